Background: an optimization exercise with open tools, aiming at small area. Do not read the settings as production practice.
RTL that was checked went through simulation tests only; none was proved equivalent to the original.
The runs stand in the order in which they began. Some may have run side by side, so a run need not build on the results above it, and the first need not be the original design.
Not every run is shown, and edits may drop behaviour that the tests do not exercise.
Only the layout flow was run in runs 3, 4 and 8; the RTL was not checked for function there.

File: constraint.sdc
create_clock -name core_clock -period 10.0 [get_ports {clk}]
set_input_delay 2.0000 -clock core_clock [delete_from_list [all_inputs] [get_ports {clk}]]
set_output_delay 2.0000 -clock core_clock [all_outputs]
set_load 0.01 [all_outputs]
File: config.mk
export PLATFORM = sky130hd
export DESIGN_NAME = top
export DESIGN_NICKNAME = top
export VERILOG_FILES = /design/flow/design.v
export SDC_FILE = /design/flow/constraint.sdc
export NUM_CORES = 4
export LEC_CHECK = 0
export CAP_MARGIN = 20
export CORE_MARGIN = 2
export CORE_UTILIZATION = 40
export SLEW_MARGIN = 20
File: design.v
module i2c
	(	
		i_clk,
		i_rst,
		i_RW,
		i_start,
		i_opcode,
		i_sda,
		o_sda,
		o_sda_oe,
		o_scl,
		o_data,
		o_tick_done,
		o_busy
	);
	input					i_clk;
	input					i_rst;
	input					i_RW;
	input					i_start;
	input		[7:0]		i_opcode;
	input					i_sda;
	output				o_sda;
	output				o_sda_oe;
	output				o_scl;
	output	[15:0]	o_data;
	output				o_tick_done;
	output				o_busy;
	parameter			s_ready				= 0;
	parameter 			s_start 				= 1;
	parameter			s_address			= 2;
	parameter			s_slave_ack1		= 3;
	parameter			s_opcode				= 4;
	parameter			s_slave_ack2		= 5;
	parameter			s_master_ack		= 6;
	parameter			s_master_nack		= 7;
	parameter			s_read_h_byte		= 8;
	parameter			s_read_l_byte		= 9;
	parameter			s_stop				= 10;
	parameter			s_idle				= 11;
	parameter			p_devider			= 500;
	parameter			p_ADDRESS			= 7'b010_0011;
	parameter			p_WRITE				= 1'b0;
	parameter			p_READ				= 1'b1;
	reg	[3:0]			r_state;
	reg 	[8:0]			r_clk_count;
	reg					r_sda;
	reg					r_scl;
	reg					r_sda_en;
	reg					r_scl_en;
	reg					r_tick_done;
	reg 					r_RW;
	reg	[2:0]			r_bit_index;
	reg 	[7:0]			r_address_buf;
	reg	[7:0]			r_opcode_buf;
	reg	[15:0]		r_data_buf;
	reg					r_ack_flag;
	reg					r_start;
	reg					r_busy;
	assign o_sda = r_sda;
	assign o_sda_oe = r_sda_en;			 
	assign o_scl = r_scl_en ? r_scl : 1'b1;
	assign o_data = r_data_buf;
	assign o_tick_done = r_tick_done;
	assign o_busy = r_busy;
	always @(posedge i_clk)
		begin
			if(i_rst == 0)
				begin
					r_tick_done <= 0;
					r_clk_count	<= 0;
					r_address_buf <= 0;
					r_opcode_buf <= 0;
					r_data_buf <= 0;
					r_start <= 0;
					r_busy <= 0;
					r_state <= s_idle;
					r_sda <= 1;
					r_scl <= 1;
					r_sda_en <= 1;
					r_scl_en <= 1;
					r_RW <= 0;
					r_bit_index <= 7;
					r_ack_flag <= 0;
				end
			else
				begin
					case(r_state)
						s_ready:
							begin
								r_clk_count <= 0;
								r_tick_done <= 0;
								r_RW <= i_RW;
								r_scl	<= 1;
								r_sda <= 1;
								r_sda_en <= 1;
								r_scl_en <= 1;
								r_state <= s_start;
								r_busy <= 1;
								if(i_RW)
									r_address_buf <= {p_ADDRESS, p_READ};
								else
									begin
										r_address_buf <= {p_ADDRESS, p_WRITE};
										r_opcode_buf <= i_opcode;
									end
							end
						s_start:
							begin
								r_clk_count <= r_clk_count + 1;
								if(r_clk_count == 0)
									r_sda <= 0;
								else if(r_clk_count == p_devider/4 - 1)
									r_scl <= 0;
								else if(r_clk_count == p_devider/2 - 1)
									begin
										r_clk_count <= 0;
										r_state <= s_address;
									end
							end
						s_address:
							begin
								r_clk_count <= r_clk_count + 1;
								if(r_clk_count == 0)
									r_sda <= r_address_buf[r_bit_index];
								else if(r_clk_count == p_devider/4 - 1)
									r_scl <= 1;
								else if(r_clk_count == p_devider*3/4 - 1)
									r_scl <= 0;
								else if(r_clk_count == p_devider*4/5 - 1)
									r_sda <= 0;
								else if(r_clk_count == p_devider - 1)
									begin
										r_clk_count <= 0;
										if(r_bit_index > 0)
											begin
												r_bit_index <= r_bit_index - 1;
												r_state <= s_address;
											end
										else
											begin
												r_bit_index <= 7;
												r_sda_en <= 0;
												r_state <= s_slave_ack1;
											end
									end
							end
						s_slave_ack1:
							begin
								r_clk_count <= r_clk_count + 1;
								if(r_clk_count == p_devider/4 - 1)
									r_scl <= 1;
								else if(r_clk_count == p_devider*3/4 - 1)
									r_scl <= 0;
								else if(r_clk_count == p_devider - 1)
									begin
										if(r_ack_flag)
											begin
												r_ack_flag <= 0;
												r_clk_count <= 0;
												if(r_address_buf[0] == 0)
													begin
														r_state <= s_opcode;
														r_sda_en <= 1;
													end
												else
													begin
														r_state <= s_read_h_byte;
														r_sda_en <= 0;
													end
											end
										else
											begin
												r_clk_count <= p_devider*3/4;
												r_state <= s_slave_ack1;
											end
									end
								else if(r_clk_count > p_devider/4 - 1)
									begin
										if(i_sda == 0)
											r_ack_flag <= 1;
										else
											r_ack_flag <= r_ack_flag;
									end							
							end
						s_opcode:
							begin
								r_clk_count <= r_clk_count + 1;
								if(r_clk_count == 0)
									r_sda <= r_opcode_buf[r_bit_index];
								else if(r_clk_count == p_devider/4 - 1)
									r_scl <= 1;
								else if(r_clk_count == p_devider*3/4 - 1)
									r_scl <= 0;
								else if(r_clk_count == p_devider*4/5 - 1)
									r_sda <= 0;
								else if(r_clk_count == p_devider - 1)
									begin
										r_clk_count <= 0;
										if(r_bit_index > 0)
											begin
												r_bit_index <= r_bit_index - 1;
												r_state <= s_opcode;
											end
										else
											begin
												r_bit_index <= 7;
												r_sda_en <= 0;
												r_state <= s_slave_ack2;
											end
									end
							end
						s_slave_ack2:
							begin
								r_clk_count <= r_clk_count + 1;
								if(r_clk_count == p_devider/4 - 1)
									r_scl <= 1;
								else if(r_clk_count == p_devider*3/4 - 1)
									r_scl <= 0;
								else if(r_clk_count == p_devider - 1)
									begin
										if(r_ack_flag)
											begin
												r_ack_flag <= 0;
												r_clk_count <= 0;
												r_sda_en <= 1;
												r_state <= s_stop;
											end
										else
											begin
												r_clk_count <= p_devider*3/4;
												r_state <= s_slave_ack2;
											end
									end
								else if(r_clk_count > p_devider/4 - 1)
									begin
										if(i_sda == 0)
											r_ack_flag <= 1;
										else
											r_ack_flag <= r_ack_flag;
									end							
							end
						s_read_h_byte:
							begin
								r_clk_count <= r_clk_count + 1;
								if(r_clk_count == p_devider/4 - 1)
									r_scl <= 1;
								else if(r_clk_count == p_devider/2 - 1)
									r_data_buf[r_bit_index + 8] <= i_sda;
								else if(r_clk_count == p_devider*3/4 - 1)
									r_scl <= 0;
								else if(r_clk_count == p_devider - 1)
									begin
										r_clk_count <= 0;
										if(r_bit_index > 0)
											begin
												r_bit_index <= r_bit_index - 1;
												r_state <= s_read_h_byte;
											end
										else
											begin
												r_bit_index <= 7;
												r_sda_en <= 1;
												r_state <= s_master_ack;
											end
									end
							end
						s_master_ack:
							begin	
								r_clk_count <= r_clk_count + 1;
								if(r_clk_count == 0)
									r_sda <= 0;
								else if(r_clk_count == p_devider/4 - 1)
									r_scl <= 1;
								else if(r_clk_count == p_devider*3/4 - 1)
									r_scl <= 0;
								else if(r_clk_count == p_devider - 1)
									begin
										r_clk_count <= 0;
										r_sda_en <= 0;
										r_state <= s_read_l_byte;
									end
							end
						s_read_l_byte:
							begin
								r_clk_count <= r_clk_count + 1;
								if(r_clk_count == p_devider/4 - 1)
									r_scl <= 1;
								else if(r_clk_count == p_devider/2 - 1)
									r_data_buf[r_bit_index] <= i_sda;
								else if(r_clk_count == p_devider*3/4 - 1)
									r_scl <= 0;
								else if(r_clk_count == p_devider - 1)
									begin
										r_clk_count <= 0;
										if(r_bit_index > 0)
											begin
												r_bit_index <= r_bit_index - 1;
												r_state <= s_read_l_byte;
											end
										else
											begin
												r_bit_index <= 7;
												r_sda_en <= 1;
												r_state <= s_master_nack;
											end
									end
							end
						s_master_nack:
							begin
								r_clk_count <= r_clk_count + 1;
								if(r_clk_count == 0)
									r_sda <= 1;
								else if(r_clk_count == p_devider/4 - 1)
									r_scl <= 1;
								else if(r_clk_count == p_devider*3/4 - 1)
									r_scl <= 0;
								else if(r_clk_count == p_devider - 1)
									begin
										r_clk_count <= 0;
										r_sda_en <= 1;
										r_state <= s_stop;
									end
							end
						s_stop:
							begin
								r_clk_count <= r_clk_count + 1;
								if(r_clk_count == 0)
									r_sda <= 0;
								if(r_clk_count == p_devider/4 - 1)
									r_scl <= 1;
								if(r_clk_count == p_devider/2 - 1)
									begin
										r_sda <= 1;
										r_tick_done <= 1;
										r_clk_count <= 0;
										r_state <= s_idle;
									end
							end
						s_idle:
							begin
								r_tick_done <= 0;
								r_busy <= 0;
								r_start <= i_start;
								r_clk_count <= r_clk_count + 1;
								if(r_clk_count < p_devider - 1)
									r_state <= s_idle;
								else
									begin
										if(r_start)
											r_state <= s_ready;
										else
											r_state <= s_idle;
									end	
							end
					endcase
				end
		end
endmodule
module bh1750_i2c(
	i_clk,
	i_rst,
	i_sda,
	o_sda,
	o_sda_oe,
	o_scl,
	o_data,
	o_tick_done
);
	input 			i_clk;
	input			i_rst;
	input 			i_sda;
	output			o_sda;
	output			o_sda_oe;
	output			o_scl;
	output	[15:0] 	o_data;
	output			o_tick_done;
	parameter			s_power_down		= 0;
	parameter			s_power_on			= 1;
	parameter			s_reg_reset			= 2;
	parameter			s_command			= 3;
	parameter			s_measure			= 4;
	parameter			s_read_data			= 5;
	parameter			s_idle				= 6;
	parameter			p_POWER_DOWN		= 8'b0000_0000;
	parameter			p_POWER_ON			= 8'b0000_0001;
	parameter			p_RESET				= 8'b0000_0111;
	parameter			p_ONE_TIME_H		= 8'b0010_0000;
	parameter			t_200ms		= 50_000;
	parameter			t_1s		= 250_000;
	reg	[2:0]			r_state;
	reg	[31:0]		    r_clk_count;
	reg	[7:0]			r_opcode;
	reg					r_RW;
	reg					r_start;
	reg					r_tick_done;
	wire				w_busy;
	wire				w_tick_done;
	wire	[15:0]		w_data;
	i2c U0(
		.i_clk(i_clk),
		.i_rst(i_rst),
		.i_RW(r_RW),
		.i_start(r_start),
		.i_opcode(r_opcode),
		.i_sda(i_sda),
		.o_sda(o_sda),
		.o_sda_oe(o_sda_oe),
		.o_scl(o_scl),
		.o_data(w_data),
		.o_tick_done(w_tick_done),
		.o_busy(w_busy)
	);
	assign o_data = w_data;
	assign o_tick_done = r_tick_done;
	always @(posedge i_clk)
		begin
			if(i_rst == 0)
				begin
					r_state <= s_power_down;
					r_opcode <= p_POWER_DOWN;
					r_clk_count <= 0;
					r_tick_done <= 0;
					r_RW <= 0;
					r_start <= 0;
				end
			else
				begin
					case(r_state)
						s_power_down:
							begin
								r_opcode <= p_POWER_DOWN;
								r_RW <= 0;
								if(w_busy == 0)
									r_start <= 1;
								else if(w_busy == 1)
									r_start <= 0;	
								if(w_tick_done == 1)
									r_state <= s_power_on;
								else
									r_state <= s_power_down;
							end
						s_power_on:
							begin
								r_opcode <= p_POWER_ON;
								r_RW <= 0;
								if(w_busy == 0)
									r_start <= 1;
								else if(w_busy == 1)
									r_start <= 0;	
								if(w_tick_done == 1)
									r_state <= s_reg_reset;
								else
									r_state <= s_power_on;
							end
						s_reg_reset:
							begin
								r_opcode <= p_RESET;
								r_RW <= 0;
								if(w_busy == 0)
									r_start <= 1;
								else if(w_busy == 1)
									r_start <= 0;	
								if(w_tick_done == 1)
									r_state <= s_command;
								else
									r_state <= s_reg_reset;
							end
						s_command:
							begin
								r_opcode <= p_ONE_TIME_H;
								r_RW <= 0;
								if(w_busy == 0)
									r_start <= 1;
								else if(w_busy == 1)
									r_start <= 0;	
								if(w_tick_done == 1)
									r_state <= s_measure;
								else
									r_state <= s_command;
							end
						s_measure:
							begin
								r_clk_count <= r_clk_count + 1;
								if(r_clk_count == t_200ms - 1)
									begin
										r_state <= s_read_data;
										r_clk_count <= 0;
									end
								else
									r_state <= s_measure;
							end
						s_read_data:
							begin
								r_RW <= 1;
								if(w_busy == 0)
									r_start <= 1;
								else if(w_busy == 1)
									r_start <= 0;	
								if(w_tick_done == 1)
									begin
										r_state <= s_idle;
										r_tick_done <= 1;
									end
								else
									r_state <= s_read_data;
							end
						s_idle:
							begin
								r_clk_count <= r_clk_count + 1;
								r_start <= 0;
								if(r_clk_count == t_1s - 1)
									begin
										r_tick_done <= 0;
										r_state <= s_power_down;
										r_clk_count <= 0;
									end
								else
									r_state <= s_idle;
							end
					endcase
				end
		end
endmodule
module i2c_control #(
    parameter CLK_FREQ = 25_000_000
) (
    input  logic clk,
    input  logic rst_n,
    input  logic [7:0] sda_i,
    output logic [7:0] sda_o,
    output logic [7:0] sda_oe,
    output logic [7:0] scl,
    output logic [127:0] data_o
);
    parameter TWO_SECONDS = 2 * CLK_FREQ;  
    logic [15:0] bh1750_data [8];
    logic [7:0]  bh1750_tick_done;
    genvar i;
    generate
        for (i = 0; i < 8; i = i + 1) begin : g_bh1750
            bh1750_i2c U (
                .i_clk       (clk),
                .i_rst       (rst_n),
                .i_sda       (sda_i[i]),
                .o_sda       (sda_o[i]),
                .o_sda_oe    (sda_oe[i]),
                .o_scl       (scl[i]),
                .o_data      (bh1750_data[i]),
                .o_tick_done (bh1750_tick_done[i])
            );
        end
    endgenerate
    logic [127:0] data_buffer_reg;
    always_ff @(posedge clk) begin
        if (!rst_n) begin
            data_buffer_reg <= 128'h0;
        end else begin
            if (bh1750_tick_done[0]) data_buffer_reg[15:0]   <= bh1750_data[0];
            if (bh1750_tick_done[1]) data_buffer_reg[31:16]  <= bh1750_data[1];
            if (bh1750_tick_done[2]) data_buffer_reg[47:32]  <= bh1750_data[2];
            if (bh1750_tick_done[3]) data_buffer_reg[63:48]  <= bh1750_data[3];
            if (bh1750_tick_done[4]) data_buffer_reg[79:64]  <= bh1750_data[4];
            if (bh1750_tick_done[5]) data_buffer_reg[95:80]  <= bh1750_data[5];
            if (bh1750_tick_done[6]) data_buffer_reg[111:96] <= bh1750_data[6];
            if (bh1750_tick_done[7]) data_buffer_reg[127:112]<= bh1750_data[7];
        end
    end
    assign data_o = data_buffer_reg;
endmodule
module top (
    input  logic clk,
    input  logic rst,
    output logic builtin_led,
    input  logic [7:0] sda_i,
    output logic [7:0] sda_o,
    output logic [7:0] sda_oe,
    output logic [7:0] scl,
    output logic [127:0] lux_data
);
    localparam SECOND       = 250_000;
    logic [31:0] counter;
    logic rst_n;
    assign rst_n = ~rst;
    always_ff @(posedge clk) begin
        if (rst) begin
            counter     <= 0;
            builtin_led <= 0;
        end else if(counter < SECOND) begin
            counter <= counter + 1;
        end else begin
            builtin_led <= ~builtin_led;
            counter     <= 0;
        end
    end
    i2c_control #(
        .CLK_FREQ             (25_000_000)
    ) u_i2c_control (
        .clk                  (clk),
        .rst_n                (rst_n),
        .sda_i                (sda_i),
        .sda_o                (sda_o),
        .sda_oe               (sda_oe),
        .scl                  (scl),
        .data_o               (lux_data)
    );
endmodule
File: run.sh
#!/bin/bash
# synth_recipe.tcl (not shown) runs the flow's synth.tcl, then flattens the netlist and writes it again
# the make line also repeats each setting of config.mk as NAME=value (left out here)
make -C /OpenROAD-flow-scripts/flow DESIGN_CONFIG=/design/flow/config.mk WORK_HOME=/design/flow/orfs CLKGATE_MAP_FILE= SYNTH_SCRIPT=/design/flow/synth_recipe.tcl finish
==> metrics.md, run 1 <==
| Metric | Value |
|---|---|
| Outcome | timing/DRC/antenna clean |
| Share of layout cells above drive strength 1 | 5.31% |
| Total grt overflow | 0 |
| Starting Density | about two fifths |
| Slew Limit Fails | 0 |
| Fin Setup TNS | 0 ps |
| CTS root buf | clkbuf_16 |
| Cell Area, Synth | 43,900 um2 |
| Syn Inst Count | 5,490 |
| Max FFs per register | ~260 |
| CP Max Fanout | 98 |
| Peak Freq | 233 MHz |
| Clk buf depth | 3 |
| DIE AREA | approximately 110,000 um2 |
| # hold bufs at CTS | 0 |
| Top-count cell post-synth | nor2_1 |
| Sequential element share of the synthesized area | 38.3% |
| Worst slew margin | roughly 27% |
| GR Layer Usage met1 | 26.3% |
| First-pass GRT wire length | 180,000 um |
| Die Y | 335 um |
| Synth top area cells | dfxtp_1 (38%), nor2_1 (7.3%), nand2_1 (4.3%), mux2i_1 (4.2%), a21oi_1 (3.6%) |
| All-Layer GR Usage | between 10% and 20% |
| Max Cap Viol | 0 |
| Final period util | 42.9% |
| RSZ-0062 raised after global routing | false |
| Count of final hold-check violations | 0 |
| GR peak layer | met2 |
| FF+latch count, synth | between 800 and 900 |
| Drt drc | 0 |
| Die width | 335 um |
| Antenna violations before repair | 0 |
| Core Area | 109,000 um2 |
| Layout Nets | 5,534 |
| Post-synth top cells | nor2_1 (859), dfxtp_1 (841), nand2_1 (504) |
| CTS H-tree lvls | 3 |
| Vias | 38,500 |
| CTS tree | yes |
| Layout area overhead | 12.5% |
| Post-Syn Area per Cell | between 7 and 8 um2 |
| Insertion delay to the later sink of the worst-skew pair | 660 ps |
| Worst setup SP type | input pin |
| Worst slew pin tran | 1090 ps |
| Setup Crit Path Kind | in -> reg |
| Via count of the first global-routing pass | 35,300 |
| Largest net degree at the start of global routing | 162 |
| Crit. End Element | flip-flop |
| DP HPWL | 73,100 um |
| Final worst path period need | 4290 ps |
| WL per Instance | 15.6 um |
| Reg-to-reg setup timing slack | around 6800 ps |
| 1st-iter DRT viols | 2,893 |
| Post-route ant nets | 0 |
| Syn. warnings | 5 |
| Hold crit path type | reg -> reg |
| IO buf count | between 150 and 200 |
| Pre-antenna DRT Iters | 6 |
| # setup viols final | 0 |
| Post-synth EDFFs | 0 |
| CP Data Arrival Time | 4860 ps |
| GRT met3 Usage | approximately 2.4% |
| GR Util met2 | a little under 30% |
| Cts bufs inserted | 97 |
| GPL Wtd Cong | 0.877 |
| Final WL | 108,000 um |
| Ys flop type | dfxtp_1 |
| Post-synth ARST share | 0% |
| Largest area contributor in the netlist | dfxtp_1 |
| Clk slew on worst S/H paths | 60 ps |
| Final clock skew | about 21 ps |
| Netlist cell types | 107 |
| Post-CTS Setup Bufs | 0 |
| Antenna cells | 0 |
| CP Data Required Time | 10,560 ps |
| Core Rows | 121 |
| Cts repair resizes | 0 |
| Top cell type's share of synthesized area | 38.3% |
| Clk sinks | about 840 |
| Vias/cell | 5.56 |
| Ports | 163 |
==> path summary, 6_finish.rpt <==
kind | end | from | depth (start not counted)
max | u_i2c_control.g_bh1750[4].U.r_clk_count[14]$_SDFFE_PP0P_ | rst | 5
min reg2reg | u_i2c_control.g_bh1750[0].U.U0.r_opcode_buf[5]$_SDFFE_PP0P_ | u_i2c_control.g_bh1750[0].U.r_opcode[5]$_SDFFE_PP0P_ | 2
max reg2reg | u_i2c_control.g_bh1750[4].U.U0.r_data_buf[2]$_SDFFE_PP0P_ | u_i2c_control.g_bh1750[4].U.U0.r_bit_index[0]$_SDFFE_PP1P_ | 9
min | u_i2c_control.g_bh1750[0].U.U0.r_opcode_buf[5]$_SDFFE_PP0P_ | u_i2c_control.g_bh1750[0].U.r_opcode[5]$_SDFFE_PP0P_ | 2
==> stage by stage <==
step	setup slack (ps)	hold slack (ps)	area (um2)	util, %	std cells
2_1_floorplan	6680	426	44000	-	5503
3_3_place_gp	5050	441	46000	42.3	6747
3_5_place_dp	5010	449	46000	42.3	6747
4_1_cts	5740	458	49400	45.4	6928
5_1_grt	5500	474	49400	45.4	6928
6_report	5710	451	49400	45.4	6928
==> critical path, stage by stage <==
cell	delay, ps
buf_8	220
inv_4	700
buf_4	680
nand2_1	770
nor2_1	290
==> cells in the final DEF (no fill, tap or decap), types with 92 or more instances in the layout <==
master	n
nor2_1	859
dfxtp_1	841
nand2_1	504
a21oi_1	316
nand3_1	245
o21ai_0	219
mux2i_1	185
xor2_1	176
clkdlybuf4s50_1	161
nor3_1	152
inv_1	129
nand4_1	113
xnor2_1	113
clkbuf_16	101
nor4_1	98
ha_1	92
==> logic make-up after synthesis <==
| family | after synthesis | synth area share (%) |
|---|---|---|
| simple gates | 2487 | 27.9 |
| compound gates | 1095 | 16.3 |
| flops | 841 | 38.3 |
| buf+inv | 490 | 4.66 |
| xor+xnor | 289 | 5.76 |
| mux | 194 | 4.45 |
| fa+ha+maj | 93 | 2.64 |
| other cells | 1 | 0.00854 |
==> cell type report <==
cell class / instances / area, um2
clock inverters: 42 / 477
repair buffers: 186 / 1820
fillers: 10700 / 59400
inverters: 134 / 505
multi-input cells: 4172 / 25100
clock buffers: 139 / 2890
flip-flops and latches: 841 / 16800
well taps: 1414 / 1770
==> layer usage <==
layer,up-vias,wire length (um)
met2,853,48200
met1,18100,53300
li1,19500,-
met5,-,0
met4,0,1990
met3,134,4720
Power of run 1 is not shown: the default activity estimate is doubtful for this run.
==> inputs of run 2 (changes only) <==
==> design.v (replaced) <==
module i2c (
    input  wire        clk,
    input  wire        rst,
    input  wire        sda_i,
    output wire        sda_o,
    output wire        sda_oe,
    output wire        scl,
    output reg  [15:0] lux
);
    localparam [6:0] S0 = 7'd0;
    localparam [6:0] S24 = 7'd87;
    localparam [6:0] S38 = 7'd116;
    localparam [6:0] S105 = 7'd81;
    localparam [6:0] S124 = 7'd80;
    localparam [8:0] WSEEDL = 9'd0;
    localparam [8:0] WSEEDM = 9'd336;
    localparam [8:0] WEND = 9'd67;
    localparam [3:0] P_IDLE   = 4'b0000;   
    localparam [3:0] P_IDLEM  = 4'b0001;   
    localparam [3:0] P_IDLEL0 = 4'b0010;   
    localparam [3:0] P_IDLEL1 = 4'b0011;   
    localparam [3:0] P_IDLEL  = 4'b0100;   
    localparam [3:0] P_READY  = 4'b0101;
    localparam [3:0] P_START  = 4'b0110;
    localparam [3:0] P_STOP   = 4'b0111;
    localparam [3:0] P_ADDR   = 4'b1000;
    localparam [3:0] P_OPC    = 4'b1001;
    localparam [3:0] P_MACK   = 4'b1010;
    localparam [3:0] P_MNACK  = 4'b1011;
    localparam [3:0] P_ACK1   = 4'b1100;
    localparam [3:0] P_ACK2   = 4'b1101;
    localparam [3:0] P_RDH    = 4'b1110;
    localparam [3:0] P_RDL    = 4'b1111;
    reg [6:0]  s;
    reg [1:0]  q;
    reg [3:0]  ph;
    reg [2:0]  txn;      
    reg [2:0]  bi;
    reg        ack;
    reg        sda_r;
    reg [15:0] sh;
    wire tick    = (s == S124);
    wire at0     = (s == S0);
    wire slot    = ph[3];
    wire en_low  = ph[3] & ph[2];
    wire in_ack  = (ph == P_ACK1) | (ph == P_ACK2);
    wire byte_ph = ph[3] & ~(ph[2] ^ ph[1]);
    wire idle_l  = ~ph[3] & ~(ph[2] & ph[1]);
    wire slot_end = tick & (q == 2'd3);
    wire is_rd   = txn[2];
    wire wend    = (sh[8:0] == WEND);
    reg  [7:0] byte_v;
    always @* begin
        if (ph == P_ADDR) byte_v = {7'b0100011, is_rd};
        else case (txn[1:0])
            2'd0: byte_v = 8'h00;
            2'd1: byte_v = 8'h01;
            2'd2: byte_v = 8'h07;
            default: byte_v = 8'h20;
        endcase
    end
    wire bit_v = byte_v[bi];
    assign sda_o  = sda_r;
    assign sda_oe = ~en_low;
    assign scl    = idle_l | (q == 2'd1) | (q == 2'd2);
    reg [3:0] ph_n;
    reg [2:0] txn_n;
    always @* begin
        ph_n = ph;
        txn_n = txn;
        case (ph)
            P_IDLE:   if (q == 2'd1 && tick) ph_n = P_READY;
            P_IDLEM:  if (wend && q == 2'd3 && s == S38) ph_n = P_READY;
            P_IDLEL0: ph_n = P_IDLEL1;
            P_IDLEL1: ph_n = P_IDLEL;
            P_IDLEL:  if (wend && q == 2'd0 && s == S105) ph_n = P_READY;
            P_READY:  ph_n = P_START;
            P_START:  if (q == 2'd3 && tick) ph_n = P_ADDR;
            P_ADDR:   if (slot_end && bi == 3'd0) ph_n = P_ACK1;
            P_ACK1:   if (slot_end && ack) ph_n = is_rd ? P_RDH : P_OPC;
            P_OPC:    if (slot_end && bi == 3'd0) ph_n = P_ACK2;
            P_ACK2:   if (slot_end && ack) ph_n = P_STOP;
            P_RDH:    if (slot_end && bi == 3'd0) ph_n = P_MACK;
            P_MACK:   if (slot_end) ph_n = P_RDL;
            P_RDL:    if (slot_end && bi == 3'd0) ph_n = P_MNACK;
            P_MNACK:  if (slot_end) ph_n = P_STOP;
            P_STOP:   if (q == 2'd1 && tick) begin
                          ph_n  = is_rd ? P_IDLEL0 : (txn[1:0] == 2'd3) ? P_IDLEM : P_IDLE;
                          txn_n = is_rd ? 3'd0 : txn + 3'd1;
                      end
            default:  ph_n = ph;
        endcase
    end
    always @(posedge clk) begin
        if (rst) begin
            ph  <= P_IDLE;
            txn <= 3'd0;
        end else begin
            ph  <= ph_n;
            txn <= txn_n;
        end
    end
    always @(posedge clk) begin
        if (rst || tick || ph == P_READY)
            s <= S0;
        else
            s <= {s[5:0], ~(s[6] ^ s[5])};
    end
    always @(posedge clk) begin
        if (rst || ph == P_READY)
            q <= 2'd2;
        else if (tick && !(in_ack && q == 2'd3 && !ack))
            q <= q + 2'd1;
    end
    always @(posedge clk) begin
        if (rst)
            bi <= 3'd7;
        else if (slot_end && byte_ph)
            bi <= bi - 3'd1;
    end
    always @(posedge clk) begin
        if (!in_ack || slot_end)
            ack <= 1'b0;
        else if (!sda_i && (q == 2'd1 || !tick) && q != 2'd0)
            ack <= 1'b1;
    end
    always @(posedge clk) begin
        if (rst)
            sda_r <= 1'b1;
        else if (at0 && q == 2'd0 && (ph == P_ADDR || ph == P_OPC))
            sda_r <= bit_v;
        else if (s == S24 && q == 2'd3 && (ph == P_ADDR || ph == P_OPC))
            sda_r <= 1'b0;
        else if (at0 && q == 2'd0 && ph == P_MNACK)
            sda_r <= 1'b1;
        else if (at0 && q == 2'd0 && ph == P_STOP)
            sda_r <= 1'b0;
        else if (at0 && q == 2'd2 && ph == P_START)
            sda_r <= 1'b0;
        else if (tick && q == 2'd1 && ph == P_STOP)
            sda_r <= 1'b1;
    end
    wire sh_step = tick && q == 2'd1 &&
                   (ph == P_RDH || ph == P_RDL || ph == P_IDLEM || ph == P_IDLEL);
    wire sh_in   = en_low ? sda_i : ~(sh[8] ^ sh[4]);
    always @(posedge clk) begin
        if (ph == P_STOP && tick && q == 2'd1 && txn == 3'd3)
            sh[8:0] <= WSEEDM;
        else if (ph == P_IDLEL1)
            sh[8:0] <= WSEEDL;
        else if (sh_step)
            sh[8:0] <= {sh[7:0], sh_in};
        if (sh_step)
            sh[15:9] <= sh[14:8];
    end
    always @(posedge clk) begin
        if (rst)
            lux <= 16'h0;
        else if (ph == P_IDLEL1)
            lux <= sh;
    end
endmodule
module i2c_control (
    input  logic clk,
    input  logic rst,
    input  logic [7:0] sda_i,
    output logic [7:0] sda_o,
    output logic [7:0] sda_oe,
    output logic [7:0] scl,
    output logic [127:0] data_o
);
    genvar i;
    generate
        for (i = 0; i < 8; i = i + 1) begin : g_ch
            i2c U (
                .clk    (clk),
                .rst    (rst),
                .sda_i  (sda_i[i]),
                .sda_o  (sda_o[i]),
                .sda_oe (sda_oe[i]),
                .scl    (scl[i]),
                .lux    (data_o[16*i +: 16])
            );
        end
    endgenerate
endmodule
module top (
    input  logic clk,
    input  logic rst,
    output logic builtin_led,
    input  logic [7:0] sda_i,
    output logic [7:0] sda_o,
    output logic [7:0] sda_oe,
    output logic [7:0] scl,
    output logic [127:0] lux_data
);
    localparam [17:0] LEND = 18'd56963;
    logic [17:0] lc;
    logic        lend;
    assign lend = (lc == LEND);
    always_ff @(posedge clk) begin
        if (rst || lend)
            lc <= 18'd0;
        else
            lc <= {lc[16:0], ~(lc[17] ^ lc[10])};
    end
    always_ff @(posedge clk) begin
        if (rst)
            builtin_led <= 1'b0;
        else if (lend)
            builtin_led <= ~builtin_led;
    end
    i2c_control u_i2c_control (
        .clk    (clk),
        .rst    (rst),
        .sda_i  (sda_i),
        .sda_o  (sda_o),
        .sda_oe (sda_oe),
        .scl    (scl),
        .data_o (lux_data)
    );
endmodule
==> run 2 against run 1 <==
  * Largest cell class unchanged
  * Maximum frequency fell by 4.2%
  * Highest routed layer is now met5
  * Count of clock-buffer cells in the layout is 72 lower
  * Critical path depth decreased by 2
  * Cell count fell by 55%
  * Die area fell by 53%
  * Flip-flop and latch count decreased by 398
  * Still clean
  * Final area shrank 51%
  * First-iteration DRC count is 61% lower
  * Synthesized area shrank 54%
==> metrics.md, run 2 <==
| Metric | Value |
|---|---|
| Outcome | timing/DRC/antenna clean |
| Antenna violations before repair | 1 (+1) |
| First-pass GRT wire length | 78,800 um (-56%) |
| CTS root buf | clkbuf_16 |
| Cell Area, Synth | 20,300 um2 (-54%) |
| Core Rows | 82 (-32%) |
| Antenna cells | 0 (unchanged) |
| Sequential element share of the synthesized area | 46.4% (+8.0 points) |
| Netlist cell types | 81 (-24%) |
| Post-CTS Setup Bufs | 0 (unchanged) |
| Core Area | 50,200 um2 (-54%) |
| Drt drc | 0 (unchanged) |
| Layout Nets | 2,480 (-55%) |
| Fin Setup TNS | 0 ps (unchanged) |
| Hold crit path type | reg -> reg |
| Post-route ant nets | 0 (unchanged) |
| Max Cap Viol | 0 (unchanged) |
| Commonest non-fill, non-tap cell in the layout | dfxtp_1 |
| Top cell type's share of synthesized area | 38.1% (-0.22 points) |
| Clk sinks | 443 (-47%) |
| 1st-iter DRT viols | 1,141 (-61%) |
| Post-synth ARST share | 0% (unchanged) |
| Largest area contributor in the netlist | dfxtp_1 |
| Slew Limit Fails | 0 (unchanged) |
| Post-synth top cells | dfxtp_1 (387), nand2_1 (376), a21oi_1 (210) |
| Clk slew on worst S/H paths | 60 ps (about the same) |
| Synth top area cells | dfxtp_1 (38%), edfxtp_1 (8.3%), nand2_1 (6.9%), a21oi_1 (5.2%), mux2i_1 (4.6%) |
| Layout area overhead | 18.1% |
| Count of final hold-check violations | 0 (unchanged) |
| RSZ-0062 raised after global routing | false |
| Peak Freq | 223 MHz (-4.2%) |
| Pre-antenna DRT Iters | 5 (-1) |
| Share of layout cells above drive strength 1 | 4.84% (-0.48 points) |
| Syn. warnings | 2 (-3) |
| Insertion delay to the later sink of the worst-skew pair | 590 ps (-70 ps) |
| Post-synth EDFFs | 56 (+56) |
| WL per Instance | 15.1 um (-3.2%) |
| Worst slew margin | 33.3% (+6.1 points) |
| Crit. End Element | primary output |
| Ports | 163 (unchanged) |
| Largest net degree at the start of global routing | 79 (-51%) |
| Fill cells | 4,717 (-56%) |
| Commonest non-fill, non-tap cells in the layout | dfxtp_1 (387), nand2_1 (376), a21oi_1 (210) |
| Setup Crit Path Kind | reg -> out |
| Total grt overflow | 0 (unchanged) |
| Final period util | 44.8% (+1.9 points) |
| CTS tree | yes |
| Via count of the first global-routing pass | 15,700 (-55%) |
| Ys flop type | dfxtp_1 |
| Worst slew pin tran | 998 ps (-92.3 ps) |
| Final WL | 47,100 um (-57%) |
| Top-count cell post-synth | dfxtp_1 |
| # hold bufs at CTS | 0 (unchanged) |
| Starting Density | 40.5% (+0.17 points) |
| Cts repair resizes | 0 (unchanged) |
| GPL Wtd Cong | 0.851 (-3.0%) |
| # setup viols final | 0 (unchanged) |
| IO buf count | 162 (unchanged) |
| DIE AREA | 52,600 um2 (-53%) |
| All-Layer GR Usage | 17.6% (-0.91 points) |
| Final clock skew | 17.1 ps (-3.46 ps) |
| Final worst path period need | 4480 ps (+188 ps) |
| DP HPWL | 32,100 um (-56%) |
| CP Max Fanout | 17 (-83%) |
| Vias/cell | 5.34 (-4.1%) |
| Vias | 16,600 (-57%) |
| CTS H-tree lvls | 2 (-1) |
| CP Data Required Time | 8000 ps (-2560 ps) |
| Clk buf depth | 3 (unchanged) |
| Die width | 229 um (-32%) |
| Post-Syn Area per Cell | 8.79 um2 (+9.9%) |
| Syn Inst Count | 2,313 (-58%) |
| Worst setup SP type | flip-flop |
| CP Data Arrival Time | 2480 ps (-2380 ps) |
| Cts bufs inserted | 49 (-49%) |
| Die Y | 229 um (-32%) |
| FF+latch count, synth | 443 (-47%) |
-- run 2: cell type report --
cell class	instances	area (um2)	area share, %
Clock inverter	25	312	1.30
Multi-Input combinational cell	1645	9990	41.6
Clock buffer	67	1410	5.86
Inverter	87	327	1.36
Sequential cell	443	9430	39.3
Tap cell	672	841	3.50
Timing Repair Buffer	172	1700	7.07
-- run 2: stage by stage --
step | hold slack, ps | std cells | area, um2 | util (%) | setup WS (ps)
global placement | 431 | 3019 | 22300 | 44.4 | 5770
CTS | 445 | 3111 | 24000 | 47.8 | 5400
detailed placement | 431 | 3019 | 22300 | 44.4 | 5680
global route | 457 | 3111 | 24000 | 47.9 | 5330
floorplan | 426 | 2313 | 20300 | - | 6830
finish | 436 | 3111 | 24000 | 47.9 | 5520
-- run 2: logic make-up (layout without fill, tap and decap cells) --
group / count (synthesis) / count (layout) / synth area share (%)
simple gates: 946 / 946 / 22.9
mux: 98 / 98 / 4.85
xor+xnor: 50 / 50 / 2.15
buf+inv: 225 / 351 / 4.60
compound gates: 479 / 479 / 14.7
flops: 443 / 443 / 46.4
fa+ha+maj: 72 / 72 / 4.43
-- run 2: worst paths after layout --
kind                                                            startpoint                                    endpoint  slack (ps)  depth (start not counted)
worst max-delay path            u_i2c_control.g_ch[0].U.ph[1]$_SDFFE_PP0P_                                      scl[0]        5520                          3
worst min-delay path               u_i2c_control.g_ch[3].U.sh[9]$_DFFE_PN_    u_i2c_control.g_ch[3].U.sh[10]$_DFFE_PN_         440                          0
worst max register to register  u_i2c_control.g_ch[3].U.sh[3]$_SDFFE_PP0N_  u_i2c_control.g_ch[3].U.ph[0]$_SDFFE_PP0P_        7230                          6
worst min register to register     u_i2c_control.g_ch[3].U.sh[9]$_DFFE_PN_    u_i2c_control.g_ch[3].U.sh[10]$_DFFE_PN_         440                          0
-- run 2: critical path: stages (launching register included) --
cell             delay [ps]
dfxtp_1                 490
ha_1                    290
o21ai_0                 470
clkdlybuf4s50_1         650
-- run 2: routing by layer --
layer  track usage (%)  wire length (um)  vias up
met3              3.17              2040       88
met5                 0                13        -
met2              28.6             21400      335
li1                  -                 -     8288
met4              5.07              1050        2
met1              23.8             22500     7889
Power of run 2 is not shown: the default activity estimate is doubtful for this run.
==> inputs of run 3 (changes only) <==
--- a/design.v
+++ b/design.v
@@ -9,16 +9,16 @@
 );
-    localparam [6:0] S0 = 7'd0;
-    localparam [6:0] S24 = 7'd87;
-    localparam [6:0] S38 = 7'd116;
+    localparam [6:0] S0   = 7'd0;
+    localparam [6:0] S24  = 7'd87;
+    localparam [6:0] S38  = 7'd116;
     localparam [6:0] S105 = 7'd81;
     localparam [6:0] S124 = 7'd80;
-    localparam [8:0] WSEEDL = 9'd0;
-    localparam [8:0] WSEEDM = 9'd336;
-    localparam [8:0] WEND = 9'd67;
+    localparam [8:0] WSEED = 9'd141;    
+    localparam [8:0] W0    = 9'd133;    
+    localparam [8:0] WM    = 9'd229;    
+    localparam [1:0] Q0 = 2'b00, Q1 = 2'b01, Q2 = 2'b11, Q3 = 2'b10;
     localparam [3:0] P_IDLE   = 4'b0000;   
     localparam [3:0] P_IDLEM  = 4'b0001;   
-    localparam [3:0] P_IDLEL0 = 4'b0010;   
-    localparam [3:0] P_IDLEL1 = 4'b0011;   
-    localparam [3:0] P_IDLEL  = 4'b0100;   
-    localparam [3:0] P_READY  = 4'b0101;
+    localparam [3:0] P_IDLEL1 = 4'b0010;   
+    localparam [3:0] P_IDLEL  = 4'b0011;   
+    localparam [3:0] P_READY  = 4'b0100;
     localparam [3:0] P_START  = 4'b0110;
@@ -36,3 +36,3 @@
     reg [3:0]  ph;
-    reg [2:0]  txn;      
+    reg        rd;       
     reg [2:0]  bi;
@@ -41,41 +41,36 @@
     reg [15:0] sh;
-    wire tick    = (s == S124);
-    wire at0     = (s == S0);
-    wire slot    = ph[3];
-    wire en_low  = ph[3] & ph[2];
-    wire in_ack  = (ph == P_ACK1) | (ph == P_ACK2);
-    wire byte_ph = ph[3] & ~(ph[2] ^ ph[1]);
-    wire idle_l  = ~ph[3] & ~(ph[2] & ph[1]);
-    wire slot_end = tick & (q == 2'd3);
-    wire is_rd   = txn[2];
-    wire wend    = (sh[8:0] == WEND);
-    reg  [7:0] byte_v;
+    wire tick     = (s == S124);
+    wire at0      = (s == S0);
+    wire en_low   = ph[3] & ph[2];
+    wire in_ack   = (ph == P_ACK1) | (ph == P_ACK2);
+    wire byte_ph  = ph[3] & ~(ph[2] ^ ph[1]);
+    wire idle_l   = ~ph[3] & ~(ph[2] & ph[1]);
+    wire slot_end = tick & (q == Q3);
+    wire q1_end   = tick & (q == Q1);
+    reg  bit_v;
     always @* begin
-        if (ph == P_ADDR) byte_v = {7'b0100011, is_rd};
-        else case (txn[1:0])
-            2'd0: byte_v = 8'h00;
-            2'd1: byte_v = 8'h01;
-            2'd2: byte_v = 8'h07;
-            default: byte_v = 8'h20;
+        if (ph == P_ADDR)
+            bit_v = (bi == 3'd6) | (bi == 3'd2) | (bi == 3'd1) | ((bi == 3'd0) & rd);
+        else case (sh[1:0])
+            2'd3:    bit_v = (bi == 3'd0);                  
+            2'd2:    bit_v = (bi == 3'd0) | (bi == 3'd1) | (bi == 3'd2);  
+            2'd0:    bit_v = (bi == 3'd5);                  
+            default: bit_v = 1'b0;                          
         endcase
     end
-    wire bit_v = byte_v[bi];
     assign sda_o  = sda_r;
     assign sda_oe = ~en_low;
-    assign scl    = idle_l | (q == 2'd1) | (q == 2'd2);
+    assign scl    = idle_l | q[0];
     reg [3:0] ph_n;
-    reg [2:0] txn_n;
     always @* begin
         ph_n = ph;
-        txn_n = txn;
         case (ph)
-            P_IDLE:   if (q == 2'd1 && tick) ph_n = P_READY;
-            P_IDLEM:  if (wend && q == 2'd3 && s == S38) ph_n = P_READY;
-            P_IDLEL0: ph_n = P_IDLEL1;
+            P_IDLE:   if (q1_end) ph_n = P_READY;
+            P_IDLEM:  if (sh[8:0] == WM && q == Q3 && s == S38) ph_n = P_READY;
             P_IDLEL1: ph_n = P_IDLEL;
-            P_IDLEL:  if (wend && q == 2'd0 && s == S105) ph_n = P_READY;
+            P_IDLEL:  if (sh[8:0] == W0 && q == Q0 && s == S105) ph_n = P_READY;
             P_READY:  ph_n = P_START;
-            P_START:  if (q == 2'd3 && tick) ph_n = P_ADDR;
+            P_START:  if (slot_end) ph_n = P_ADDR;
             P_ADDR:   if (slot_end && bi == 3'd0) ph_n = P_ACK1;
-            P_ACK1:   if (slot_end && ack) ph_n = is_rd ? P_RDH : P_OPC;
+            P_ACK1:   if (slot_end && ack) ph_n = rd ? P_RDH : P_OPC;
             P_OPC:    if (slot_end && bi == 3'd0) ph_n = P_ACK2;
@@ -86,6 +81,4 @@
             P_MNACK:  if (slot_end) ph_n = P_STOP;
-            P_STOP:   if (q == 2'd1 && tick) begin
-                          ph_n  = is_rd ? P_IDLEL0 : (txn[1:0] == 2'd3) ? P_IDLEM : P_IDLE;
-                          txn_n = is_rd ? 3'd0 : txn + 3'd1;
-                      end
+            P_STOP:   if (q == Q2 && at0)
+                          ph_n = rd ? P_IDLEL1 : rd_next ? P_IDLEM : P_IDLE;
             default:  ph_n = ph;
@@ -93,9 +86,11 @@
     end
+    wire rd_next = (sh[1:0] == 2'd1);   
     always @(posedge clk) begin
         if (rst) begin
-            ph  <= P_IDLE;
-            txn <= 3'd0;
+            ph <= P_IDLE;
+            rd <= 1'b0;
         end else begin
-            ph  <= ph_n;
-            txn <= txn_n;
+            ph <= ph_n;
+            if (ph == P_STOP && q == Q2 && at0)
+                rd <= ~rd & rd_next;
         end
@@ -110,5 +105,5 @@
         if (rst || ph == P_READY)
-            q <= 2'd2;
-        else if (tick && !(in_ack && q == 2'd3 && !ack))
-            q <= q + 2'd1;
+            q <= Q2;
+        else if (tick && !(in_ack && q == Q3 && !ack))
+            q <= {q[0], ~q[1]};
     end
@@ -118,3 +113,3 @@
         else if (slot_end && byte_ph)
-            bi <= bi - 3'd1;
+            bi <= {bi[2] ^ ~(bi[1] | bi[0]), bi[1] ^ ~bi[0], ~bi[0]};
     end
@@ -123,3 +118,3 @@
             ack <= 1'b0;
-        else if (!sda_i && (q == 2'd1 || !tick) && q != 2'd0)
+        else if (!sda_i && (q == Q1 || (!tick && q != Q0)))
             ack <= 1'b1;
@@ -129,23 +124,24 @@
             sda_r <= 1'b1;
-        else if (at0 && q == 2'd0 && (ph == P_ADDR || ph == P_OPC))
+        else if (at0 && q == Q0 && (ph == P_ADDR || ph == P_OPC))
             sda_r <= bit_v;
-        else if (s == S24 && q == 2'd3 && (ph == P_ADDR || ph == P_OPC))
+        else if (s == S24 && q == Q3 && (ph == P_ADDR || ph == P_OPC))
             sda_r <= 1'b0;
-        else if (at0 && q == 2'd0 && ph == P_MNACK)
+        else if (at0 && q == Q0 && ph == P_MNACK)
             sda_r <= 1'b1;
-        else if (at0 && q == 2'd0 && ph == P_STOP)
+        else if (at0 && q == Q0 && ph == P_STOP)
             sda_r <= 1'b0;
-        else if (at0 && q == 2'd2 && ph == P_START)
+        else if (at0 && q == Q2 && ph == P_START)
             sda_r <= 1'b0;
-        else if (tick && q == 2'd1 && ph == P_STOP)
+        else if (q1_end && ph == P_STOP)
             sda_r <= 1'b1;
     end
-    wire sh_step = tick && q == 2'd1 &&
-                   (ph == P_RDH || ph == P_RDL || ph == P_IDLEM || ph == P_IDLEL);
+    wire sh_step = q1_end &&
+                   (ph == P_RDH || ph == P_RDL || ph == P_IDLEM || ph == P_IDLEL ||
+                    (ph == P_STOP && !rd));
     wire sh_in   = en_low ? sda_i : ~(sh[8] ^ sh[4]);
     always @(posedge clk) begin
-        if (ph == P_STOP && tick && q == 2'd1 && txn == 3'd3)
-            sh[8:0] <= WSEEDM;
+        if (rst)
+            sh[8:0] <= W0;
         else if (ph == P_IDLEL1)
-            sh[8:0] <= WSEEDL;
+            sh[8:0] <= WSEED;
         else if (sh_step)
==> flow/run.sh (new file) <==
#!/bin/bash
# Standard ORFS layout with port buffers made of the smallest buffer cell.
set -euo pipefail
bash standard.sh "BUFFER_PORTS_ARGS=-buffer_cell sky130_fd_sc_hd__buf_1" finish > make_finish.log 2>&1
==> standard.sh (new file) <==
#!/bin/bash
# synth_recipe.tcl (not shown) runs the flow's synth.tcl, then flattens the netlist and writes it again
# the make line also repeats each setting of config.mk as NAME=value (left out here)
make -C /OpenROAD-flow-scripts/flow DESIGN_CONFIG=/design/flow/config.mk WORK_HOME=/design/flow/orfs CLKGATE_MAP_FILE= SYNTH_SCRIPT=/design/flow/synth_recipe.tcl "${@:-finish}"
removed: run.sh
==> run 3 against run 2 <==
  * Synthesized cell count decreased by 2.1%
  * Flip-flop and latch count down 16
  * Maximum frequency rose by 15%
  * Via count shrank 2.5%
  * Worst setup slack better by 570 ps
  * Sequential share of layout area grew 2.4 points
  * Critical path type unchanged
  * Highest routed layer unchanged
==> metrics.md, run 3 <==
| Metric | Value |
|---|---|
| Worst hold slack | 445 ps (+8.88 ps) |
| Clk sinks | 427 (-3.6%) |
| Post-synth ARST share | 0% (unchanged) |
| # setup viols final | 0 (unchanged) |
| Hold Crit Endpoint | u_i2c_control.g_ch[6].U.sh[14]$_DFFE_PP_ |
| Die width | 224 um (-2.2%) |
| Ports | 163 (unchanged) |
| Commonest non-fill, non-tap cells in the layout | nand2_1 (443), dfxtp_1 (371), a21oi_1 (200) |
| Slew Limit Fails | 0 (unchanged) |
| Worst slew pin tran | 1040 ps (+45.6 ps) |
| Starting Density | 40.6% (+0.075 points) |
| CTS root buf | clkbuf_16 |
| Final worst path period need | 3910 ps (-575 ps) |
| Drt drc | 0 (unchanged) |
| CP Cell Sequence | nand2_1, buf_1 |
| Largest area contributor in the netlist | dfxtp_1 |
| Pre-antenna DRT Iters | 5 (unchanged) |
| Antenna violations before repair | 1 (unchanged) |
| Cts bufs inserted | 48 (-2.0%) |
| Top-count cell post-synth | nand2_1 |
| Share of layout cells above drive strength 1 | 5.35% (+0.51 points) |
| Vias/cell | 5.41 (+1.4%) |
| Post-route ant nets | 0 (unchanged) |
| Sequential element share of the synthesized area | 46.9% (+0.51 points) |
| Largest net degree at the start of global routing | 79 (unchanged) |
| Vias | 16,200 (-2.5%) |
| Post-synth EDFFs | 56 (unchanged) |
| Cell Area, Synth | 19,400 um2 (-4.5%) |
| Crit path max-delay cell type | dfxtp_1 |
| Worst stage delay on the critical path | 770 ps (+120 ps) |
| CTS H-tree lvls | 2 (unchanged) |
| Core Rows | 80 (-2.4%) |
| Setup Crit Path Kind | reg -> out |
| Worst slew margin | 30.4% (-2.9 points) |
| Clk slew on worst S/H paths | 60 ps (about the same) |
| WL per Instance | 15.3 um (+1.4%) |
| Reg2Reg Depth | 5 (-1) |
| CTS tree | yes |
| GPL Wtd Cong | 0.907 (+6.5%) |
| Cts repair resizes | 0 (unchanged) |
| CP Max Fanout | 20 (+3) |
| Outcome | timing/DRC/antenna clean |
| RSZ-0062 raised after global routing | false |
| Via count of the first global-routing pass | 15,400 (-2.3%) |
| Antenna cells | 0 (unchanged) |
| Post-Syn Area per Cell | 8.58 um2 (-2.4%) |
| Max Cap Viol | 0 (unchanged) |
| Total grt overflow | 0 (unchanged) |
| Reg-to-reg setup timing slack | 7160 ps (-70 ps) |
| Hold path depth | 0 (unchanged) |
| Hold crit path type | reg -> reg |
| Layout Nets | 2,386 (-3.8%) |
| # hold bufs at CTS | 0 (unchanged) |
| Syn Inst Count | 2,264 (-2.1%) |
| IO buf count | 162 (unchanged) |
| Post-synth top cells | nand2_1 (443), dfxtp_1 (371), a21oi_1 (201) |
| Worst reg2reg endpoint | u_i2c_control.g_ch[0].U.sh[14]$_DFFE_PP_ |
| Core Area | 47,800 um2 (-4.6%) |
| Die Y | 224 um (-2.2%) |
| Fin Setup TNS | 0 ps (unchanged) |
| Ys flop type | dfxtp_1 |
| Clk buf depth | 3 (unchanged) |
| Peak Freq | 256 MHz (+15%) |
| CP Data Arrival Time | 1910 ps (-570 ps) |
| DP HPWL | 31,100 um (-3.2%) |
| 1st-iter DRT viols | 1,398 (+23%) |
| Crit. End Element | primary output |
| CP Data Required Time | 8000 ps (about the same) |
| Layout area overhead | 12.4% |
| Placed cell count | 2,901 (-3.9%) |
| Final WL | 45,900 um (-2.5%) |
| DIE AREA | 50,300 um2 (-4.4%) |
| Crit Reg-Reg Startpoint | u_i2c_control.g_ch[0].U.s[1]$_SDFF_PP0_ |
| Syn. warnings | 2 (unchanged) |
| Top cell type's share of synthesized area | 38.2% (+0.13 points) |
| Layout Cells excl Fill | 2,991 (-3.9%) |
| Final period util | 39.1% (-5.7 points) |
| All-Layer GR Usage | 18.0% (+0.40 points) |
| First-pass GRT wire length | 76,800 um (-2.6%) |
| Count of final hold-check violations | 0 (unchanged) |
| Hold Path Origin | u_i2c_control.g_ch[6].U.sh[13]$_DFFE_PP_ |
| Post-CTS Setup Bufs | 0 (unchanged) |
| Netlist cell types | 91 (+12%) |
| Commonest non-fill, non-tap cell in the layout | nand2_1 |
| FF+latch count, synth | 427 (-3.6%) |
| Insertion delay to the later sink of the worst-skew pair | 580 ps (about the same) |
| Synth top area cells | dfxtp_1 (38%), edfxtp_1 (8.7%), nand2_1 (8.6%), a21oi_1 (5.2%), mux2i_1 (3.6%) |
| Final clock skew | 13.3 ps (-3.84 ps) |
| Worst setup SP type | flip-flop |
-- run 3: cell types whose count changed after synthesis, sizes merged, moves of 13 or more --
cell | before | now
a211oi | 26 | 10
a31oi | 15 | 32
and2 | 71 | 52
clkbuf | 100 | 116
dfxtp | 387 | 371
ha | 72 | 40
inv | 87 | 68
mux2i | 94 | 70
nand2 | 376 | 443
nand3 | 30 | 60
nor2 | 171 | 158
-- run 3: area by class of cell --
class	instances	area, um2
clock buffers	66	1350
clock inverters	24	324
fillers	4659	26000
inverters	69	259
multi-input cells	1612	9290
flip-flops and latches	427	9110
well taps	615	769
repair buffers	178	732
-- run 3: critical path: cells and delay by family (launching register included) --
family / cells / cell delay [ps]
simple gates: 1 / 340
flops: 1 / 770
buf+inv: 1 / 220
-- run 3: cell families after synthesis --
kind of cell,Yosys count,synth area share (%)
simple gates,998,25.0
compound gates,469,14.9
flops,427,46.9
buf+inv,225,5.39
mux,72,3.72
fa+ha+maj,40,2.58
xor+xnor,33,1.49
-- run 3: per-layer routing --
layer  vias up  routed length, um  track usage, %
li1       8105                  -               -
met1      7657              21500            24.7
met2       357              21300            28.7
met3        67               2010            3.12
met4         2               1100            6.07
met5         -                 13               0
-- run 3: metrics by stage --
| stage | worst slack (ps) | util [%] | cell area, um2 |
|---|---|---|---|
| 2_1_floorplan | 6850 | - | 19400 |
| 3_3_place_gp | 5970 | 42.1 | 20200 |
| 3_5_place_dp | 5880 | 42.1 | 20200 |
| 4_1_cts | 6060 | 45.6 | 21800 |
| 5_1_grt | 5960 | 45.6 | 21800 |
| 6_report | 6090 | 45.6 | 21800 |
-- run 3: worst max path at each step --
stage | startpoint | endpoint | slack, ps | cells past startpoint
final | u_i2c_control.g_ch[2].U.ph[2]$_SDFFE_PP0P_ | sda_oe[2] | 6090 | 2
after global routing | u_i2c_control.g_ch[2].U.ph[2]$_SDFFE_PP0P_ | sda_oe[2] | 5960 | 2
after CTS | u_i2c_control.g_ch[3].U.ph[2]$_SDFFE_PP0P_ | scl[3] | 6060 | 3
after detailed placement | rst | u_i2c_control.g_ch[1].U.s[5]$_SDFF_PP0_ | 5880 | 5
after global placement | rst | u_i2c_control.g_ch[1].U.s[5]$_SDFF_PP0_ | 5970 | 5
after floorplan | rst | u_i2c_control.g_ch[7].U.sh[2]$_SDFFE_PP1P_ | 6850 | 5
Power of run 3 is not shown: the default activity estimate is doubtful for this run.
==> inputs of run 4 (changes only) <==
==> flow/run.sh (replaced) <==
#!/bin/bash
# Standard ORFS layout with port buffers made of the smallest buffer cell
# and a clock tree with larger sink clusters and no dummy loads.
set -euo pipefail
bash standard.sh "BUFFER_PORTS_ARGS=-buffer_cell sky130_fd_sc_hd__buf_1" \
  "CTS_ARGS=-sink_clustering_enable -repair_clock_nets -dont_use_dummy_load -sink_clustering_size 30 -sink_clustering_max_diameter 100" \
  finish > make_finish.log 2>&1
==> run 4 against run 3 <==
  * Hold slack better by 7.9 ps
  * Wire length down 2.0%
  * Synthesized cell count unchanged
  * Count of clock-buffer cells in the layout down 47
  * Global-route usage down 0.56 points
  * Register-to-register slack about the same
  * Synthesized area unchanged
  * Via count down 1.9%
  * Critical path type unchanged
  * Largest cell class unchanged
==> metrics.md, run 4 <==
| Metric | Value |
|---|---|
| Syn. warnings | 2 (unchanged) |
| Via count of the first global-routing pass | 15,000 (-2.3%) |
| Vias | 15,900 (-1.9%) |
| Post-synth top cells | nand2_1 (443), dfxtp_1 (371), a21oi_1 (201) |
| CTS tree | yes |
| Pre-CTS setup slack | 5880 ps (unchanged) |
| Worst reg2reg endpoint | u_i2c_control.g_ch[0].U.sh[14]$_DFFE_PP_ |
| Crit Reg-Reg Startpoint | u_i2c_control.g_ch[0].U.s[1]$_SDFF_PP0_ |
| Slew Limit Fails | 0 (unchanged) |
| Layout area overhead | 6.26% |
| Fin Setup TNS | 0 ps (unchanged) |
| 1st-iter DRT viols | 1,399 (+0.072%) |
| Largest area contributor in the netlist | dfxtp_1 |
| Outcome | timing/DRC/antenna clean |
| Adder-cell share of the synthesized area | 2.58% (unchanged) |
| Top-count cell post-synth | nand2_1 |
| Drt drc | 0 (unchanged) |
| CP Data Required Time | 8000 ps (about the same) |
| FF+latch count, synth | 427 (unchanged) |
| Cts bufs inserted | 19 (-60%) |
| Share of layout cells above drive strength 1 | 3.12% (-2.2 points) |
| Hold Path Origin | u_i2c_control.g_ch[5].U.sh[12]$_DFFE_PP_ |
| Cell Area, Synth | 19,400 um2 (unchanged) |
| Worst slew margin | 30.7% (+0.32 points) |
| Die Y | 224 um (unchanged) |
| FF+latch area | 9110 um2 (unchanged) |
| Layout Nets | 2,357 (-1.2%) |
| DP HPWL | 31,100 um (unchanged) |
| Final clock skew | 32.3 ps (+19.1 ps) |
| Multi-input logic area | 9290 um2 (unchanged) |
| Post-synthesis simple-gate area fraction | 25.0% (unchanged) |
| Commonest non-fill, non-tap cells in the layout | nand2_1 (443), dfxtp_1 (371), a21oi_1 (200) |
| Reg-to-reg setup timing slack | 7150 ps (about the same) |
| Die width | 224 um (unchanged) |
| Critical Path Source | u_i2c_control.g_ch[3].U.ph[1]$_SDFFE_PP0P_ |
| Sequential element share of the synthesized area | 46.9% (unchanged) |
| Starting Density | 40.6% (unchanged) |
| DIE AREA | 50,300 um2 (unchanged) |
| Post-synth EDFFs | 56 (unchanged) |
| # setup viols final | 0 (unchanged) |
| Post-synth ARST share | 0% (unchanged) |
| CTS root buf | clkbuf_16 |
| IO buf count | 162 (unchanged) |
| CP Data Arrival Time | 1890 ps (-20 ps) |
| Worst Setup Slack, final | 6110 ps (+12.4 ps) |
| Clk sinks | 427 (unchanged) |
| Netlist cell types | 91 (unchanged) |
| CTS H-tree lvls | 1 (-1) |
| Worst setup SP type | flip-flop |
| Post-Syn Area per Cell | 8.58 um2 (unchanged) |
| Clk slew on worst S/H paths | 110 ps (+50 ps) |
| Mux cell area share after synthesis | 3.72% (unchanged) |
| Post-route ant nets | 0 (unchanged) |
| Final WL | 45,000 um (-2.0%) |
| Final period util | 38.9% (-0.12 points) |
| Ports | 163 (unchanged) |
| Final worst path period need | 3890 ps (-12.4 ps) |
| # hold bufs at CTS | 0 (unchanged) |
| Core Area | 47,800 um2 (unchanged) |
| Hold crit path type | reg -> reg |
| Count of final hold-check violations | 0 (unchanged) |
| Post-Synth XOR/XNOR Area | 1.49% (unchanged) |
| Synth top area cells | dfxtp_1 (38%), edfxtp_1 (8.7%), nand2_1 (8.6%), a21oi_1 (5.2%), mux2i_1 (3.6%) |
| Peak Freq | 257 MHz (+0.32%) |
| Antenna violations before repair | 1 (unchanged) |
| RSZ-0062 raised after global routing | false |
| WL per Instance | 15.4 um (+0.42%) |
| Max Cap Viol | 0 (unchanged) |
| Clk buf depth | 3 (unchanged) |
| GPL Wtd Cong | 0.907 (unchanged) |
| Commonest non-fill, non-tap cell in the layout | nand2_1 |
| Hold path depth | 0 (unchanged) |
| CP Max Fanout | 22 (+10%) |
| Hold Crit Endpoint | u_i2c_control.g_ch[5].U.sh[13]$_DFFE_PP_ |
| First-pass GRT wire length | 75,300 um (-1.9%) |
| Pre-antenna DRT Iters | 5 (unchanged) |
| Syn Inst Count | 2,264 (unchanged) |
| Reg2Reg Depth | 5 (unchanged) |
| Compound-gate portion of the synthesized area | 14.9% (unchanged) |
| Vias/cell | 5.44 (+0.44%) |
| Placed cell count | 2,901 (unchanged) |
| Insertion delay to the later sink of the worst-skew pair | 540 ps (-40 ps) |
| Worst slew pin tran | 1040 ps (-4.83 ps) |
| Antenna cells | 0 (unchanged) |
| Layout Cells excl Fill | 2,920 (-2.4%) |
| Crit. End Element | primary output |
| Core Rows | 80 (unchanged) |
| Post-CTS Setup Bufs | 0 (unchanged) |
| Cts repair resizes | 0 (unchanged) |
| All-Layer GR Usage | 17.4% (-0.56 points) |
| Top cell type's share of synthesized area | 38.2% (unchanged) |
| Setup Crit Path Kind | reg -> out |
| Ys flop type | dfxtp_1 |
| Largest net degree at the start of global routing | 79 (unchanged) |
| Largest family of logic cells by synthesized area | simple AND/OR/NAND/NOR gates |
| Post-layout util | 43.1% (-2.5 points) |
| Total grt overflow | 0 (unchanged) |
| Fill cells | 4,764 (+2.3%) |
## run 4: through the flow
| step | instance area [um2] | hold slack [ps] |
|---|---|---|
| 5_1_grt | 20600 | 464 |
| 2_1_floorplan | 19400 | 426 |
| 3_5_place_dp | 20200 | 432 |
| 3_3_place_gp | 20200 | 427 |
| 6_report | 20600 | 453 |
| 4_1_cts | 20600 | 459 |
## run 4: area by class of cell
| type | count | area share (%) |
|---|---|---|
| multi-input cells | 1612 | 45.0 |
| flip-flops and latches | 427 | 44.1 |
| well taps | 615 | 3.73 |
| repair buffers | 178 | 3.55 |
| clock buffers | 19 | 2.30 |
| inverters | 69 | 1.26 |
## run 4: per-layer routing
layer / share of wire [%] / global-route usage [%] / routed length, um / vias to the layer above
met5: 0.029 / 0 / 13 / -
met4: 2.1 / 4.87 / 950 / 2
met3: 3.4 / 1.71 / 1530 / 57
met2: 46 / 28.5 / 20900 / 303
met1: 48 / 24.5 / 21700 / 7514
li1: - / - / - / 7997
## run 4: worst max-delay path, stage by stage, from the launching register on
cell and delay [ps]:
dfxtp_1 830, ha_1 270, o21bai_1 90, buf_1 160
## run 4: kinds of logic after synthesis
logic type / after synthesis
buf+inv: 225
flops: 427
mux: 72
fa+ha+maj: 40
compound gates: 469
simple gates: 998
xor+xnor: 33
## run 4: worst max path at each step
stage                                                            end  slack (ps)  cells after the start
after detailed placement     u_i2c_control.g_ch[1].U.s[5]$_SDFF_PP0_        5880                      5
after global placement       u_i2c_control.g_ch[1].U.s[5]$_SDFF_PP0_        5970                      5
after CTS                                                     scl[3]        6090                      3
final                                                         scl[3]        6110                      3
after global routing                                          scl[3]        5980                      3
after floorplan           u_i2c_control.g_ch[7].U.sh[2]$_SDFFE_PP1P_        6850                      5
Power of run 4 is not shown: the default activity estimate is doubtful for this run.
==> inputs of run 5 (changes only) <==
==> design.v (replaced) <==
module i2c (
    input  wire        clk,
    input  wire        rst,
    input  wire        sda_i,
    output wire        sda_o,
    output wire        sda_oe,
    output wire        scl,
    output reg  [15:0] lux
);
    localparam [6:0] S24  = 7'd87;
    localparam [6:0] S39  = 7'd105;
    localparam [6:0] S106 = 7'd34;
    localparam [6:0] S124 = 7'd80;
    localparam [8:0] WSEED = 9'd89;     
    localparam [8:0] W0    = 9'd121;    
    localparam [8:0] WM    = 9'd309;    
    localparam [1:0] Q0 = 2'b00, Q1 = 2'b01, Q2 = 2'b11, Q3 = 2'b10;
    localparam [3:0] P_IDLE   = 4'b0000;   
    localparam [3:0] P_IDLEM  = 4'b0001;   
    localparam [3:0] P_IDLEL  = 4'b0011;   
    localparam [3:0] P_STOPR  = 4'b0010;   
    localparam [3:0] P_START  = 4'b0110;
    localparam [3:0] P_STOP   = 4'b0111;
    localparam [3:0] P_ADDR   = 4'b1000;
    localparam [3:0] P_OPC    = 4'b1001;
    localparam [3:0] P_MACK   = 4'b1010;
    localparam [3:0] P_MNACK  = 4'b1011;
    localparam [3:0] P_ACK1   = 4'b1100;
    localparam [3:0] P_ACK2   = 4'b1101;
    localparam [3:0] P_RDH    = 4'b1110;
    localparam [3:0] P_RDL    = 4'b1111;
    reg [6:0]  s;
    reg [1:0]  q;
    reg [3:0]  ph;
    reg [3:0]  bi;       
    reg        ack;
    reg        sda_r;
    reg [15:0] sh;
    wire hi0      = (s[6:1] == 6'd0);
    wire at0      = hi0 & ~s[0];
    wire at1      = hi0 & s[0];
    wire tick     = (s == S124);
    wire en_low   = ph[3] & ph[2];
    wire idle     = (ph == P_IDLE) | (ph == P_IDLEM) | (ph == P_IDLEL);
    wire in_ack   = (ph == P_ACK1) | (ph == P_ACK2);
    wire byte_ph  = (ph == P_ADDR) | (ph == P_OPC) | (ph == P_RDH) | (ph == P_RDL);
    wire tx_ph    = (ph == P_ADDR) | (ph == P_OPC);
    wire stop_ph  = (ph == P_STOP) | (ph == P_STOPR);
    wire slot_end = tick & (q == Q3);
    wire q1_end   = tick & (q == Q1);
    wire last_bit = bi[3] & ~bi[2];
    wire rd       = ~sh[6];              
    wire idle_end = ((ph == P_IDLE)  & (q == Q2) & at0) |
                    ((ph == P_IDLEM) & (q == Q3) & (s == S39) &
                     (sh[7] == WM[7]) & (sh[6] == WM[6]) & (sh[4] == WM[4]) &
                     (sh[2] == WM[2]) & (sh[1] == WM[1])) |
                    ((ph == P_IDLEL) & (q == Q0) & (s == S106) & (sh[8:0] == W0));
    reg  bit_v;
    always @* begin
        if (ph == P_ADDR)                
            bit_v = (bi[0] & ~bi[1]) | (bi[2] & ~bi[0]) | (last_bit & rd);
        else case (sh[4:3])
            2'd2:    bit_v = last_bit;                
            2'd0:    bit_v = bi[3] & ~bi[0];          
            2'd1:    bit_v = bi[1] & ~bi[2];          
            default: bit_v = 1'b0;                    
        endcase
    end
    assign sda_o  = sda_r;
    assign sda_oe = ~en_low;
    assign scl    = idle | q[0] | (stop_ph & q[1]);
    reg [3:0] ph_n;
    always @* begin
        ph_n = ph;
        case (ph)
            P_IDLE, P_IDLEM, P_IDLEL:
                      if (idle_end) ph_n = P_START;
            P_START:  if (slot_end) ph_n = P_ADDR;
            P_ADDR:   if (slot_end && last_bit) ph_n = P_ACK1;
            P_ACK1:   if (slot_end && ack) ph_n = rd ? P_RDH : P_OPC;
            P_OPC:    if (slot_end && last_bit) ph_n = P_ACK2;
            P_ACK2:   if (slot_end && ack) ph_n = P_STOP;
            P_RDH:    if (slot_end && last_bit) ph_n = P_MACK;
            P_MACK:   if (slot_end) ph_n = P_RDL;
            P_RDL:    if (slot_end && last_bit) ph_n = P_MNACK;
            P_MNACK:  if (slot_end) ph_n = P_STOPR;
            P_STOP:   if (slot_end) ph_n = sh[6] ? P_IDLE : P_IDLEM;
            P_STOPR:  if (slot_end) ph_n = P_IDLEL;
            default:  ph_n = ph;
        endcase
    end
    always @(posedge clk) begin
        if (rst)
            ph <= P_STOP;    
        else
            ph <= ph_n;
    end
    always @(posedge clk) begin
        if (rst || tick || idle_end)
            s <= 7'd0;
        else
            s <= {s[5:0], ~(s[6] ^ s[5])};
    end
    always @(posedge clk) begin
        if (rst || idle_end)
            q <= Q2;
        else if (tick && !(in_ack && q == Q3 && !ack))
            q <= {q[0], ~q[1]};
    end
    always @(posedge clk) begin
        if (rst)
            bi <= 4'b0000;
        else if (slot_end && byte_ph)
            bi <= {bi[2:0], ~bi[3]};
    end
    always @(posedge clk) begin
        if (!in_ack || slot_end)
            ack <= 1'b0;
        else if (!sda_i && (q == Q1 || (!tick && q != Q0)))
            ack <= 1'b1;
    end
    always @(posedge clk) begin
        if (rst)
            sda_r <= 1'b1;
        else if (at0 && q == Q0)
            sda_r <= tx_ph ? bit_v : (idle || ph == P_MNACK);
        else if (at0 && q == Q2 && ph == P_START)
            sda_r <= 1'b0;
        else if (s == S24 && q == Q3 && tx_ph)
            sda_r <= 1'b0;
        else if (q1_end && stop_ph)
            sda_r <= 1'b1;
    end
    wire sh_step = q1_end &&
                   (ph == P_RDH || ph == P_RDL || ph == P_IDLEM || ph == P_IDLEL ||
                    ph == P_STOP);
    wire sh_in   = en_low ? sda_i : ~(sh[8] ^ sh[4]);
    always @(posedge clk) begin
        if (rst)
            sh[8:0] <= W0;
        else if (ph == P_STOPR && slot_end)
            sh[8:0] <= WSEED;
        else if (sh_step)
            sh[8:0] <= {sh[7:0], sh_in};
        if (sh_step)
            sh[15:9] <= sh[14:8];
    end
    always @(posedge clk) begin
        if (rst)
            lux <= 16'h0;
        else if (ph == P_STOPR && q == Q2 && at1)
            lux <= sh;
    end
endmodule
module i2c_control (
    input  logic clk,
    input  logic rst,
    input  logic [7:0] sda_i,
    output logic [7:0] sda_o,
    output logic [7:0] sda_oe,
    output logic [7:0] scl,
    output logic [127:0] data_o
);
    genvar i;
    generate
        for (i = 0; i < 8; i = i + 1) begin : g_ch
            i2c U (
                .clk    (clk),
                .rst    (rst),
                .sda_i  (sda_i[i]),
                .sda_o  (sda_o[i]),
                .sda_oe (sda_oe[i]),
                .scl    (scl[i]),
                .lux    (data_o[16*i +: 16])
            );
        end
    endgenerate
endmodule
module top (
    input  logic clk,
    input  logic rst,
    output logic builtin_led,
    input  logic [7:0] sda_i,
    output logic [7:0] sda_o,
    output logic [7:0] sda_oe,
    output logic [7:0] scl,
    output logic [127:0] lux_data
);
    localparam [17:0] LEND = 18'd56963;
    logic [17:0] lc;
    logic        lend;
    assign lend = (lc == LEND);
    always_ff @(posedge clk) begin
        if (rst || lend)
            lc <= 18'd0;
        else
            lc <= {lc[16:0], ~(lc[17] ^ lc[10])};
    end
    always_ff @(posedge clk) begin
        if (rst)
            builtin_led <= 1'b0;
        else if (lend)
            builtin_led <= ~builtin_led;
    end
    i2c_control u_i2c_control (
        .clk    (clk),
        .rst    (rst),
        .sda_i  (sda_i),
        .sda_o  (sda_o),
        .sda_oe (sda_oe),
        .scl    (scl),
        .data_o (lux_data)
    );
endmodule
--- a/config.mk
+++ b/config.mk
@@ -9,3 +9,3 @@
 export CORE_MARGIN = 2
-export CORE_UTILIZATION = 40
+export CORE_UTILIZATION = 65
 export SLEW_MARGIN = 20
==> run 5 against run 4 <==
  * Via count down 3.6%
  * Critical path depth up 3
  * Non-clock buffer count down 10
  * Synthesized area down 0.95%
  * Worst setup slack worse by 250 ps
  * Register-to-register slack better by 190 ps
  * Cell count down 12%
  * Final area down 2.5%
  * Wire length down 6.7%
  * First-iteration DRC count up 6.4%
  * Sequential share of layout area up 1.2 points
  * Global-route usage up 9.1 points
==> metrics.md, run 5 <==
| Metric | Value |
|---|---|
| Final WL | 42,000 um (-6.7%) |
| Crit path max-delay cell type | dfxtp_1 |
| DIE AREA | 31,000 um2 (-38%) |
| Crit. End Element | primary output |
| All-Layer GR Usage | 26.5% (+9.1 points) |
| Worst setup SP type | flip-flop |
| Bufs and invs on worst path | 2 (+1) |
| Setup Crit Path Kind | reg -> out |
| Cts repair resizes | 0 (unchanged) |
| Commonest non-fill, non-tap cells in the layout | dfxtp_1 (371), nand2_1 (298), nor2_1 (251) |
| Worst slew pin tran | 903 ps (-136 ps) |
| First-pass GRT wire length | 69,800 um (-7.2%) |
| Antenna cells | 0 (unchanged) |
| 1st-iter DRT viols | 1,488 (+6.4%) |
| Hold path depth | 2 (+2) |
| Max Cap Viol | 0 (unchanged) |
| Setup crit end | scl[5] |
| Multi-input logic area | 9190 um2 (-1.0%) |
| Starting Density | 66.5% (+26 points) |
| Die Y | 176 um (-22%) |
| Fill cells | 2,414 (-49%) |
| Worst stage delay on the critical path | 670 ps (-160 ps) |
| Crit Reg-Reg Startpoint | u_i2c_control.g_ch[2].U.ph[1]$_SDFFE_PP1P_ |
| Post-route ant nets | 0 (unchanged) |
| Delay-heaviest family, CP | flip-flops |
| Cts bufs inserted | 18 (-1) |
| Reg-to-reg setup timing slack | 7340 ps (+190 ps) |
| Post-synth ARST share | 0% (unchanged) |
| Layout area overhead | 4.55% |
| Vias | 15,300 (-3.6%) |
| Hold crit path type | reg -> reg |
| Crit path top cell by count | nor2_1 |
| Top cell type's share of synthesized area | 38.6% (+0.37 points) |
| Number of cells on the critical path | 6 (+3) |
| Post-synth top cells | dfxtp_1 (371), nand2_1 (298), nor2_1 (251) |
| Reg2Reg Depth | 6 (+1) |
| Ys flop type | dfxtp_1 |
| Sequential element share of the synthesized area | 47.4% (+0.45 points) |
| Post-CTS Setup Bufs | 0 (unchanged) |
| Peak Freq | 241 MHz (-6.1%) |
| Synth top area cells | dfxtp_1 (39%), edfxtp_1 (8.7%), mux2i_1 (8.4%), nand2_1 (5.8%), nor2_1 (4.9%) |
| # setup viols final | 0 (unchanged) |
| Clk buf depth | 3 (unchanged) |
| Top-count cell post-synth | dfxtp_1 |
| CTS H-tree lvls | 1 (unchanged) |
| Outcome | timing/DRC/antenna clean |
| Via count of the first global-routing pass | 14,100 (-6.0%) |
| Final period util | 41.5% (+2.5 points) |
| CP Cell Sequence | inv_1, nor2_1, nor2_1, a21oi_1, o21bai_1, buf_1 |
| CP Data Required Time | 8000 ps (about the same) |
| WL per Instance | 16.3 um (+6.0%) |
| Core Area | 28,900 um2 (-40%) |
| Pre-antenna DRT Iters | 5 (unchanged) |
| Count of final hold-check violations | 0 (unchanged) |
| Final worst path period need | 4150 ps (+255 ps) |
| Syn Inst Count | 2,165 (-4.4%) |
| Worst reg2reg endpoint | u_i2c_control.g_ch[2].U.ph[3]$_SDFFE_PP0P_ |
| RSZ-0062 raised after global routing | false |
| Vias/cell | 5.95 (+9.5%) |
| Syn. warnings | 2 (unchanged) |
| Antenna violations before repair | 0 (-1) |
| DP HPWL | 28,600 um (-8.1%) |
| Clk sinks | 427 (unchanged) |
| CTS root buf | clkbuf_16 |
| Share of layout cells above drive strength 1 | 2.84% (-0.29 points) |
| FF+latch area | 9110 um2 (unchanged) |
| Drt drc | 0 (unchanged) |
| # hold bufs at CTS | 0 (unchanged) |
| Netlist cell types | 91 (unchanged) |
| Insertion delay to the later sink of the worst-skew pair | 530 ps (about the same) |
| Post-synth EDFFs | 56 (unchanged) |
| Largest area contributor in the netlist | dfxtp_1 |
| Post-Syn Area per Cell | 8.88 um2 (+3.6%) |
| CTS tree | yes |
| Total grt overflow | 0 (unchanged) |
| Die width | 176 um (-22%) |
| Worst slew margin | 39.4% (+8.7 points) |
| Final clock skew | 35.1 ps (+2.75 ps) |
| Layout Nets | 2,206 (-6.4%) |
| Core Rows | 62 (-23%) |
| Slew Limit Fails | 0 (unchanged) |
| Clk slew on worst S/H paths | 110 ps (about the same) |
| CP Max Fanout | 14 (-36%) |
| Largest net degree at the start of global routing | 160 (+100%) |
| CP Data Arrival Time | 2150 ps (+260 ps) |
| Commonest non-fill, non-tap cell in the layout | dfxtp_1 |
| Ports | 163 (unchanged) |
| Cell Area, Synth | 19,200 um2 (-0.95%) |
| Fin Setup TNS | 0 ps (unchanged) |
| Critical Path Source | u_i2c_control.g_ch[5].U.ph[1]$_SDFFE_PP1P_ |
| GPL Wtd Cong | 0.908 (+0.20%) |
| IO buf count | 162 (unchanged) |
| FF+latch count, synth | 427 (unchanged) |
-- run 5: layout make-up --
| cell class | count | share of cell area, % |
|---|---|---|
| clock buffers | 18 | 2.24 |
| well taps | 384 | 2.39 |
| multi-input cells | 1518 | 45.7 |
| inverters | 55 | 1.03 |
| flip-flops and latches | 427 | 45.3 |
| repair buffers | 168 | 3.33 |
-- run 5: cell families (layout without fill, tap and decap cells) --
group                      after synthesis  after routing  synth area share (%)
adders and majority gates                8              8                 0.520
xor gates and xnor gates                19             19                 0.865
muxes                                  165            165                  8.61
AOI/OAI and AO/OA                      365            365                  12.0
DFF                                    427            427                  47.4
and+or+nand+nor                        961            961                  25.8
buffers and inverters                  220            241                  4.88
-- run 5: worst min path at each step --
| stage | startpoint | to | slack [ps] |
|---|---|---|---|
| after floorplan | u_i2c_control.g_ch[3].U.sh[9]$_DFFE_PP_ | u_i2c_control.g_ch[3].U.sh[10]$_DFFE_PP_ | 430 |
| after global placement | u_i2c_control.g_ch[6].U.sh[9]$_DFFE_PP_ | u_i2c_control.g_ch[6].U.sh[10]$_DFFE_PP_ | 430 |
| after global routing | u_i2c_control.g_ch[0].U.lux[10]$_SDFFE_PP0P_ | u_i2c_control.g_ch[0].U.lux[10]$_SDFFE_PP0P_ | 470 |
| final | u_i2c_control.g_ch[1].U.lux[3]$_SDFFE_PP0P_ | u_i2c_control.g_ch[1].U.lux[3]$_SDFFE_PP0P_ | 450 |
| after CTS | u_i2c_control.g_ch[1].U.lux[9]$_SDFFE_PP0P_ | u_i2c_control.g_ch[1].U.lux[9]$_SDFFE_PP0P_ | 460 |
| after detailed placement | u_i2c_control.g_ch[1].U.sh[14]$_DFFE_PP_ | u_i2c_control.g_ch[1].U.sh[15]$_DFFE_PP_ | 440 |
-- run 5: worst reg2reg max path, cell delays in order, from the launching register on --
cell	delay [ps]
dfxtp_1	560
or3b_1	490
or3_1	430
a2111oi_4	440
o211a_2	320
mux2i_1	220
a21oi_1	80
-- run 5: stage by stage --
| stage | utilization, % | cell area (um2) | instances | hold WS, ps | setup slack [ps] |
|---|---|---|---|---|---|
| after floorplan | - | 19200 | 2165 | 426 | 6560 |
| after global placement | 67.9 | 19700 | 2552 | 430 | 5870 |
| after detailed placement | 67.9 | 19700 | 2552 | 436 | 5810 |
| after CTS | 69.5 | 20100 | 2570 | 456 | 5830 |
| after global routing | 69.5 | 20100 | 2570 | 470 | 5670 |
| final | 69.5 | 20100 | 2570 | 453 | 5850 |
-- run 5: per-layer routing --
metal / GRT usage, % / part of all wire [%] / up-vias
met5: 0 / 0 / -
met4: 6.92 / 2.5 / 0
met3: 4.13 / 5.5 / 71
met2: 42.4 / 45 / 401
met1: 37.6 / 47 / 7205
li1: - / - / 7625
Power of run 5 is not shown: the default activity estimate is doubtful for this run.
==> inputs of run 6 (changes only) <==
--- a/config.mk
+++ b/config.mk
@@ -9,3 +9,3 @@
 export CORE_MARGIN = 2
-export CORE_UTILIZATION = 65
+export CORE_UTILIZATION = 40
 export SLEW_MARGIN = 20
==> run 6 against run 5 <==
  * Largest cell class unchanged
  * Still clean on timing, DRC and antenna
  * Flip-flop and latch count unchanged
  * Synthesized area unchanged
  * Cell count up 9.1%
  * Final area up 1.5%
  * Core utilization down 27 points
  * Critical path depth unchanged
  * Clock skew down 9.3 ps
==> metrics.md, run 6 <==
| Metric | Value |
|---|---|
| Layout Nets | 2,208 (+0.091%) |
| CP Data Arrival Time | 2130 ps (-20 ps) |
| Largest area contributor in the netlist | dfxtp_1 |
| Syn Inst Count | 2,165 (unchanged) |
| Layout area overhead | 6.10% |
| Clk buf depth | 3 (unchanged) |
| Clk slew on worst S/H paths | 110 ps (about the same) |
| Cell Area, Synth | 19,200 um2 (unchanged) |
| Via count of the first global-routing pass | 14,400 (+1.9%) |
| Ys flop type | dfxtp_1 |
| Hold crit path type | reg -> reg |
| Outcome | timing/DRC/antenna clean |
| Vias | 15,300 (-0.12%) |
| CP Data Required Time | 8000 ps (about the same) |
| CTS H-tree lvls | 1 (unchanged) |
| Peak Freq | 242 MHz (+0.46%) |
| Pre-antenna DRT Iters | 6 (+1) |
| Worst slew pin tran | 966 ps (+63.3 ps) |
| Count of final hold-check violations | 0 (unchanged) |
| # hold bufs at CTS | 0 (unchanged) |
| Vias/cell | 5.45 (-8.4%) |
| Synth top area cells | dfxtp_1 (39%), edfxtp_1 (8.7%), mux2i_1 (8.4%), nand2_1 (5.8%), nor2_1 (4.9%) |
| Drt drc | 0 (unchanged) |
| Final worst path period need | 4130 ps (-19.1 ps) |
| Total grt overflow | 0 (unchanged) |
| # setup viols final | 0 (unchanged) |
| Post-Syn Area per Cell | 8.88 um2 (unchanged) |
| Die Y | 223 um (+27%) |
| Slew Limit Fails | 0 (unchanged) |
| Largest net degree at the start of global routing | 73 (-54%) |
| Antenna cells | 0 (unchanged) |
| GPL Wtd Cong | 0.866 (-4.6%) |
| Fin Setup TNS | 0 ps (unchanged) |
| Post-route ant nets | 0 (unchanged) |
| Commonest non-fill, non-tap cell in the layout | dfxtp_1 |
| Cts repair resizes | 0 (unchanged) |
| Cts bufs inserted | 18 (unchanged) |
| Max Cap Viol | 0 (unchanged) |
| CTS tree | yes |
| RSZ-0062 raised after global routing | false |
| Layout Cells excl Fill | 2,803 (+9.1%) |
| Die width | 223 um (+27%) |
| Final period util | 41.3% (-0.19 points) |
| Core Area | 47,600 um2 (+65%) |
| Top-count cell post-synth | dfxtp_1 |
| Post-CTS Setup Bufs | 0 (unchanged) |
| WL per Instance | 15.7 um (-3.7%) |
| FF+latch count, synth | 427 (unchanged) |
| DP HPWL | 30,400 um (+6.4%) |
| Clk sinks | 427 (unchanged) |
| 1st-iter DRT viols | 1,164 (-22%) |
| Core Rows | 80 (+29%) |
| Commonest non-fill, non-tap cells in the layout | dfxtp_1 (371), nand2_1 (298), nor2_1 (251) |
| Insertion delay to the later sink of the worst-skew pair | 550 ps (+20 ps) |
| Syn. warnings | 2 (unchanged) |
| Setup Crit Path Kind | reg -> out |
| Sequential element share of the synthesized area | 47.4% (unchanged) |
| Netlist cell types | 91 (unchanged) |
| Top cell type's share of synthesized area | 38.6% (unchanged) |
| All-Layer GR Usage | 17.3% (-9.2 points) |
| Final clock skew | 25.7 ps (-9.35 ps) |
| Antenna violations before repair | 1 (+1) |
| Crit. End Element | primary output |
| Post-synth ARST share | 0% (unchanged) |
| Worst slew margin | 35.1% (-4.2 points) |
| Ports | 163 (unchanged) |
| Starting Density | 40.4% (-26 points) |
| Post-synth top cells | dfxtp_1 (371), nand2_1 (298), nor2_1 (251) |
| Final WL | 44,100 um (+5.0%) |
| Placed cell count | 2,785 (+9.1%) |
| Share of layout cells above drive strength 1 | 3.02% (+0.18 points) |
| IO buf count | 162 (unchanged) |
| Worst setup SP type | flip-flop |
| CTS root buf | clkbuf_16 |
| CP Max Fanout | 14 (unchanged) |
| Post-synth EDFFs | 56 (unchanged) |
| DIE AREA | 49,900 um2 (+61%) |
| First-pass GRT wire length | 73,500 um (+5.3%) |
run 6: cell counts after synthesis:
Identical to the previous run, type by type.
run 6: final cells by class:
| class | instances | area, um2 |
|---|---|---|
| sequential | 427 | 9110 |
| fill | 4732 | 27200 |
| clock buffer | 18 | 450 |
| tap | 615 | 769 |
| timing repair buffer | 170 | 672 |
| multi-input combinational | 1518 | 9200 |
| inverter | 55 | 206 |
run 6: kinds of logic after synthesis:
family,count (synthesis),synth area share [%]
AOI/OAI and AO/OA,365,12.0
DFF,427,47.4
adders and majority gates,8,0.520
xor gates and xnor gates,19,0.865
buffers and inverters,220,4.88
and+or+nand+nor,961,25.8
muxes,165,8.61
run 6: path summary, 6_finish.rpt:
kind              slack [ps]                                         from                                           to  cells past startpoint
hold / removal           450  u_i2c_control.g_ch[1].U.lux[6]$_SDFFE_PP0P_  u_i2c_control.g_ch[1].U.lux[6]$_SDFFE_PP0P_                      2
setup reg to reg        7280      u_i2c_control.g_ch[4].U.s[0]$_SDFF_PP0_     u_i2c_control.g_ch[4].U.sh[10]$_DFFE_PP_                      5
setup / recovery        5870   u_i2c_control.g_ch[5].U.ph[1]$_SDFFE_PP1P_                                       scl[5]                      6
hold reg to reg          450  u_i2c_control.g_ch[1].U.lux[6]$_SDFFE_PP0P_  u_i2c_control.g_ch[1].U.lux[6]$_SDFFE_PP0P_                      2
run 6: worst max-delay path, cell delays in order, from the launching register on:
cell	delay (ps)
dfxtp_1	660
inv_1	220
nor2_1	270
nor2_1	70
a21oi_1	140
o21bai_1	90
buf_1	160
run 6: metal layers:
| metal | global-route usage (%) | share of wire [%] |
|---|---|---|
| met4 | 4.54 | 2.2 |
| met2 | 27.5 | 44 |
| met1 | 24.3 | 48 |
| met5 | 0 | 0.029 |
| met3 | 2.87 | 5.4 |
run 6: through the flow:
stage	setup WS, ps	utilization [%]	hold slack, ps	cell area [um2]
2_1_floorplan	6560	-	426	19200
3_3_place_gp	5480	41.9	429	20000
3_5_place_dp	5440	41.9	433	20000
4_1_cts	5830	42.8	458	20400
5_1_grt	5630	42.8	471	20400
6_report	5870	42.8	455	20400
Power of run 6 is not shown: the default activity estimate is doubtful for this run.
==> inputs of run 7 (changes only) <==
--- a/design.v
+++ b/design.v
@@ -35,4 +35,3 @@
     reg [3:0]  bi;       
-    reg        ack;
-    reg        sda_r;
+    reg        sda_r;    
     reg [15:0] sh;
@@ -52,2 +51,3 @@
     wire rd       = ~sh[6];              
+    wire ack      = sda_r;               
     wire idle_end = ((ph == P_IDLE)  & (q == Q2) & at0) |
@@ -116,10 +116,6 @@
     always @(posedge clk) begin
-        if (!in_ack || slot_end)
-            ack <= 1'b0;
-        else if (!sda_i && (q == Q1 || (!tick && q != Q0)))
-            ack <= 1'b1;
-    end
-    always @(posedge clk) begin
         if (rst)
             sda_r <= 1'b1;
+        else if (in_ack)
+            sda_r <= !slot_end && (sda_r || (!sda_i && (q == Q1 || (!tick && q != Q0))));
         else if (at0 && q == Q0)
==> run 7 against run 6 <==
  * Still clean
  * Final area rose by 0.50%
  * Critical path type unchanged
  * Maximum frequency decreased by 0.84%
  * Hold slack got worse by 47 ps
  * Flip-flop and latch count is 8 lower
  * Synthesized area up 0.33%
  * First-iteration DRC count up 5.9%
  * Clock skew grew 23 ps
==> metrics.md, run 7 <==
| Metric | Value |
|---|---|
| Final worst path period need | 4170 ps (+35.1 ps) |
| Final period util | 41.7% (+0.35 points) |
| 1st-iter DRT viols | 1,233 (+5.9%) |
| First-pass GRT wire length | 74,600 um (+1.5%) |
| Count of final hold-check violations | 0 (unchanged) |
| Commonest non-fill, non-tap cell in the layout | dfxtp_1 |
| Peak Freq | 240 MHz (-0.84%) |
| Commonest non-fill, non-tap cells in the layout | dfxtp_1 (363), nand2_1 (327), nor2_1 (220) |
| Final clock skew | 48.7 ps (+23.0 ps) |
| Largest net degree at the start of global routing | 84 (+15%) |
| Clk slew on worst S/H paths | 110 ps (about the same) |
| Pre-antenna DRT Iters | 5 (-1) |
| Top cell type's share of synthesized area | 37.7% (-0.96 points) |
| WL per Instance | 15.8 um (+0.47%) |
| Final WL | 44,800 um (+1.7%) |
| Routed met1 length | 21,700 um (+2.5%) |
| Core Rows | 80 (unchanged) |
| Post-CTS Setup Bufs | 0 (unchanged) |
| Share of layout cells above drive strength 1 | 2.93% (-0.091 points) |
| CTS tree | yes |
| RSZ-0062 raised after global routing | false |
| Insertion delay to the later sink of the worst-skew pair | 550 ps (about the same) |
| Cts bufs inserted | 20 (+2) |
| Layout Cells excl Fill | 2,837 (+1.2%) |
| Layout area overhead | 6.28% |
| Post-synth top cells | dfxtp_1 (363), nand2_1 (327), nor2_1 (220) |
| Setup Crit Path Kind | reg -> out |
| Via count of the first global-routing pass | 14,500 (+0.44%) |
| IO buf count | 162 (unchanged) |
| Starting Density | 40.5% (+0.13 points) |
| Placed cell count | 2,817 (+1.1%) |
| CP Data Required Time | 8000 ps (about the same) |
| WL met3 | 1920 um (-19%) |
| Clk sinks | 419 (-1.9%) |
| Ys flop type | dfxtp_1 |
| Vias/cell | 5.54 (+1.6%) |
| Post-layout util | 43.0% (+0.22 points) |
| Cts repair resizes | 0 (unchanged) |
| Synth top area cells | dfxtp_1 (38%), edfxtp_1 (8.7%), mux2i_1 (8.2%), nand2_1 (6.4%), nor2_1 (4.3%) |
| Hold crit path type | reg -> reg |
| Layout Nets | 2,242 (+1.5%) |
| Antenna violations before repair | 0 (-1) |
| CP Data Arrival Time | 2170 ps (+40 ps) |
| # hold bufs at CTS | 0 (unchanged) |
| Post-route ant nets | 0 (unchanged) |
| FF+latch count, synth | 419 (-1.9%) |
| CTS H-tree lvls | 1 (unchanged) |
| Reg-to-reg setup timing slack | 7190 ps (-90 ps) |
| Netlist cell types | 85 (-6.6%) |
| CTS root buf | clkbuf_16 |
| Ports | 163 (unchanged) |
| Worst slew pin tran | 1010 ps (+47.5 ps) |
| Antenna cells | 0 (unchanged) |
| Largest area contributor in the netlist | dfxtp_1 |
| Worst slew margin | 32.2% (-2.9 points) |
| Max Cap Viol | 0 (unchanged) |
| Worst setup SP type | flip-flop |
| Die width | 224 um (+0.16%) |
| Critical Path Source | u_i2c_control.g_ch[1].U.ph[1]$_SDFFE_PP1P_ |
| GPL Wtd Cong | 0.886 (+2.3%) |
| Slew Limit Fails | 0 (unchanged) |
| Crit. End Element | primary output |
| Post-synth EDFFs | 56 (unchanged) |
| CP Max Fanout | 19 (+5) |
| Core Area | 47,600 um2 (unchanged) |
| Post-Syn Area per Cell | 8.78 um2 (-1.2%) |
| Total grt overflow | 0 (unchanged) |
| All-Layer GR Usage | 17.4% (+0.18 points) |
| Clk buf depth | 3 (unchanged) |
| Die Y | 224 um (+0.16%) |
| Post-synth ARST share | 0% (unchanged) |
| Met2 wire len | 20,400 um (+4.1%) |
| DP HPWL | 30,700 um (+0.82%) |
| Hold Path Origin | u_i2c_control.g_ch[4].U.sh[12]$_DFFE_PP_ |
| Syn Inst Count | 2,199 (+1.6%) |
| Fin Setup TNS | 0 ps (unchanged) |
| Vias | 15,700 (+2.8%) |
| DIE AREA | 50,000 um2 (+0.33%) |
| Outcome | timing/DRC/antenna clean |
| Top-count cell post-synth | dfxtp_1 |
| Cell Area, Synth | 19,300 um2 (+0.33%) |
| # setup viols final | 0 (unchanged) |
| Max layer used | met4 |
| Sequential element share of the synthesized area | 46.4% (-0.99 points) |
| Syn. warnings | 2 (unchanged) |
| Crit Reg-Reg Startpoint | u_i2c_control.g_ch[7].U.s[1]$_SDFF_PP0_ |
| Drt drc | 0 (unchanged) |
[run 7: changes by cell type after synthesis, sizes merged, moves of 7 or more]
cell	delta
nor2	-32
a21oi	+22
a31oi	-7
nand2	+29
dfxtp	-8
nand4	+8
buf	+9
a22oi	+7
o21ai	-7
and2	-8
[run 7: kinds of logic (layout without fill, tap and decap cells)]
logic type                 count (synthesis)  in the layout  synth area share (%)
AOI/OAI and AO/OA                        391            391                  12.8
xor gates and xnor gates                  19             19                 0.862
DFF                                      419            419                  46.4
buffers and inverters                    227            250                  5.13
muxes                                    159            159                  8.25
adders and majority gates                  8              8                 0.519
and+or+nand+nor                          976            976                  26.1
[run 7: critical path: stages, from the launching register on]
cell	delay, ps
dfxtp_1	730
nor2b_1	320
nor2_1	80
a21oi_1	130
o21ai_0	160
buf_1	190
[run 7: path summary, 6_finish.rpt]
path                                               to  cells past startpoint
max                                            scl[1]                      5
max reg2reg  u_i2c_control.g_ch[7].U.sh[10]$_DFFE_PP_                      5
min reg2reg  u_i2c_control.g_ch[4].U.sh[13]$_DFFE_PP_                      0
min          u_i2c_control.g_ch[4].U.sh[13]$_DFFE_PP_                      0
[run 7: per-layer routing]
| metal | vias up | track usage [%] |
|---|---|---|
| li1 | 7798 | - |
| met1 | 7507 | 25.3 |
| met2 | 370 | 27.9 |
| met3 | 41 | 2.07 |
| met4 | 0 | 3.63 |
| met5 | - | 0 |
[run 7: layout make-up]
cell class,instances,area (um2)
Sequential cell,419,8950
Clock buffer,20,500
Multi-Input combinational cell,1553,9380
Tap cell,615,769
Fill cell,4721,27100
Inverter,58,218
Timing Repair Buffer,172,694
[run 7: through the flow]
step / hold slack, ps / setup slack (ps) / area, um2
detailed placement: 432 / 5450 / 20000
finish: 408 / 5830 / 20500
global route: 412 / 5660 / 20500
CTS: 410 / 5790 / 20500
global placement: 429 / 5530 / 20000
floorplan: 426 / 6520 / 19300
Power of run 7 is not shown: the default activity estimate is doubtful for this run.
==> inputs of run 8 (changes only) <==
--- a/design.v
+++ b/design.v
@@ -57,13 +57,8 @@
                     ((ph == P_IDLEL) & (q == Q0) & (s == S106) & (sh[8:0] == W0));
-    reg  bit_v;
-    always @* begin
-        if (ph == P_ADDR)                
-            bit_v = (bi[0] & ~bi[1]) | (bi[2] & ~bi[0]) | (last_bit & rd);
-        else case (sh[4:3])
-            2'd2:    bit_v = last_bit;                
-            2'd0:    bit_v = bi[3] & ~bi[0];          
-            2'd1:    bit_v = bi[1] & ~bi[2];          
-            default: bit_v = 1'b0;                    
-        endcase
-    end
+    wire j0  = bi[3] & ~bi[2];
+    wire j12 = bi[2] & ~bi[0];
+    wire j5  = bi[1] & ~bi[2];
+    wire j6  = bi[0] & ~bi[1];
+    wire bit_v = (ph == P_ADDR) ? (j6 | j12 | (j0 & rd))           
+                                : ((j0 & ~sh[3]) | (j12 & sh[2]) | (j5 & ~sh[5]));
     assign sda_o  = sda_r;
==> run 8 against run 7 <==
  * Still clean
  * Count of clock-buffer cells in the layout down 1
  * Global-route usage down 0.18 points
  * Die area down 1.6%
  * Synthesized area down 1.6%
  * Worst setup slack worse by 64 ps
  * First-iteration DRC count down 0.97%
  * Non-clock buffer count unchanged
  * Register-to-register slack worse by 60 ps
  * Sequential share of layout area up 0.57 points
  * Critical endpoint is now scl[7]
==> metrics.md, run 8 <==
| Metric | Value |
|---|---|
| WL met3 | 1890 um (-1.9%) |
| First-pass GRT wire length | 73,100 um (-2.1%) |
| Reg2Reg Depth | 6 (+1) |
| Sequential element share of the synthesized area | 47.1% (+0.76 points) |
| Largest area contributor in the netlist | dfxtp_1 |
| Final worst path period need | 4230 ps (+63.5 ps) |
| Layout Nets | 2,216 (-1.2%) |
| CP Data Required Time | 8000 ps (about the same) |
| Peak Freq | 236 MHz (-1.5%) |
| Syn. warnings | 2 (unchanged) |
| Starting Density | 40.7% (+0.20 points) |
| Post-synthesis simple-gate area fraction | 24.8% (-1.2 points) |
| Clk slew on worst S/H paths | 110 ps (about the same) |
| Post-Synth XOR/XNOR Area | 1.01% (+0.15 points) |
| Core Area | 46,700 um2 (-2.1%) |
| Hold crit path type | reg -> reg |
| Die width | 222 um (-0.79%) |
| Vias | 15,200 (-3.0%) |
| Netlist cell types | 77 (-9.4%) |
| Slew Limit Fails | 0 (unchanged) |
| Crit path max-delay cell type | dfxtp_1 |
| # hold bufs at CTS | 0 (unchanged) |
| DP HPWL | 30,500 um (-0.70%) |
| Ys flop type | dfxtp_1 |
| Crit. End Element | primary output |
| Vias/cell | 5.44 (-1.8%) |
| Post-Syn Area per Cell | 8.79 um2 (+0.12%) |
| Worst slew pin tran | 1040 ps (+26.7 ps) |
| Hold Crit Endpoint | u_i2c_control.g_ch[4].U.sh[12]$_DFFE_PP_ |
| CP Max Fanout | 15 (-4) |
| Post-synth EDFFs | 56 (unchanged) |
| Final WL | 44,200 um (-1.4%) |
| Crit Reg-Reg Startpoint | u_i2c_control.g_ch[2].U.ph[1]$_SDFFE_PP1P_ |
| GPL Wtd Cong | 0.866 (-2.3%) |
| Pre-antenna DRT Iters | 5 (unchanged) |
| FF+latch count, synth | 419 (unchanged) |
| Max layer used | met4 |
| # setup viols final | 0 (unchanged) |
| 1st-iter DRT viols | 1,221 (-0.97%) |
| Post-layout util | 43.4% (+0.35 points) |
| Max Cap Viol | 0 (unchanged) |
| Layout area overhead | 6.62% |
| Fin Setup TNS | 0 ps (unchanged) |
| Synth top area cells | dfxtp_1 (38%), edfxtp_1 (8.9%), mux2i_1 (8.0%), nand2_1 (5.5%), nor2_1 (5.1%) |
| Core Rows | 79 (-1.3%) |
| Met2 wire len | 19,800 um (-2.7%) |
| Compound-gate portion of the synthesized area | 13.3% (+0.49 points) |
| Post-route ant nets | 0 (unchanged) |
| Top cell type's share of synthesized area | 38.3% (+0.62 points) |
| Multi-input logic area | 9070 um2 (-3.3%) |
| Antenna violations before repair | 0 (unchanged) |
| Hold path depth | 0 (unchanged) |
| Syn Inst Count | 2,161 (-1.7%) |
| Post-synth top cells | dfxtp_1 (363), nand2_1 (280), nor2_1 (257) |
| Cts bufs inserted | 19 (-5.0%) |
| Routed met1 length | 21,600 um (-0.53%) |
| Commonest non-fill, non-tap cells in the layout | dfxtp_1 (363), nand2_1 (280), nor2_1 (256) |
| Largest family of logic cells by synthesized area | simple AND/OR/NAND/NOR gates |
| Hold Path Origin | u_i2c_control.g_ch[4].U.sh[11]$_DFFE_PP_ |
| Top-count cell post-synth | dfxtp_1 |
| CTS root buf | clkbuf_16 |
| Ports | 163 (unchanged) |
| CTS tree | yes |
| Setup Crit Path Kind | reg -> out |
| Cell Area, Synth | 19,000 um2 (-1.6%) |
| Share of layout cells above drive strength 1 | 2.41% (-0.51 points) |
| Via count of the first global-routing pass | 14,200 (-2.0%) |
| Clk buf depth | 3 (unchanged) |
| Insertion delay to the later sink of the worst-skew pair | 550 ps (about the same) |
| Outcome | timing/DRC/antenna clean |
| CTS H-tree lvls | 1 (unchanged) |
| Post-synth ARST share | 0% (unchanged) |
| CP Cell Sequence | inv_1, nor2_1, nor2_1, a21oi_1, o21bai_1, buf_1 |
| Post-CTS Setup Bufs | 0 (unchanged) |
| Clk sinks | 419 (unchanged) |
| Antenna cells | 0 (unchanged) |
| IO buf count | 162 (unchanged) |
| Worst reg2reg endpoint | u_i2c_control.g_ch[2].U.ph[1]$_SDFFE_PP1P_ |
| Final period util | 42.3% (+0.64 points) |
| All-Layer GR Usage | 17.3% (-0.18 points) |
| Worst setup SP type | flip-flop |
| Drt drc | 0 (unchanged) |
| Mux cell area share after synthesis | 8.07% (-0.18 points) |
| FF+latch area | 8950 um2 (unchanged) |
| Final clock skew | 54.2 ps (+5.54 ps) |
| Die Y | 222 um (-0.79%) |
| Commonest non-fill, non-tap cell in the layout | dfxtp_1 |
| WL per Instance | 15.8 um (-0.18%) |
| Cts repair resizes | 0 (unchanged) |
| Worst stage delay on the critical path | 690 ps (-40 ps) |
| Total grt overflow | 0 (unchanged) |
| Fill cells | 4,674 (-1.0%) |
| Worst slew margin | 30.4% (-1.8 points) |
| Largest net degree at the start of global routing | 68 (-19%) |
| RSZ-0062 raised after global routing | false |
| Count of final hold-check violations | 0 (unchanged) |
| DIE AREA | 49,200 um2 (-1.6%) |
| Crit path top cell by count | nor2_1 |
| CP Data Arrival Time | 2230 ps (+60 ps) |
| Adder-cell share of the synthesized area | 0.527% (+0.0085 points) |
| Reg-to-reg setup timing slack | 7130 ps (-60 ps) |
## run 8: how the worst max path moves through the flow
stage,from,end,cells past startpoint
floorplan,u_i2c_control.g_ch[5].U.ph[1]$_SDFFE_PP1P_,scl[5],7
global placement,rst,u_i2c_control.g_ch[2].U.s[0]$_SDFF_PP0_,4
detailed placement,rst,u_i2c_control.g_ch[2].U.s[0]$_SDFF_PP0_,4
CTS,u_i2c_control.g_ch[7].U.ph[1]$_SDFFE_PP1P_,scl[7],6
global route,u_i2c_control.g_ch[7].U.ph[1]$_SDFFE_PP1P_,scl[7],6
finish,u_i2c_control.g_ch[7].U.ph[1]$_SDFFE_PP1P_,scl[7],6
## run 8: metal layers
layer	vias up	GRT usage, %
li1	7675	-
met1	7188	24.7
met2	325	27.5
met3	54	2.31
met4	0	4.42
met5	-	0
## run 8: through the flow
stage / std cells / setup slack [ps] / instance area, um2 / hold WS, ps
6_report: 2803 / 5770 / 20200 / 437
5_1_grt: 2803 / 5590 / 20200 / 442
4_1_cts: 2803 / 5770 / 20200 / 434
3_5_place_dp: 2784 / 5920 / 19800 / 431
3_3_place_gp: 2783 / 6010 / 19800 / 429
2_1_floorplan: 2161 / 6650 / 19000 / 426
## run 8: cells by family after synthesis
| family | after synthesis |
|---|---|
| AOI/OAI and AO/OA | 394 |
| xor gates and xnor gates | 22 |
| adders and majority gates | 8 |
| buffers and inverters | 235 |
| DFF | 419 |
| muxes | 153 |
| and+or+nand+nor | 930 |
## run 8: area by class of cell
cell class | count | area share (%)
clock buffer | 19 | 2.35
inverter | 79 | 1.46
multi-input combinational | 1507 | 44.8
sequential | 419 | 44.2
tap | 607 | 3.75
timing repair buffer | 172 | 3.41
## run 8: worst max-delay path, delay by kind of cell, from the launching register on
family                 cells  cell delay, ps
AO/OA/AOI/OAI              2             260
AND/OR/NAND/NOR            2             370
flip-flops                 1             690
buffers and inverters      2             360
Power of run 8 is not shown: the default activity estimate is doubtful for this run.
==> inputs of run 9 (changes only) <==
--- a/design.v
+++ b/design.v
@@ -36,3 +36,4 @@
     reg        sda_r;    
-    reg [15:0] sh;
+    reg [8:0]  sh;
+    reg [6:0]  ring;     
     wire hi0      = (s[6:1] == 6'd0);
@@ -130,10 +131,10 @@
         if (rst)
-            sh[8:0] <= W0;
+            sh <= W0;
         else if (ph == P_STOPR && slot_end)
-            sh[8:0] <= WSEED;
+            sh <= WSEED;
         else if (sh_step)
-            sh[8:0] <= {sh[7:0], sh_in};
-        if (sh_step)
-            sh[15:9] <= sh[14:8];
-    end
+            sh <= {sh[7:0], sh_in};
+    end
+    always @(posedge clk)
+        ring <= {ring[5:0], sh_step ? sh[8] : ring[6]};
     always @(posedge clk) begin
@@ -142,3 +143,3 @@
         else if (ph == P_STOPR && q == Q2 && at1)
-            lux <= sh;
+            lux <= {ring[4], ring[1], ring[5], ring[2], ring[6], ring[3], ring[0], sh};
     end
==> run 9 against run 8 <==
  * Die area down 2.5%
  * Synthesized area down 2.6%
  * Critical endpoint is now scl[3]
  * Via count up 0.29%
  * Largest cell class unchanged
==> metrics.md, run 9 <==
| Metric | Value |
|---|---|
| Outcome | timing/DRC/antenna clean |
| Fin Setup TNS | 0 ps (unchanged) |
| Final period util | 42.4% (+0.15 points) |
| Die width | 219 um (-1.3%) |
| 1st-iter DRT viols | 1,013 (-17%) |
| Cell Area, Synth | 18,500 um2 (-2.6%) |
| Worst setup SP type | flip-flop |
| Cts bufs inserted | 19 (unchanged) |
| Clk buf depth | 3 (unchanged) |
| FF+latch count, synth | 419 (unchanged) |
| # hold bufs at CTS | 0 (unchanged) |
| Commonest non-fill, non-tap cell in the layout | dfxtp_1 |
| Crit. End Element | primary output |
| IO buf count | 162 (unchanged) |
| Hold path depth | 0 (unchanged) |
| Share of layout cells above drive strength 1 | 2.83% (+0.42 points) |
| Worst slew margin | 31.2% (+0.78 points) |
| Final worst path period need | 4240 ps (+15.3 ps) |
| Clk slew on worst S/H paths | 110 ps (about the same) |
| Largest Register | u_i2c_control.g_ch.U.lux |
| Syn Inst Count | 2,201 (+1.9%) |
| Pre-antenna DRT Iters | 5 (unchanged) |
| Reg2Reg Depth | 6 (unchanged) |
| WL per Instance | 15.8 um (about the same) |
| Ys flop type | dfxtp_1 |
| Ports | 163 (unchanged) |
| Commonest non-fill, non-tap cells in the layout | dfxtp_1 (419), nand2_1 (373), nor2_1 (198) |
| CTS H-tree lvls | 1 (unchanged) |
| CP Max Fanout | 15 (unchanged) |
| Post-Syn Area per Cell | 8.40 um2 (-4.4%) |
| Crit Reg-Reg Startpoint | u_i2c_control.g_ch[3].U.s[1]$_SDFF_PP0_ |
| Worst slew pin tran | 1030 ps (-8.80 ps) |
| Antenna cells | 0 (unchanged) |
| Netlist cell types | 83 (+7.8%) |
| Max Cap Viol | 0 (unchanged) |
| Max FFs per register | 128 |
| Final WL | 44,500 um (+0.76%) |
| Setup crit end | scl[3] |
| First-pass GRT wire length | 72,800 um (-0.33%) |
| Syn. warnings | 2 (unchanged) |
| # setup viols final | 0 (unchanged) |
| Largest net degree at the start of global routing | 65 (-4.4%) |
| Sequential element share of the synthesized area | 45.3% (-1.8 points) |
| DIE AREA | 48,000 um2 (-2.5%) |
| CP Data Required Time | 8000 ps (about the same) |
| Critical Path Source | u_i2c_control.g_ch[3].U.ph[1]$_SDFFE_PP1P_ |
| Synth top area cells | dfxtp_1 (45%), nand2_1 (7.6%), mux2i_1 (6.4%), a21oi_1 (4.5%), nor2_1 (4.0%) |
| CTS tree | yes |
| Post-synth ARST share | 0% (unchanged) |
| Drt drc | 0 (unchanged) |
| Post-synth top cells | dfxtp_1 (419), nand2_1 (373), nor2_1 (198) |
| Layout area overhead | 6.39% |
| FF+latch area | 8390 um2 (-6.3%) |
| Vias/cell | 5.41 (-0.49%) |
| Core Rows | 78 (-1.3%) |
| Cts repair resizes | 0 (unchanged) |
| Insertion delay to the later sink of the worst-skew pair | 550 ps (about the same) |
| Slew Limit Fails | 0 (unchanged) |
| Final clock skew | 49.6 ps (-4.65 ps) |
| DP HPWL | 30,800 um (+1.0%) |
| Count of final hold-check violations | 0 (unchanged) |
| Via count of the first global-routing pass | 14,200 (+0.45%) |
| All-Layer GR Usage | 18.0% (+0.72 points) |
| RSZ-0062 raised after global routing | false |
| Setup Crit Path Kind | reg -> out |
| Antenna violations before repair | 0 (unchanged) |
| Die Y | 219 um (-1.3%) |
| Starting Density | 40.7% (about the same) |
| Post-CTS Setup Bufs | 0 (unchanged) |
| Clk sinks | 419 (unchanged) |
| Reg-to-reg setup timing slack | 7260 ps (+130 ps) |
| Peak Freq | 236 MHz (-0.36%) |
| Worst reg2reg endpoint | u_i2c_control.g_ch[3].U.sda_r$_SDFFE_PP1P_ |
| CTS root buf | clkbuf_16 |
| Vias | 15,300 (+0.29%) |
| Top cell type's share of synthesized area | 45.3% (+7.1 points) |
| Layout Nets | 2,245 (+1.3%) |
| Worst hold slack | 334 ps (-103 ps) |
| Fill cells | 4,642 (-0.68%) |
| CP Data Arrival Time | 2240 ps (about the same) |
| Hold crit path type | reg -> reg |
| Multi-input logic area | 9170 um2 (+1.0%) |
| Largest area contributor in the netlist | dfxtp_1 |
| GPL Wtd Cong | 0.868 (+0.29%) |
| Top-count cell post-synth | dfxtp_1 |
| Post-route ant nets | 0 (unchanged) |
| Core Area | 45,500 um2 (-2.5%) |
| Post-synth EDFFs | 0 (-100%) |
| Total grt overflow | 0 (unchanged) |
==> run 9: changes by cell type after synthesis, sizes merged, moves of 16 or more <==
cell,change
a21oi,+38
nand2,+93
nor4bb,-16
edfxtp,-56
nor2,-59
mux2i,-34
dfxtp,+56
==> run 9: per-layer routing <==
metal,vias to the layer above,GRT usage [%],part of all wire [%]
met3,31,2.33,4.0
met4,0,3.27,1.6
li1,7732,-,-
met1,7265,25.3,48
met2,258,29.7,47
met5,-,0,0
==> run 9: stage by stage <==
step	utilization, %	setup slack, ps	instance area, um2	cells
floorplan	-	6560	18500	2201
global placement	42.2	5420	19200	2806
detailed placement	42.2	5350	19200	2806
CTS	43.3	5740	19700	2825
global route	43.3	5550	19700	2825
finish	43.3	5760	19700	2825
==> run 9: cell families after synthesis <==
group,synth area share (%)
xor gates and xnor gates,0.900
DFF,45.3
adders and majority gates,0.541
muxes,6.87
AOI/OAI and AO/OA,14.9
and+or+nand+nor,26.3
buffers and inverters,5.12
==> run 9: layout make-up <==
| class | count | area share (%) |
|---|---|---|
| tap | 600 | 3.81 |
| sequential | 419 | 42.6 |
| timing repair buffer | 168 | 3.34 |
| clock buffer | 19 | 2.42 |
| multi-input combinational | 1555 | 46.6 |
| inverter | 64 | 1.22 |
==> run 9: worst max-delay path, stage by stage, from the launching register on <==
cell	delay (ps)
dfxtp_1	630
inv_1	180
o21ai_0	300
a21oi_1	120
or2_2	300
buf_1	160
==> run 9: how the worst min path moves through the flow <==
stage	startpoint	end	slack, ps
4_1_cts	u_i2c_control.g_ch[5].U.ring[0]$_DFF_P_	u_i2c_control.g_ch[5].U.ring[1]$_DFF_P_	340
3_3_place_gp	u_i2c_control.g_ch[0].U.ring[1]$_DFF_P_	u_i2c_control.g_ch[0].U.ring[2]$_DFF_P_	330
6_report	u_i2c_control.g_ch[5].U.ring[0]$_DFF_P_	u_i2c_control.g_ch[5].U.ring[1]$_DFF_P_	330
3_5_place_dp	u_i2c_control.g_ch[6].U.ring[1]$_DFF_P_	u_i2c_control.g_ch[6].U.ring[2]$_DFF_P_	340
5_1_grt	u_i2c_control.g_ch[5].U.ring[0]$_DFF_P_	u_i2c_control.g_ch[5].U.ring[1]$_DFF_P_	340
2_1_floorplan	u_i2c_control.g_ch[3].U.ring[0]$_DFF_P_	u_i2c_control.g_ch[3].U.ring[1]$_DFF_P_	330
Power of run 9 is not shown: the default activity estimate is doubtful for this run.
==> inputs of run 10 (changes only) <==
==> flow/run.sh (replaced) <==
#!/bin/bash
# Standard ORFS layout with port buffers made of the smallest buffer cell
# and a clock tree with larger sink clusters and no dummy loads.
set -euo pipefail
bash standard.sh "BUFFER_PORTS_ARGS=-buffer_cell sky130_fd_sc_hd__buf_1" \
  "CTS_ARGS=-sink_clustering_enable -repair_clock_nets -dont_use_dummy_load -sink_clustering_size 16 -sink_clustering_max_diameter 60 -buf_list sky130_fd_sc_hd__clkbuf_8 -root_buf sky130_fd_sc_hd__clkbuf_16" \
  finish > make_finish.log 2>&1
==> run 10 against run 9 <==
  * Worst setup slack improved by 40 ps
  * First-iteration DRC count decreased by 3.2%
  * Synthesized cell count unchanged
==> metrics.md, run 10 <==
| Metric | Value |
|---|---|
| Outcome | timing/DRC/antenna clean |
| FF+latch area | 8390 um2 (unchanged) |
| Ys flop type | dfxtp_1 |
| Final period util | 42.0% (-0.40 points) |
| Worst stage delay on the critical path | 620 ps (about the same) |
| Core Area | 45,500 um2 (unchanged) |
| Final WL | 44,900 um (+0.84%) |
| Syn. warnings | 2 (unchanged) |
| Post-route ant nets | 0 (unchanged) |
| Die width | 219 um (unchanged) |
| Starting Density | 40.7% (unchanged) |
| IO buf count | 162 (unchanged) |
| # setup viols final | 0 (unchanged) |
| Clk slew on worst S/H paths | 90 ps (-20 ps) |
| Drt drc | 0 (unchanged) |
| Met2 wire len | 20,700 um (-0.15%) |
| Post-synth EDFFs | 0 (unchanged) |
| Antenna violations before repair | 0 (unchanged) |
| Crit path max-delay cell type | dfxtp_1 |
| Cts repair resizes | 0 (unchanged) |
| Final clock skew | 65.5 ps (+15.9 ps) |
| FF+latch count, synth | 419 (unchanged) |
| Post-synth top cells | dfxtp_1 (419), nand2_1 (373), nor2_1 (198) |
| DP HPWL | 30,800 um (unchanged) |
| Sequential element share of the synthesized area | 45.3% (unchanged) |
| GPL Wtd Cong | 0.868 (unchanged) |
| Syn Inst Count | 2,201 (unchanged) |
| Post-Syn Area per Cell | 8.40 um2 (unchanged) |
| CTS tree | yes |
| Cts bufs inserted | 40 (+21) |
| Commonest non-fill, non-tap cells in the layout | dfxtp_1 (419), nand2_1 (373), nor2_1 (198) |
| CTS root buf | clkbuf_16 |
| All-Layer GR Usage | 18.4% (+0.37 points) |
| Largest area contributor in the netlist | dfxtp_1 |
| Hold crit path type | reg -> reg |
| Commonest non-fill, non-tap cell in the layout | dfxtp_1 |
| Worst slew pin tran | 1040 ps (+10.1 ps) |
| Fill cells | 4,632 (-0.22%) |
| Via count of the first global-routing pass | 14,400 (+1.1%) |
| 1st-iter DRT viols | 981 (-3.2%) |
| RSZ-0062 raised after global routing | false |
| Insertion delay to the later sink of the worst-skew pair | 540 ps (about the same) |
| Max Cap Viol | 0 (unchanged) |
| CP Cell Sequence | inv_1, o21ai_0, a21oi_1, or2_2, buf_1 |
| Hold path depth | 0 (unchanged) |
| Crit. End Element | primary output |
| Max layer used | met4 |
| Number of cells on the critical path | 5 (unchanged) |
| Vias | 15,300 (+0.41%) |
| Bufs and invs on worst path | 2 (unchanged) |
| Synth top area cells | dfxtp_1 (45%), nand2_1 (7.6%), mux2i_1 (6.4%), a21oi_1 (4.5%), nor2_1 (4.0%) |
| Count of final hold-check violations | 0 (unchanged) |
| Final worst path period need | 4200 ps (-39.8 ps) |
| Delay-heaviest family, CP | flip-flops |
| Clk sinks | 419 (unchanged) |
| DIE AREA | 48,000 um2 (unchanged) |
| Clk buf depth | 3 (unchanged) |
| Vias/cell | 5.39 (-0.34%) |
| Largest net degree at the start of global routing | 65 (unchanged) |
| WL met3 | 2300 um (+29%) |
| Pre-antenna DRT Iters | 5 (unchanged) |
| Post-CTS Setup Bufs | 0 (unchanged) |
| CTS H-tree lvls | 2 (+1) |
| Antenna cells | 0 (unchanged) |
| WL per Instance | 15.8 um (about the same) |
| # hold bufs at CTS | 0 (unchanged) |
| Cell Area, Synth | 18,500 um2 (unchanged) |
| Setup Crit Path Kind | reg -> out |
| Netlist cell types | 83 (unchanged) |
| Slew Limit Fails | 0 (unchanged) |
| Worst slew margin | 30.5% (-0.67 points) |
| CP Data Required Time | 8000 ps (about the same) |
| Layout area overhead | 7.10% |
| Reg2Reg Depth | 6 (unchanged) |
| Fin Setup TNS | 0 ps (unchanged) |
| Peak Freq | 238 MHz (+0.95%) |
| Layout Nets | 2,266 (+0.94%) |
| Top-count cell post-synth | dfxtp_1 |
| Share of layout cells above drive strength 1 | 3.74% (+0.91 points) |
| CP Max Fanout | 15 (unchanged) |
| Die Y | 219 um (unchanged) |
| Total grt overflow | 0 (unchanged) |
| Max FFs per register | 128 (unchanged) |
| Core Rows | 78 (unchanged) |
| Post-synth ARST share | 0% (unchanged) |
| Routed met1 length | 21,000 um (-1.4%) |
| Largest Register | u_i2c_control.g_ch.U.lux |
| First-pass GRT wire length | 73,500 um (+0.91%) |
| Top cell type's share of synthesized area | 45.3% (unchanged) |
| Multi-input logic area | 9170 um2 (unchanged) |
| Ports | 163 (unchanged) |
| Worst setup SP type | flip-flop |
| CP Data Arrival Time | 2200 ps (-40 ps) |
run 10: cell counts after synthesis:
No cell type changed its count.
run 10: path summary, 6_finish.rpt:
| path | endpoint | start | slack, ps |
|---|---|---|---|
| min reg2reg | u_i2c_control.g_ch[3].U.ring[2]$_DFF_P_ | u_i2c_control.g_ch[3].U.ring[1]$_DFF_P_ | 330 |
| min | u_i2c_control.g_ch[3].U.ring[2]$_DFF_P_ | u_i2c_control.g_ch[3].U.ring[1]$_DFF_P_ | 330 |
| max | scl[3] | u_i2c_control.g_ch[3].U.ph[1]$_SDFFE_PP1P_ | 5800 |
| max reg2reg | u_i2c_control.g_ch[3].U.sda_r$_SDFFE_PP1P_ | u_i2c_control.g_ch[3].U.s[1]$_SDFF_PP0_ | 7260 |
run 10: layer usage:
layer  global-route usage, %  vias up
met5                       0        -
met4                    5.16        0
met3                    3.20       55
met2                    29.7      319
met1                    25.1     7225
li1                        -     7749
run 10: layout make-up:
class,count,share of cell area [%]
Timing Repair Buffer,168,3.32
Multi-Input combinational cell,1555,46.3
Tap cell,600,3.79
Inverter,64,1.21
Clock buffer,40,3.06
Sequential cell,419,42.3
run 10: worst register-to-register path, stage by stage (launching register included):
cell and delay [ps]:
dfxtp_1 360, or4_1 630, nor4b_1 680, o311ai_1 210, a31oi_1 290, o211ai_1 130, a221o_1 330
run 10: cell families after synthesis:
logic type	synth area share, %
AOI/OAI and AO/OA	14.9
xor gates and xnor gates	0.900
adders and majority gates	0.541
buffers and inverters	5.12
DFF	45.3
muxes	6.87
and+or+nand+nor	26.3
run 10: metrics by stage:
stage	utilization, %	worst slack, ps	hold WS [ps]	area, um2	instances
after floorplan	-	6560	330	18500	2201
after global placement	42.2	5420	333	19200	2806
after detailed placement	42.2	5350	336	19200	2806
after CTS	43.6	5750	326	19800	2846
after global routing	43.6	5590	339	19800	2846
final	43.6	5800	327	19800	2846
Power of run 10 is not shown: the default activity estimate is doubtful for this run.
==> inputs of run 11 (changes only) <==
--- a/design.v
+++ b/design.v
@@ -20,3 +20,3 @@
     localparam [3:0] P_IDLEL  = 4'b0011;   
-    localparam [3:0] P_STOPR  = 4'b0010;   
+    localparam [3:0] P_STOPR  = 4'b0101;   
     localparam [3:0] P_START  = 4'b0110;
@@ -43,3 +43,3 @@
     wire en_low   = ph[3] & ph[2];
-    wire idle     = (ph == P_IDLE) | (ph == P_IDLEM) | (ph == P_IDLEL);
+    wire idle     = ~ph[3] & ~ph[2];
     wire in_ack   = (ph == P_ACK1) | (ph == P_ACK2);
==> flow/run.sh (replaced) <==
#!/bin/bash
# Standard ORFS layout with port buffers made of the smallest buffer cell
# and a clock tree with larger sink clusters and no dummy loads.
set -euo pipefail
bash standard.sh "BUFFER_PORTS_ARGS=-buffer_cell sky130_fd_sc_hd__buf_1" \
  "CTS_ARGS=-sink_clustering_enable -repair_clock_nets -dont_use_dummy_load -sink_clustering_size 30 -sink_clustering_max_diameter 100" \
  finish > make_finish.log 2>&1
==> run 11 against run 10 <==
  * Maximum frequency rose by 5.1%
  * Largest cell class unchanged
  * Critical path depth fell by 1
  * Global-route usage fell by 0.69 points
  * Non-clock buffer count rose by 5
  * Sequential share of layout area rose by 0.27 points
  * Via count fell by 4.1%
  * Flip-flop and latch count did not move
  * Critical endpoint is now scl[0]
  * Core utilization fell by 0.28 points
  * Synthesized cell count fell by 5.9%
  * Wire length fell by 4.6%
  * Worst setup slack improved by 200 ps
  * Still clean
==> metrics.md, run 11 <==
| Metric | Value |
|---|---|
| Largest Register | u_i2c_control.g_ch.U.lux |
| All-Layer GR Usage | 17.7% (-0.69 points) |
| Starting Density | 40.6% (-0.12 points) |
| Max FFs per register | 128 (unchanged) |
| CP Cell Sequence | inv_1, a21oi_1, o21ai_0, buf_1 |
| Share of layout cells above drive strength 1 | 4.12% (+0.38 points) |
| CP Data Arrival Time | 2000 ps (-200 ps) |
| IO buf count | 162 (unchanged) |
| Post-synth top cells | dfxtp_1 (419), nor2_1 (268), mux2i_1 (201) |
| Core Area | 45,500 um2 (unchanged) |
| Synth top area cells | dfxtp_1 (45%), mux2i_1 (11%), nor2_1 (5.5%), nand2_1 (4.1%), a21oi_1 (2.2%) |
| CTS tree | yes |
| CTS H-tree lvls | 1 (-1) |
| # hold bufs at CTS | 0 (unchanged) |
| Setup Crit Path Kind | reg -> out |
| Pre-CTS setup slack | 5460 ps (+113 ps) |
| Hold crit path type | reg -> reg |
| Fin Setup TNS | 0 ps (unchanged) |
| Drt drc | 0 (unchanged) |
| Peak Freq | 250 MHz (+5.1%) |
| Die Y | 219 um (-0.14%) |
| Netlist cell types | 88 (+6.0%) |
| RSZ-0062 raised after global routing | false |
| Worst setup SP type | flip-flop |
| FF+latch count, synth | 419 (unchanged) |
| Reg-to-reg setup timing slack | 7310 ps (+50 ps) |
| Post-CTS Setup Bufs | 0 (unchanged) |
| GPL Wtd Cong | 0.890 (+2.6%) |
| Ports | 163 (unchanged) |
| Post-synth ARST share | 0% (unchanged) |
| DIE AREA | 47,800 um2 (-0.28%) |
| Die width | 219 um (-0.14%) |
| Vias/cell | 5.43 (+0.66%) |
| Ys flop type | dfxtp_1 |
| Insertion delay to the later sink of the worst-skew pair | 550 ps (about the same) |
| Largest family of logic cells by synthesized area | simple AND/OR/NAND/NOR gates |
| # setup viols final | 0 (unchanged) |
| Clk buf depth | 3 (unchanged) |
| CP Max Fanout | 16 (+1) |
| Slew Limit Fails | 0 (unchanged) |
| Post-route ant nets | 0 (unchanged) |
| Worst stage delay on the critical path | 690 ps (+70 ps) |
| Syn. warnings | 2 (unchanged) |
| Antenna violations before repair | 1 (+1) |
| Crit. End Element | primary output |
| Post-synth EDFFs | 0 (unchanged) |
| Post-Syn Area per Cell | 8.90 um2 (+5.9%) |
| Final period util | 40.0% (-2.0 points) |
| Crit path max-delay cell type | dfxtp_1 |
| Fill cells | 4,575 (-1.2%) |
| Delay-heaviest family, CP | flip-flops |
| WL per Instance | 15.8 um (+0.11%) |
| Antenna cells | 0 (unchanged) |
| Count of final hold-check violations | 0 (unchanged) |
| Core Rows | 78 (unchanged) |
| Vias | 14,700 (-4.1%) |
| Final WL | 42,800 um (-4.6%) |
| Outcome | timing/DRC/antenna clean |
| Cts repair resizes | 0 (unchanged) |
| Final worst path period need | 4000 ps (-204 ps) |
| Sequential element share of the synthesized area | 45.5% (+0.13 points) |
| Mux cell area share after synthesis | 11.5% (+4.6 points) |
| 1st-iter DRT viols | 866 (-12%) |
| Layout area overhead | 6.73% |
| First-pass GRT wire length | 71,800 um (-2.2%) |
| Clk sinks | 419 (unchanged) |
| Commonest non-fill, non-tap cell in the layout | dfxtp_1 |
| DP HPWL | 29,900 um (-2.7%) |
| Syn Inst Count | 2,072 (-5.9%) |
| Post-Synth XOR/XNOR Area | 0.950% (+0.050 points) |
| Largest area contributor in the netlist | dfxtp_1 |
| Worst slew margin | 30.3% (-0.21 points) |
| Pre-antenna DRT Iters | 5 (unchanged) |
| Worst slew pin tran | 1040 ps (+3.11 ps) |
| Top cell type's share of synthesized area | 45.5% (+0.13 points) |
| Clk slew on worst S/H paths | 110 ps (+20 ps) |
| Adder-cell share of the synthesized area | 0.543% (+0.0015 points) |
| CP Data Required Time | 8000 ps (about the same) |
| Layout Nets | 2,131 (-6.0%) |
| Bufs and invs on worst path | 2 (unchanged) |
| CTS root buf | clkbuf_16 |
| Max Cap Viol | 0 (unchanged) |
| Post-synthesis simple-gate area fraction | 24.8% (-1.4 points) |
| Worst Setup Slack, final | 6000 ps (+204 ps) |
| Via count of the first global-routing pass | 14,200 (-1.4%) |
| Compound-gate portion of the synthesized area | 11.6% (-3.3 points) |
| Cell Area, Synth | 18,400 um2 (-0.28%) |
| Largest net degree at the start of global routing | 71 (+9.2%) |
| Total grt overflow | 0 (unchanged) |
| Top-count cell post-synth | dfxtp_1 |
| Commonest non-fill, non-tap cells in the layout | dfxtp_1 (419), nor2_1 (268), mux2i_1 (201) |
| Final clock skew | 43.0 ps (-22.5 ps) |
| Cts bufs inserted | 19 (-53%) |
[run 11: cell count changes after synthesis, sizes merged, moves of 10 or more]
cell	before	now
a21oi	167	81
nand2	373	200
nand2b	39	29
buf	35	53
mux2i	118	201
nor2	198	268
nor4b	13	24
clkbuf	128	100
[run 11: final cells by class]
type | instances | area (um2) | share of cell area (%)
Clock buffer | 19 | 475 | 2.42
Tap cell | 600 | 751 | 3.81
Sequential cell | 419 | 8390 | 42.6
Timing Repair Buffer | 173 | 698 | 3.55
Multi-Input combinational cell | 1438 | 9140 | 46.4
Inverter | 62 | 233 | 1.18
[run 11: stage by stage]
stage / instances / cell area [um2] / util [%] / hold WS (ps)
3_5_place_dp: 2692 / 19200 / 42.2 / 336
2_1_floorplan: 2072 / 18400 / - / 330
6_report: 2711 / 19700 / 43.3 / 338
5_1_grt: 2711 / 19700 / 43.3 / 347
4_1_cts: 2711 / 19700 / 43.3 / 332
3_3_place_gp: 2691 / 19200 / 42.2 / 333
[run 11: worst reg2reg max path: cells and delay by family (launching register included)]
family | cells | cell delay, ps
flip-flops | 1 | 390
AND/OR/NAND/NOR | 3 | 1510
AO/OA/AOI/OAI | 1 | 170
buffers and inverters | 1 | 220
multiplexers | 1 | 300
[run 11: logic make-up after synthesis]
group / count (synthesis)
mux: 210
flops: 419
fa+ha+maj: 8
buf+inv: 215
simple gates: 875
xor+xnor: 20
compound gates: 325
[run 11: worst paths after layout]
check / start / end / cells past startpoint
worst max register to register: u_i2c_control.g_ch[0].U.s[0]$_SDFF_PP0_ / u_i2c_control.g_ch[0].U.ring[0]$_DFF_P_ / 6
worst min register to register: u_i2c_control.g_ch[1].U.ring[2]$_DFF_P_ / u_i2c_control.g_ch[1].U.ring[3]$_DFF_P_ / 0
worst min-delay path: u_i2c_control.g_ch[1].U.ring[2]$_DFF_P_ / u_i2c_control.g_ch[1].U.ring[3]$_DFF_P_ / 0
worst max-delay path: u_i2c_control.g_ch[0].U.ph[2]$_SDFFE_PP1P_ / scl[0] / 4
[run 11: routing by layer]
layer	part of all wire [%]	GRT usage (%)	vias to the layer above
met2	48	30.1	285
li1	-	-	7333
met4	1.5	4.19	2
met1	47	24.0	7052
met5	0.030	0	-
met3	3.5	1.86	44
Power of run 11 is not shown: the default activity estimate is doubtful for this run.
==> inputs of run 12 (changes only) <==
--- a/design.v
+++ b/design.v
@@ -9,9 +9,9 @@
 );
-    localparam [6:0] S24  = 7'd87;
-    localparam [6:0] S39  = 7'd105;
-    localparam [6:0] S106 = 7'd34;
-    localparam [6:0] S124 = 7'd80;
-    localparam [8:0] WSEED = 9'd89;     
-    localparam [8:0] W0    = 9'd121;    
-    localparam [8:0] WM    = 9'd309;    
+    localparam [6:0] S24  = 7'd22;
+    localparam [6:0] S39  = 7'd66;
+    localparam [6:0] S106 = 7'd47;
+    localparam [6:0] S124 = 7'd112;
+    localparam [8:0] WSEED = 9'd178;    
+    localparam [8:0] W0    = 9'd242;    
+    localparam [8:0] WM    = 9'd107;    
     localparam [1:0] Q0 = 2'b00, Q1 = 2'b01, Q2 = 2'b11, Q3 = 2'b10;
@@ -51,3 +51,3 @@
     wire last_bit = bi[3] & ~bi[2];
-    wire rd       = ~sh[6];              
+    wire rd       = sh[0];               
     wire ack      = sda_r;               
@@ -55,4 +55,4 @@
                     ((ph == P_IDLEM) & (q == Q3) & (s == S39) &
-                     (sh[7] == WM[7]) & (sh[6] == WM[6]) & (sh[4] == WM[4]) &
-                     (sh[2] == WM[2]) & (sh[1] == WM[1])) |
+                     (sh[2] == WM[2]) & (sh[3] == WM[3]) & (sh[5] == WM[5]) &
+                     (sh[7] == WM[7]) & (sh[8] == WM[8])) |
                     ((ph == P_IDLEL) & (q == Q0) & (s == S106) & (sh[8:0] == W0));
@@ -63,3 +63,3 @@
     wire bit_v = (ph == P_ADDR) ? (j6 | j12 | (j0 & rd))           
-                                : ((j0 & ~sh[3]) | (j12 & sh[2]) | (j5 & ~sh[5]));
+                                : ((j0 & ~sh[4]) | (j12 & sh[3]) | (j5 & ~sh[6]));
     assign sda_o  = sda_r;
@@ -82,3 +82,3 @@
             P_MNACK:  if (slot_end) ph_n = P_STOPR;
-            P_STOP:   if (slot_end) ph_n = sh[6] ? P_IDLE : P_IDLEM;
+            P_STOP:   if (slot_end) ph_n = ~sh[0] ? P_IDLE : P_IDLEM;
             P_STOPR:  if (slot_end) ph_n = P_IDLEL;
@@ -97,3 +97,3 @@
         else
-            s <= {s[5:0], ~(s[6] ^ s[5])};
+            s <= {s[5:0], ~(s[6] ^ s[0])};
     end
==> run 12 against run 11 <==
  * Maximum frequency rose by 1.9%
  * Register-to-register slack got worse by 110 ps
  * Worst setup slack improved by 74 ps
  * Final area fell by 1.7%
  * Sequential share of layout area rose by 0.76 points
  * Flip-flop and latch count did not move
==> metrics.md, run 12 <==
| Metric | Value |
|---|---|
| Outcome | timing/DRC/antenna clean |
| Top-count cell post-synth | dfxtp_1 |
| Core Rows | 77 (-1.3%) |
| Clk sinks | 419 (unchanged) |
| Commonest non-fill, non-tap cells in the layout | dfxtp_1 (419), nor2_1 (291), nand2_1 (199) |
| Commonest non-fill, non-tap cell in the layout | dfxtp_1 |
| CTS H-tree lvls | 1 (unchanged) |
| Top cell type's share of synthesized area | 46.5% (+0.98 points) |
| Post-synth top cells | dfxtp_1 (419), nor2_1 (291), nand2_1 (199) |
| Cts bufs inserted | 19 (unchanged) |
| Starting Density | 40.7% (+0.096 points) |
| RSZ-0062 raised after global routing | false |
| Pre-antenna DRT Iters | 5 (unchanged) |
| Max FFs per register | 128 (unchanged) |
| Layout area overhead | 7.12% |
| Final clock skew | 49.0 ps (+6.01 ps) |
| Largest Register | u_i2c_control.g_ch.U.lux |
| Fin Setup TNS | 0 ps (unchanged) |
| Syn. warnings | 2 (unchanged) |
| FF+latch area | 8390 um2 (unchanged) |
| Total grt overflow | 0 (unchanged) |
| Die Y | 216 um (-1.0%) |
| Cts repair resizes | 0 (unchanged) |
| Vias | 14,400 (-1.9%) |
| Insertion delay to the later sink of the worst-skew pair | 550 ps (about the same) |
| Drt drc | 0 (unchanged) |
| CP Data Required Time | 8000 ps (about the same) |
| Sequential element share of the synthesized area | 46.5% (+0.98 points) |
| Worst slew margin | 30.4% (+0.059 points) |
| Core Area | 44,400 um2 (-2.3%) |
| Hold crit path type | reg -> reg |
| DP HPWL | 29,600 um (-1.1%) |
| # hold bufs at CTS | 0 (unchanged) |
| Slew Limit Fails | 0 (unchanged) |
| Vias/cell | 5.38 (-0.98%) |
| First-pass GRT wire length | 70,100 um (-2.4%) |
| CTS tree | yes |
| IO buf count | 162 (unchanged) |
| Cell Area, Synth | 18,100 um2 (-2.1%) |
| Post-synth ARST share | 0% (unchanged) |
| Post-route ant nets | 0 (unchanged) |
| FF+latch count, synth | 419 (unchanged) |
| Count of final hold-check violations | 0 (unchanged) |
| Crit Reg-Reg Startpoint | u_i2c_control.g_ch[6].U.s[6]$_SDFF_PP0_ |
| Multi-input logic area | 8870 um2 (-2.9%) |
| Post-synth EDFFs | 0 (unchanged) |
| Placed cell count | 2,665 (-1.0%) |
| Crit. End Element | primary output |
| Peak Freq | 255 MHz (+1.9%) |
| WL per Instance | 15.8 um (-0.26%) |
| Layout Nets | 2,104 (-1.3%) |
| Critical Path Source | u_i2c_control.g_ch[6].U.ph[2]$_SDFFE_PP1P_ |
| 1st-iter DRT viols | 878 (+1.4%) |
| Share of layout cells above drive strength 1 | 3.54% (-0.58 points) |
| Worst setup SP type | flip-flop |
| Antenna violations before repair | 1 (unchanged) |
| Final period util | 39.3% (-0.74 points) |
| Ys flop type | dfxtp_1 |
| CTS root buf | clkbuf_16 |
| Die width | 216 um (-1.0%) |
| CP Data Arrival Time | 1930 ps (-70 ps) |
| Netlist cell types | 93 (+5.7%) |
| Post-CTS Setup Bufs | 0 (unchanged) |
| Fill cells | 4,379 (-4.3%) |
| # setup viols final | 0 (unchanged) |
| Post-Syn Area per Cell | 8.83 um2 (-0.77%) |
| Clk slew on worst S/H paths | 110 ps (about the same) |
| Worst slew pin tran | 1040 ps (-3.79 ps) |
| Max Cap Viol | 0 (unchanged) |
| GPL Wtd Cong | 0.868 (-2.5%) |
| All-Layer GR Usage | 17.6% (-0.11 points) |
| Final WL | 42,300 um (-1.2%) |
| Setup Crit Path Kind | reg -> out |
| Largest area contributor in the netlist | dfxtp_1 |
| Syn Inst Count | 2,044 (-1.4%) |
| Synth top area cells | dfxtp_1 (46%), mux2i_1 (11%), nor2_1 (6.0%), nand2_1 (4.1%), clkbuf_1 (2.3%) |
| Final worst path period need | 3930 ps (-73.7 ps) |
| DIE AREA | 46,900 um2 (-2.1%) |
| Ports | 163 (unchanged) |
| Via count of the first global-routing pass | 13,500 (-4.9%) |
| Hold Path Origin | u_i2c_control.g_ch[6].U.ring[1]$_DFF_P_ |
| Largest net degree at the start of global routing | 75 (+5.6%) |
| CP Max Fanout | 21 (+5) |
| Layout Cells excl Fill | 2,685 (-0.96%) |
| Clk buf depth | 3 (unchanged) |
==> run 12: area by class of cell <==
type                            instances  share of cell area (%)
Clock buffer                           19                    2.46
Tap cell                              592                    3.83
Multi-Input combinational cell       1435                    45.9
Inverter                               48                   0.932
Timing Repair Buffer                  171                    3.51
Sequential cell                       419                    43.4
Antenna cell                            1                  0.0129
==> run 12: cells by family (layout without fill, tap and decap cells) <==
logic type / count (synthesis) / in the layout / synth area share, %
flops: 419 / 419 / 46.5
simple gates: 880 / 880 / 24.4
compound gates: 329 / 329 / 12.2
xor+xnor: 25 / 25 / 1.21
other cells: 0 / 1 / 0
buf+inv: 190 / 238 / 4.48
mux: 201 / 201 / 11.2
==> run 12: stage by stage <==
step	utilization, %	setup slack (ps)	hold WS [ps]	area (um2)
3_3_place_gp	42.5	6350	333	18900
6_report	43.5	6070	343	19300
3_5_place_dp	42.5	6280	336	18900
5_1_grt	43.5	5910	355	19300
2_1_floorplan	-	6630	330	18100
4_1_cts	43.5	6080	350	19300
==> run 12: final timing paths <==
path / end / slack [ps] / cells past startpoint
max: scl[6] / 6070 / 3
min: u_i2c_control.g_ch[6].U.ring[2]$_DFF_P_ / 340 / 0
max reg2reg: u_i2c_control.g_ch[6].U.ph[3]$_SDFFE_PP0P_ / 7200 / 7
min reg2reg: u_i2c_control.g_ch[6].U.ring[2]$_DFF_P_ / 340 / 0
==> run 12: layer usage <==
metal,track usage (%),vias to the layer above,part of all wire (%)
li1,-,7274,-
met1,25.2,6850,49
met2,27.5,261,45
met3,2.86,47,4.6
met4,4.18,0,1.7
met5,0,-,0
==> run 12: critical path, cell delays in order (launching register included) <==
cell and delay (ps):
dfxtp_1 760, a21oi_1 150, or2_2 340, buf_1 150
Power of run 12 is not shown: the default activity estimate is doubtful for this run.

==> afterwards: timing with drivers on the ports <==
In the flow no input, the clock included, has a driving cell. The finished layouts below were timed again as built, in two steps.
Step 1 sets driving cells, clkbuf_16 on the clock port and buf_2 on the other inputs (assumed; they add their load-dependent delay and slew).
Step 2 moves the port delays by t, midway between the first and last clock arrival at a register: inputs arrive t later, outputs are due t later. That takes back most of the time a late clock gives input paths.
Slacks: ideal ports / drivers / drivers and shift; pairs: ideal ports / drivers.
run | t, ns | setup WS [ns] | worst setup path at the end | latest minus earliest clock arrival (ns) | cell pins on the clock port's net
run 1 | 0.718 | 5.707 / 5.735 / 5.016 | input to register | 0.028 / 0.029 | 1
run 2 | 0.635 | 5.519 / 5.462 / 5.700 | input to register | 0.023 / 0.023 | 1
run 3 | 0.623 | 6.093 / 6.044 / 5.882 | input to register | 0.019 / 0.019 | 1
run 4 | 0.575 | 6.106 / 6.054 / 5.894 | input to register | 0.033 / 0.033 | 1
run 5 | 0.568 | 5.851 / 5.799 / 5.798 | input to register | 0.039 / 0.039 | 1
run 6 | 0.581 | 5.870 / 5.817 / 5.480 | input to register | 0.037 / 0.036 | 1
run 7 | 0.586 | 5.835 / 5.781 / 5.548 | input to register | 0.052 / 0.052 | 1
run 8 | 0.579 | 5.771 / 5.714 / 5.949 | input to register | 0.055 / 0.055 | 1
run 9 | 0.588 | 5.756 / 5.698 / 5.428 | input to register | 0.051 / 0.051 | 1
run 10 | 0.566 | 5.796 / 5.742 / 5.431 | input to register | 0.075 / 0.075 | 1
run 11 | 0.585 | 6.000 / 5.946 / 5.520 | input to register | 0.047 / 0.047 | 1
run 12 | 0.578 | 6.073 / 6.019 / 6.324 | input to register | 0.049 / 0.049 | 1
After both steps every run listed still meets setup and hold. The setup slack of run 1, which loses most, moves by +0.028 ns with the drivers and by -0.691 ns with both steps.
